Background: an optimization exercise with open tools, aiming at small area, a short achievable clock period and few clock cycles. Do not read the settings as production practice.
RTL that was checked went through simulation tests only; none was proved equivalent to the original.
Order is by start time. A run may have started before the one above it ended, and the first run may already hold edits.
Some runs may be left out. An edit can pass the tests and still lose a function that they never use.
The RTL of run 2 was laid out without a check of its function.
Power and IR drop assume default switching activity.

$ cat flow/config.mk
export PLATFORM = sky130hd
export DESIGN_NAME = Cpu
export DESIGN_NICKNAME = Cpu
export VERILOG_FILES = /design/flow/design.v
export SDC_FILE = /design/flow/constraint.sdc
export NUM_CORES = 4
export LEC_CHECK = 0
export CAP_MARGIN = 20
export CORE_MARGIN = 2
export CORE_UTILIZATION = 30
export SETUP_SLACK_MARGIN = 0.3
export SLEW_MARGIN = 20
$ cat flow/constraint.sdc
create_clock -name core_clock -period 14.0 [get_ports {clock}]
set_input_delay 2.8000 -clock core_clock [delete_from_list [all_inputs] [get_ports {clock}]]
set_output_delay 2.8000 -clock core_clock [all_outputs]
set_load 0.01 [all_outputs]
$ cat flow/design.v
typedef enum logic[6:0] {
  OP      = 7'b0110011,
  OPIMM   = 7'b0010011,
  LOAD    = 7'b0000011,
  STORE   = 7'b0100011,
  BRANCH  = 7'b1100011,
  JAL     = 7'b1101111,
  JALR    = 7'b1100111,
  LUI     = 7'b0110111,
  AUIPC   = 7'b0010111
} opcode_t;
typedef enum logic[2:0] {
  BYTE  = 3'h0,
  HALF  = 3'h1,
  WORD  = 3'h2,
  BYTEU = 3'h4,
  HALFU = 3'h5,
  ADDRESS =  3'h6
} load_t;
typedef enum logic[1:0] {
  PCSEL_PC = 2'h0,
  PCSEL_PLUS4 = 2'h1,
  PCSEL_ALU = 2'h2
} pcsel_t;
typedef enum logic {
  IRSEL_IR = 1'b0,
  IRSEL_MEM = 1'b1
} irsel_t;
typedef enum logic[1:0] {
  REGSEL_ALU = 2'h0,
  REGSEL_MEM = 2'h1,
  REGSEL_PLUS4 = 2'h2
} regsel_t;
typedef enum logic {
  ALUSEL0_REG = 1'b0,
  ALUSEL0_PC = 1'b1
} alusel0_t;
typedef enum logic {
  ALUSEL1_REG = 1'b0,
  ALUSEL1_IR = 1'b1
} alusel1_t;
typedef enum logic {
  ADDRSEL_PC = 1'b0,
  ADDRSEL_ALU = 1'b1
} addrsel_t;
typedef struct packed {
  logic[6:0] funct7;
  logic[4:0] rs2;
  logic[4:0] rs1;
  logic[2:0] funct3;
  logic[4:0] rd;
  opcode_t  opcode;
} ir_R_t;
typedef struct packed {
  logic[11:0] imm;
  logic[4:0] rs1;
  logic[2:0] funct3;
  logic[4:0] rd;
  opcode_t  opcode;
} ir_I_t;
typedef struct packed {
  logic[6:0] imm1;
  logic[4:0] rs2;
  logic[4:0] rs1;
  logic[2:0] funct3;
  logic[4:0] imm0;
  opcode_t  opcode;
} ir_S_t;
typedef struct packed {
  logic[19:0] imm;
  logic[4:0] rd;
  opcode_t opcode;
} ir_U_t;
typedef enum logic[9:0] {
  ADD   = {3'h0, 7'h00},
  SUB   = {3'h0, 7'h20},
  XOR   = {3'h4, 7'h00},
  OR    = {3'h6, 7'h00},
  AND   = {3'h7, 7'h00},
  SLL   = {3'h1, 7'h00},
  SRL   = {3'h5, 7'h00},
  SRA   = {3'h5, 7'h20},
  SLT   = {3'h2, 7'h00},
  SLTU  = {3'h3, 7'h00}
} operation_t;
typedef enum logic {
  RS1 = 1'b0,
  RSD = 1'b1
} rs1sel_t;
typedef enum logic {
  TMPSEL_BYTE = 1'b0,
  TMPSEL_HALF = 1'b1
} tmpsel_t;
typedef enum logic[1:0] {
  DATAOUTSEL_TMP = 2'h0,
  DATAOUTSEL_REG = 2'h1
} dataoutsel_t;
typedef enum logic[2:0] {
  BEQ = 3'h0,
  BNE = 3'h1,
  BLT = 3'h4,
  BGE = 3'h5,
  BLTU = 3'h6,
  BGEU = 3'h7
} branch_t;
typedef enum logic[1:0] {
  FETCH = 2'h0,  
  PART1 = 2'h1,  
  PART2 = 2'h2,  
  HALT  = 2'h3   
} state_t;
`default_nettype none
module Cpu(
  input  logic        clock,
  input  logic        resetn,
  input  logic [31:0] rdata,
  output logic [31:0] wdata,
  output logic        read, write,
  output logic [31:0] address,
  output logic        halted
);
  logic s_f, s_e, s_m, s_r, s_w, s_h;
  logic [31:0] addr_q;    
  logic [31:0] pc;        
  logic [31:0] ir;
  logic [31:0] wd_q;      
  logic [4:0]  ld_rd;     
  logic        ld_byte, ld_word, ld_uns;
  logic        st_half;
  logic [31:1][31:0] rf;
  logic [6:0] opc;
  logic [2:0] f3;
  logic [6:0] f7;
  assign opc = ir[6:0];
  assign f3  = ir[14:12];
  assign f7  = ir[31:25];
  logic is_lui, is_auipc, is_jal, is_jalr, is_br, is_ld, is_st, is_opi, is_op;
  assign is_lui   = opc == 7'b0110111;
  assign is_auipc = opc == 7'b0010111;
  assign is_jal   = opc == 7'b1101111;
  assign is_jalr  = opc == 7'b1100111 && f3 == 3'd0;
  assign is_br    = opc == 7'b1100011 && f3[2:1] != 2'b01;
  assign is_ld    = opc == 7'b0000011 && (f3 == 3'd0 || f3 == 3'd1 || f3 == 3'd2 ||
                                          f3 == 3'd4 || f3 == 3'd5);
  assign is_st    = opc == 7'b0100011 && (f3 == 3'd0 || f3 == 3'd1 || f3 == 3'd2);
  assign is_opi   = opc == 7'b0010011 &&
                    (f3 == 3'd1 ? f7 == 7'h00 :
                     f3 == 3'd5 ? (f7 == 7'h00 || f7 == 7'h20) : 1'b1);
  assign is_op    = opc == 7'b0110011 &&
                    (f7 == 7'h00 || (f7 == 7'h20 && (f3 == 3'd0 || f3 == 3'd5)));
  logic legal;
  assign legal = is_lui | is_auipc | is_jal | is_jalr | is_br | is_ld | is_st |
                 is_opi | is_op;
  logic [31:0] rs1v, rs2v;
  always_comb begin
    rs1v = '0;
    rs2v = '0;
    for (int k = 1; k < 32; k++) begin
      rs1v = rs1v | ({32{ir[19:15] == 5'(k)}} & rf[k]);
      rs2v = rs2v | ({32{ir[24:20] == 5'(k)}} & rf[k]);
    end
  end
  logic        use_rs2;    
  logic        st_fmt;     
  logic [31:0] opb;
  assign use_rs2 = ir[5] & ~ir[2] & (ir[4] | ir[6]);
  assign st_fmt  = ~ir[6] & ir[5] & ~ir[4];
  assign opb = use_rs2 ? rs2v
                       : {{20{ir[31]}}, ir[31:25], st_fmt ? ir[11:7] : ir[24:20]};
  logic do_sub;
  assign do_sub = (ir[6:4] == 3'b110 & ~ir[2]) |
                  (ir[4] & f3[2:1] == 2'b01) |
                  (ir[4] & ir[5] & f3 == 3'd0 & ir[30]);
  logic [32:0] sum;
  assign sum = {1'b0, rs1v} + {1'b0, opb ^ {32{do_sub}}} + {32'd0, do_sub};
  logic eq, lt, ltu;
  assign eq  = rs1v == rs2v;
  assign lt  = (rs1v[31] ^ opb[31]) ? rs1v[31] : sum[31];
  assign ltu = ~sum[32];
  logic        sh_left;
  logic [31:0] sh_in, sh_rev, sh_out, sh_res;
  logic [32:0] sh_ext;
  assign sh_left = ~f3[2];
  always_comb
    for (int k = 0; k < 32; k++) sh_rev[k] = rs1v[31 - k];
  assign sh_in  = sh_left ? sh_rev : rs1v;
  assign sh_ext = $signed({ir[30] & rs1v[31] & ~sh_left, sh_in}) >>> opb[4:0];
  assign sh_out = sh_ext[31:0];
  always_comb
    for (int k = 0; k < 32; k++) sh_res[k] = sh_left ? sh_out[31 - k] : sh_out[k];
  logic [31:0] alu_res;
  always_comb
    case (f3)
      3'd0:    alu_res = sum[31:0];
      3'd1:    alu_res = sh_res;
      3'd2:    alu_res = {31'd0, lt};
      3'd3:    alu_res = {31'd0, ltu};
      3'd4:    alu_res = rs1v ^ opb;
      3'd5:    alu_res = sh_res;
      3'd6:    alu_res = rs1v | opb;
      default: alu_res = rs1v & opb;
    endcase
  logic cond;
  assign cond = (f3[2] ? (f3[1] ? ltu : lt) : eq) ^ f3[0];
  logic [31:0] tgt_imm, tgt_base, tgt;
  always_comb begin
    if (s_m | s_w)
      tgt_imm = 32'd4;
    else if (ir[2] & ir[4])    
      tgt_imm = {ir[31:12], 12'd0};
    else if (ir[3])            
      tgt_imm = {{12{ir[31]}}, ir[19:12], ir[20], ir[30:21], 1'b0};
    else                       
      tgt_imm = {{20{ir[31]}}, ir[7], ir[30:25], ir[11:8], 1'b0};
  end
  assign tgt_base = (is_lui & ~(s_m | s_w)) ? 32'd0 : pc;
  assign tgt = tgt_base + tgt_imm;
  logic [31:0] inc;
  assign inc = addr_q + 32'd4;
  logic taken_pc;    
  logic taken_alu;   
  logic mem_op;      
  logic is_sw;
  assign taken_pc  = is_jal | (is_br & cond);
  assign taken_alu = is_jalr;
  assign mem_op    = is_ld | is_st;
  assign is_sw     = is_st & f3[1];
  logic [31:0] res_e;
  always_comb begin
    if (ir[2] & ir[4])                      
      res_e = tgt;
    else if (ir[2])                         
      res_e = addr_q;
    else
      res_e = alu_res;
  end
  logic [31:0] ld_ext;
  logic        ld_sign;
  assign ld_sign = ~ld_uns & (ld_byte ? rdata[7] : rdata[15]);
  assign ld_ext = {ld_word ? rdata[31:16] : {16{ld_sign}},
                   ld_byte ? {8{ld_sign}} : rdata[15:8],
                   rdata[7:0]};
  logic        rf_we;
  logic [4:0]  rf_wa;
  logic [31:0] rf_wd;
  assign rf_we = s_m | (s_e & (is_op | is_opi | is_lui | is_auipc | is_jal | is_jalr));
  assign rf_wa = s_m ? ld_rd : ir[11:7];
  assign rf_wd = s_m ? ld_ext : res_e;
  always_ff @(posedge clock)
    for (int k = 1; k < 32; k++)
      if (rf_we && rf_wa == 5'(k)) rf[k] <= rf_wd;
  always_ff @(posedge clock, negedge resetn) begin
    if (~resetn) begin
      {s_f, s_e, s_m, s_r, s_w, s_h} <= 6'b100000;
      addr_q <= 32'd0;
    end else begin
      {s_f, s_e, s_m, s_r, s_w, s_h} <= 6'b000000;
      if (s_f) begin
        s_e    <= 1'b1;
        addr_q <= inc;
      end
      if (s_e) begin
        if (~legal)
          s_h <= 1'b1;
        else if (taken_pc) begin
          s_f    <= 1'b1;
          addr_q <= tgt;
        end else if (taken_alu) begin
          s_f    <= 1'b1;
          addr_q <= {sum[31:1], 1'b0};
        end else if (mem_op) begin
          s_m    <= is_ld;
          s_w    <= is_sw;
          s_r    <= is_st & ~f3[1];
          addr_q <= sum[31:0];
        end else begin
          s_e    <= 1'b1;
          addr_q <= inc;
        end
      end
      if (s_m | s_w) begin
        s_e    <= 1'b1;
        addr_q <= tgt;
      end
      if (s_r) s_w <= 1'b1;
      if (s_h) s_h <= 1'b1;
    end
  end
  always_ff @(posedge clock) begin
    if (s_f | s_e) begin
      ir <= rdata;
      pc <= addr_q;
    end
    if (s_e) begin
      ld_rd   <= ir[11:7];
      ld_byte <= f3[1:0] == 2'd0;
      ld_word <= f3[1];
      ld_uns  <= f3[2];
      st_half <= f3[0];
    end
    if (s_r)
      wd_q <= {rdata[31:16], st_half ? wd_q[15:8] : rdata[15:8], wd_q[7:0]};
    else
      wd_q <= rs2v;
  end
  assign address = addr_q;
  assign read    = ~s_w;
  assign write   = s_w;
  assign wdata   = wd_q;
  assign halted  = s_h;
endmodule
$ cat flow/run.sh
#!/bin/bash
# synth_recipe.tcl (not shown) runs the flow's synth.tcl, then flattens the netlist and writes it again
# the make line also repeats each setting of config.mk as NAME=value (left out here)
make -C /OpenROAD-flow-scripts/flow DESIGN_CONFIG=/design/flow/config.mk WORK_HOME=/design/flow/orfs CLKGATE_MAP_FILE= SYNTH_SCRIPT=/design/flow/synth_recipe.tcl finish
==> impl_metrics.toml, run 1 <==
[clocking]
insertion_delay_ns = 0.84
cts_hold_buffers = 0
cts_sinks = 1135
cts.repair.resized = 0
post_cts_buffers = 0
cts_buffers = 111
clk_pin_slew_ns = 0.07
cts_tree = "yes"
clk_path_buf_depth = 3
cts_max_level = 3
cts_root_buffer = "clkbuf_16"

[route]
ant_nets = 0
wl_um = 335000
drt-initial-drc-count = 13700
via_per_inst = 7.07
drc = 0
routedWlPerCell_um = 41.8
vias = 56600
drt_first_pass_iters = 13

[yosys]
async_flop_share_pct = 3.35
yosysMostFrequentCell = "edfxtp_1"
synth_area_leaders = "edfxtp_1 54%, a22oi_1 6.4%, and3_1 5.3%"
muxShareOfSynthArea_pct = 3.10
synth_largest_area_cell = "edfxtp_1"
synthSimpleGateAreaFrac_pct = 15.1
synth-seq-cells = 1135
postSynthCellCount = 5197
synth_area_per_cell_um2 = 11.6
syn_area_um2 = 60400
yosys.area_share.adder_pct = 2.67
seq_area_frac_synth_pct = 55.8
synth_nets = 5359
synthFlopType = "edfxtp_1"
synth_cell_types = 99
synth_xor_area_share_pct = 2.55
synth-edff-count = 1081
synth_compound_area_share_pct = 17.1
synth_top_area_share_pct = 53.7
synth_top_family_by_area = "compound AO/OA/AOI/OAI gates"
synth.top_cells.by_count = "1,081 x edfxtp_1, 515 x a22oi_1, 514 x and3_1, 281 x clkbuf_1, 275 x nand2_1"
synth_warnings = 1

[global_routing]
antenna_found_initial = 30
grt_use_total_pct = 31.3
grt_pass1_vias = 51200
grt_pass1_wl_um = 443000
grt_max_degree = 65
grt_overflow_total = 0

[floorplan]
die_w_um = 453
start_util_pct = 30.2
core_area_um2 = 200000
rows = 164
pin_count = 101
die_h_um = 453
die_area_um2 = 205000

[min_path]
hold_depth = 2
hp-class = "register to register"
min_to = "addr_q[0]"
min-delay-start = "pc[0]"

[sta]
setup_viol = 0
hold_viol_final = 0
final.setup.tns_ns = 0
setup_slack_ns = 4.31
slew_viol_final = 0
tightest_slew_ns = 1.23
rsz0062_at_grt = "false"
slew_headroom_pct = 18.2
post-route-min-period_ns = 9.69
finalCritPeriodShare_pct = 69.2
fmax_mhz = 103
fin_skew_ns = 0.125

[worst_setup_path]
r2r_end = "addr_q[28]"
crit_type = "register to register"
r2r_start = "ir[23]"
critPathCaptureType = "register"
r2r_slack_ns = 4.31
worstPathArrival_ns = 10.30
reg2reg_depth = 27
critPathLaunchType = "register"
critPathMaxFanout = 37
cp_data_required_time_ns = 14.61

[placement]
place.gp.congestion = 0.990
place.detailed.hpwl_um = 200000
io_buffer_count = 100
dp.cells = 7761
post-place-ws_ns = 4.92

[run]
cap_violations = 0

[status]
status = "finished clean"

[finish]
fin_cells = 8013
layout.nets = 5381
drive_above_1_share_pct = 12.3
seq_area_um2 = 33700
fillerInstances = 19600
multi_input_area_um2 = 25400
area_growth_pct = 14.8
[through the flow]
step           cell area [um2]  utilization, %  hold WS (ns)
6_report                 69400            34.7         0.571
3_5_place_dp             65600            32.8         0.557
4_1_cts                  69300            34.6         0.570
3_3_place_gp             65600            32.8         0.543
5_1_grt                  69300            34.6         0.605
2_1_floorplan            60400               -         0.424
[how the worst max path moves through the flow]
stage                       to  startpoint  cells past startpoint  slack, ns
finish              addr_q[28]      ir[23]                     27       4.31
CTS                 addr_q[17]      ir[24]                     27       4.80
global placement    addr_q[17]      ir[24]                     27       4.99
global route        addr_q[17]      ir[23]                     27       4.14
detailed placement  addr_q[28]      ir[24]                     27       4.92
floorplan              rf[123]      ir[22]                     25       6.78
[critical path, stage by stage (launching register included)]
cell	delay, ns
edfxtp_1	0.32
buf_4	0.46
nand2b_1	0.55
nor2_2	0.78
buf_4	0.58
a22oi_1	0.13
nand3_1	0.11
or4_1	0.29
o21a_1	0.53
inv_2	0.51
xnor2_1	0.36
inv_1	0.09
fa_1	0.44
nor2b_1	0.16
o31a_1	0.22
o211ai_1	0.37
a311oi_1	0.54
o21ai_0	0.18
a31oi_1	0.29
o31a_1	0.19
nor3_1	0.06
nand3_1	0.14
a31oi_1	0.18
o31ai_4	0.27
buf_4	0.30
a21o_1	0.75
inv_2	0.27
o22a_1	0.28
[placed cells by master (no fill, tap or decap), types with 112 or more instances in the layout]
master	n
o21ai_0	128
ha_1	126
nor2_1	161
and3_1	513
a22oi_1	515
buf_4	224
a21oi_1	208
nand2_1	274
edfxtp_1	1081
clkbuf_16	112
a2111oi_0	138
nand3_1	195
nand4_1	120
[state kept, by name (all words and copies together), names as in the netlist, 5 cells and up]
register	count
ir	32
ld_rd	5
rf	992
pc	32
addr_q	32
wd_q	32
[cell type report]
type,instances,share of cell area [%]
well taps,2656,4.79
clock inverters,71,1.11
repair buffers,325,3.90
inverters,111,0.600
diodes,46,0.166
multi-input cells,3535,36.6
clock buffers,134,4.19
flip-flops and latches,1135,48.6
[logic make-up after synthesis]
family | count (synthesis)
xor+xnor | 176
flops | 1135
buf+inv | 527
fa+ha+maj | 128
simple gates | 1670
mux | 144
compound gates | 1417
[per-layer routing]
metal,GRT usage [%],vias to the layer above,share of wire (%)
li1,-,20800,-
met1,37.9,27400,34
met2,43.2,6461,39
met3,14.6,1952,17
met4,22.3,22,9.3
met5,0.956,-,0.12
Testbench counts, summed over its fixed seeds: cycles 77,732.
Power of run 1 is not shown: the default activity estimate is doubtful for this run.
==> run 2, diff against run 1 <==
--- a/flow/design.v
+++ b/flow/design.v
@@ -129,4 +129,5 @@
   logic        st_half;
   logic [31:1][31:0] rf;
+  logic [31:1] rs1_oh, rs2_oh;    
   logic [6:0] opc;
   logic [2:0] f3;
@@ -157,6 +158,6 @@
     rs2v = '0;
     for (int k = 1; k < 32; k++) begin
-      rs1v = rs1v | ({32{ir[19:15] == 5'(k)}} & rf[k]);
-      rs2v = rs2v | ({32{ir[24:20] == 5'(k)}} & rf[k]);
+      rs1v = rs1v | ({32{rs1_oh[k]}} & rf[k]);
+      rs2v = rs2v | ({32{rs2_oh[k]}} & rf[k]);
     end
   end
@@ -291,4 +292,8 @@
       ir <= rdata;
       pc <= addr_q;
+      for (int k = 1; k < 32; k++) begin
+        rs1_oh[k] <= rdata[19:15] == 5'(k);
+        rs2_oh[k] <= rdata[24:20] == 5'(k);
+      end
     end
     if (s_e) begin
==> flow/flow/run.sh (new file) <==
#!/bin/bash
set -uo pipefail
MARGIN=${MARGIN:-9}
bash standard.sh SETUP_SLACK_MARGIN=$MARGIN finish > flow_make.log 2>&1
==> flow/standard.sh (new file) <==
#!/bin/bash
# synth_recipe.tcl (not shown) runs the flow's synth.tcl, then flattens the netlist and writes it again
# the make line also repeats each setting of config.mk as NAME=value (left out here)
make -C /OpenROAD-flow-scripts/flow DESIGN_CONFIG=/design/flow/config.mk WORK_HOME=/design/flow/orfs CLKGATE_MAP_FILE= SYNTH_SCRIPT=/design/flow/synth_recipe.tcl "${@:-finish}"
--- a/flow/config.mk
+++ b/flow/config.mk
@@ -8,5 +8,4 @@
 export CAP_MARGIN = 20
 export CORE_MARGIN = 2
-export CORE_UTILIZATION = 30
-export SETUP_SLACK_MARGIN = 0.3
+export CORE_UTILIZATION = 50
 export SLEW_MARGIN = 20
removed: flow/run.sh
==> impl_metrics.toml, run 2 <==
[finish]
post-route-util_pct = 62.8
top_register = "rf"
largest_reg_flops = 992
area_growth_pct = 24.3
drive_above_1_share_pct = 21.7
design_area_um2 = 74300
mostFrequentLayoutCell = "edfxtp_1"
mostFrequentLayoutCells = "1,143 x edfxtp_1, 784 x a22oi_1, 298 x buf_4, 259 x nand2_1, 196 x a21oi_1"
layout.nets = 5404

[placement]
place.gp.congestion = 1.03
placedInstanceArea_um2 = 63500
io_buffer_count = 100
place.detailed.hpwl_um = 176000

[min_path]
hp-class = "register to register"
min-delay-start = "s_h"

[yosys]
synthFlopType = "edfxtp_1"
synth_nets = 5053
synth.top_cells.by_count = "1,143 x edfxtp_1, 801 x a22oi_1, 284 x clkbuf_1, 282 x nand2_1, 240 x nor2_1"
synth_area_leaders = "edfxtp_1 57%, a22oi_1 10%, ha_1 2.6%"
synth_area_per_cell_um2 = 12.2
syn_area_um2 = 59800
synth-edff-count = 1143
synth_warnings = 1
async_flop_share_pct = 3.17
seq_area_frac_synth_pct = 59.5
yosysMostFrequentCell = "edfxtp_1"
synth_cell_types = 92
synth-seq-cells = 1197
synth_top_area_share_pct = 57.4
postSynthCellCount = 4891
synth_largest_area_cell = "edfxtp_1"

[global_routing]
grt_pass1_vias = 50500
grt_use_total_pct = 51.3
grt_overflow_total = 0
antenna_found_initial = 16
grt_max_degree = 71
grt_pass1_wl_um = 425000

[floorplan]
pin_count = 101
die_h_um = 350
start_util_pct = 50.5
die_w_um = 350
rows = 126
die_area_um2 = 122000
core_area_um2 = 118000

[sta]
fin_skew_ns = 0.0700
tightest_slew_ns = 1.19
slew_viol_final = 0
fmax_mhz = 178
finalCritPeriodShare_pct = 40.2
post-route-min-period_ns = 5.63
setup_viol = 0
slew_headroom_pct = 20.7
hold_viol_final = 0
final.setup.tns_ns = 0
rsz0062_at_grt = "true"

[clocking]
clk_pin_slew_ns = 0.06
insertion_delay_ns = 0.80
cts_hold_buffers = 0
clk_path_buf_depth = 3
cts_sinks = 1197
cts_root_buffer = "clkbuf_16"
cts_tree = "yes"
cts_max_level = 3
cts_buffers = 121

[route]
drt-initial-drc-count = 14200
drc = 0
drt_first_pass_iters = 17
via_per_inst = 8.08
wl_um = 329000
routedWlPerCell_um = 47.2
ant_nets = 0
vias = 56400

[worst_setup_path]
critPathLaunchType = "register"
critPathMaxFanout = 17
critPathCaptureType = "register"
cp_common_cell = "buf_4"
worstPathArrival_ns = 6.22
crit_path_cell_trace = "buf_6 -> buf_8 -> a222oi_1 -> nand3_1 -> or4_1 -> buf_4 -> ha_1 -> a21o_1 -> o21bai_1 -> a21oi_2 -> o31ai_4 -> buf_4 -> nand2_1 -> a211oi_2 -> nor2_2 -> a311oi_2 -> buf_4 -> o21a_4 -> o31ai_4 -> buf_6 -> buf_4 -> buf_6 -> o31ai_1 -> a22oi_1"
slowest_delay_ns = 0.55
crit_type = "register to register"
r2r_start = "rs1_oh[20]"
critical-path-slowest-cell = "or4_1"
startpoint = "rs1_oh[20]"
cp_data_required_time_ns = 14.59

[run]
cap_violations = 0

[status]
status = "finished clean"
run 2: cell types whose count changed after synthesis, moves of 24 or more:
cell	before	now
and3_1	514	24
a22oi_1	515	801
a2111oi_0	138	2
edfxtp_1	1081	1143
a222oi_1	19	67
buf_2	82	40
a22o_1	35	69
o21ai_0	134	102
nand4_1	120	148
nand3_1	195	168
mux4_2	31	7
run 2: logic make-up (layout without fill, tap and decap cells):
group / Yosys count / after routing / share of synthesized area [%]
compound gates: 1671 / 1680 / 20.5
flops: 1197 / 1197 / 59.5
simple gates: 1116 / 1116 / 9.29
buf+inv: 479 / 930 / 3.14
xor+xnor: 176 / 176 / 2.58
fa+ha+maj: 128 / 128 / 2.70
mux: 124 / 124 / 2.31
other cells: 0 / 26 / 0
run 2: metal layers:
layer | vias to the layer above | global-route usage [%] | wire [um]
met3 | 2234 | 26.4 | 60100
met1 | 26900 | 59.2 | 102000
met5 | - | 3.22 | 915
li1 | 20600 | - | -
met4 | 22 | 41.2 | 38100
met2 | 6694 | 70.7 | 128000
run 2: what timing repair did:
action	4_1_cts	5_1_grt
endpoints found under the setup margin	1026	1044
hold endpoints to repair	0	0
pin swaps	102	124
gates resized for setup	374	323
setup buffers	127	116
cloned	24	30
run 2: path summary, 6_finish.rpt:
| check | end | cells past startpoint | slack, ns |
|---|---|---|---|
| min in group asynchronous | addr_q[14] | 1 | 2.22 |
| worst max-delay path | addr_q[12] | 24 | 8.37 |
| worst min-delay path | s_h | 1 | 0.48 |
| max in group asynchronous | addr_q[16] | 1 | 11.16 |
| worst max register to register | addr_q[12] | 24 | 8.37 |
| worst min register to register | s_h | 1 | 0.48 |
run 2: through the flow:
stage               std cells  setup WS, ns  hold WS [ns]
floorplan                4891          9.00         0.490
global placement         6420          6.78         0.444
detailed placement       6422          6.80         0.457
CTS                      6805          8.53         0.473
global route             6957          8.29         0.499
finish                   6977          8.37         0.475
run 2: cell type report:
| type | count | area, um2 |
|---|---|---|
| Tap cell | 1600 | 2000 |
| Fill cell | 9055 | 44100 |
| Timing Repair Buffer | 594 | 6800 |
| Clock inverter | 87 | 927 |
| Clock buffer | 145 | 3130 |
| Sequential cell | 1197 | 35600 |
| Inverter | 104 | 397 |
| Multi-Input combinational cell | 3224 | 25400 |
| Antenna cell | 26 | 65.1 |
run 2: critical path: cells and delay by family, from the launching register on:
kind | cells | cell delay [ns]
AO/OA/AOI/OAI | 11 | 2.31
buffers and inverters | 8 | 1.52
AND/OR/NAND/NOR | 4 | 0.82
flip-flops | 1 | 0.38
adder cells (fa/ha/maj) | 1 | 0.40
Power of run 2 is not shown: the default activity estimate is doubtful for this run.
==> run 3, diff against run 2 <==
--- a/flow/design.v
+++ b/flow/design.v
@@ -130,4 +130,8 @@
   logic [31:1][31:0] rf;
   logic [31:1] rs1_oh, rs2_oh;    
+  logic        fwd1, fwd2;        
+  logic [31:0] wb_q;
+  logic [4:0]  wb_rd;
+  logic        wb_en;
   logic [6:0] opc;
   logic [2:0] f3;
@@ -155,6 +159,6 @@
   logic [31:0] rs1v, rs2v;
   always_comb begin
-    rs1v = '0;
-    rs2v = '0;
+    rs1v = {32{fwd1}} & wb_q;
+    rs2v = {32{fwd2}} & wb_q;
     for (int k = 1; k < 32; k++) begin
       rs1v = rs1v | ({32{rs1_oh[k]}} & rf[k]);
@@ -170,6 +174,5 @@
                        : {{20{ir[31]}}, ir[31:25], st_fmt ? ir[11:7] : ir[24:20]};
   logic do_sub;
-  assign do_sub = (ir[6:4] == 3'b110 & ~ir[2]) |
-                  (ir[4] & f3[2:1] == 2'b01) |
+  assign do_sub = (ir[4] & f3[2:1] == 2'b01) |
                   (ir[4] & ir[5] & f3 == 3'd0 & ir[30]);
   logic [32:0] sum;
@@ -202,6 +205,8 @@
       default: alu_res = rs1v & opb;
     endcase
-  logic cond;
-  assign cond = (f3[2] ? (f3[1] ? ltu : lt) : eq) ^ f3[0];
+  logic bltu, blt, cond;
+  assign bltu = rs1v < rs2v;
+  assign blt  = (rs1v[31] ^ rs2v[31]) ? rs1v[31] : bltu;
+  assign cond = (f3[2] ? (f3[1] ? bltu : blt) : eq) ^ f3[0];
   logic [31:0] tgt_imm, tgt_base, tgt;
   always_comb begin
@@ -219,10 +224,6 @@
   logic [31:0] inc;
   assign inc = addr_q + 32'd4;
-  logic taken_pc;    
-  logic taken_alu;   
   logic mem_op;      
   logic is_sw;
-  assign taken_pc  = is_jal | (is_br & cond);
-  assign taken_alu = is_jalr;
   assign mem_op    = is_ld | is_st;
   assign is_sw     = is_st & f3[1];
@@ -242,13 +243,33 @@
                    ld_byte ? {8{ld_sign}} : rdata[15:8],
                    rdata[7:0]};
-  logic        rf_we;
-  logic [4:0]  rf_wa;
-  logic [31:0] rf_wd;
-  assign rf_we = s_m | (s_e & (is_op | is_opi | is_lui | is_auipc | is_jal | is_jalr));
-  assign rf_wa = s_m ? ld_rd : ir[11:7];
-  assign rf_wd = s_m ? ld_ext : res_e;
-  always_ff @(posedge clock)
+  logic writes_e;    
+  assign writes_e = is_op | is_opi | is_lui | is_auipc | is_jal | is_jalr;
+  always_ff @(posedge clock) begin
+    wb_en <= s_m | (s_e & writes_e);
+    wb_rd <= s_m ? ld_rd : ir[11:7];
+    wb_q  <= s_m ? ld_ext : res_e;
     for (int k = 1; k < 32; k++)
-      if (rf_we && rf_wa == 5'(k)) rf[k] <= rf_wd;
+      if (wb_en && wb_rd == 5'(k)) rf[k] <= wb_q;
+  end
+  logic fwd_src;
+  assign fwd_src = s_e & (writes_e | is_ld) & (ir[11:7] != 5'd0);
+  logic        br_taken;    
+  logic        use_sum;     
+  logic        use_tgt;     
+  logic [31:0] addr_pre, addr_d;
+  assign br_taken = s_e & is_br & cond;
+  assign use_sum  = s_e & (mem_op | is_jalr);
+  assign use_tgt  = (s_e & is_jal) | s_m | s_w;
+  always_comb begin
+    if (use_tgt)
+      addr_pre = tgt;
+    else if (s_r)
+      addr_pre = addr_q;
+    else
+      addr_pre = inc;
+    if (use_sum)
+      addr_pre = {sum[31:1], sum[0] & ~is_jalr};
+    addr_d = br_taken ? tgt : addr_pre;
+  end
   always_ff @(posedge clock, negedge resetn) begin
     if (~resetn) begin
@@ -256,34 +277,12 @@
       addr_q <= 32'd0;
     end else begin
-      {s_f, s_e, s_m, s_r, s_w, s_h} <= 6'b000000;
-      if (s_f) begin
-        s_e    <= 1'b1;
-        addr_q <= inc;
-      end
-      if (s_e) begin
-        if (~legal)
-          s_h <= 1'b1;
-        else if (taken_pc) begin
-          s_f    <= 1'b1;
-          addr_q <= tgt;
-        end else if (taken_alu) begin
-          s_f    <= 1'b1;
-          addr_q <= {sum[31:1], 1'b0};
-        end else if (mem_op) begin
-          s_m    <= is_ld;
-          s_w    <= is_sw;
-          s_r    <= is_st & ~f3[1];
-          addr_q <= sum[31:0];
-        end else begin
-          s_e    <= 1'b1;
-          addr_q <= inc;
-        end
-      end
-      if (s_m | s_w) begin
-        s_e    <= 1'b1;
-        addr_q <= tgt;
-      end
-      if (s_r) s_w <= 1'b1;
-      if (s_h) s_h <= 1'b1;
+      addr_q <= addr_d;
+      s_f <= (s_e & legal & (is_jal | is_jalr)) | br_taken;
+      s_e <= s_f | s_m | s_w |
+             (s_e & legal & ~(is_jal | is_jalr | mem_op) & ~br_taken);
+      s_m <= s_e & is_ld;
+      s_r <= s_e & is_st & ~f3[1];
+      s_w <= s_r | (s_e & is_sw);
+      s_h <= s_h | (s_e & ~legal);
     end
   end
@@ -292,7 +291,9 @@
       ir <= rdata;
       pc <= addr_q;
+      fwd1 <= fwd_src & (rdata[19:15] == ir[11:7]);
+      fwd2 <= fwd_src & (rdata[24:20] == ir[11:7]);
       for (int k = 1; k < 32; k++) begin
-        rs1_oh[k] <= rdata[19:15] == 5'(k);
-        rs2_oh[k] <= rdata[24:20] == 5'(k);
+        rs1_oh[k] <= rdata[19:15] == 5'(k) && !(fwd_src && rdata[19:15] == ir[11:7]);
+        rs2_oh[k] <= rdata[24:20] == 5'(k) && !(fwd_src && rdata[24:20] == ir[11:7]);
       end
     end
==> flow/flow/run.sh (replaced) <==
#!/bin/bash
set -uo pipefail
MARGIN=${MARGIN:-9.5}
bash standard.sh SETUP_SLACK_MARGIN=$MARGIN finish > flow_make.log 2>&1
==> impl_metrics.toml, run 3 <==
[finish]
drive_above_1_share_pct = 24.5
largest_reg_flops = 992
top_register = "rf"
area_growth_pct = 24.3
fin_cells = 7175
layout.nets = 5609
mostFrequentLayoutCells = "1,145 x edfxtp_1, 886 x a22oi_1, 339 x buf_4, 221 x nand4_1, 214 x nor2_1"
mostFrequentLayoutCell = "edfxtp_1"

[worst_setup_path]
worstPathArrival_ns = 6.14
cp_data_required_time_ns = 14.62
r2r_start = "rs1_oh[3]"
critPathLaunchType = "register"
r2r_slack_ns = 8.48
crit_type = "register to register"
critPathCaptureType = "register"
r2r_end = "wb_q[13]"
reg2reg_depth = 18
critPathMaxFanout = 32

[yosys]
postSynthCellCount = 4973
synth_cell_types = 98
synth.top_cells.by_count = "1,145 x edfxtp_1, 922 x a22oi_1, 277 x nor2_1, 221 x nand4_1, 217 x a21oi_1"
synth_warnings = 1
synth-seq-cells = 1237
synth_top_area_share_pct = 55.8
async_flop_share_pct = 3.07
synth_nets = 5167
synth-edff-count = 1145
synth_largest_area_cell = "edfxtp_1"
seq_area_frac_synth_pct = 59.1
synth_area_leaders = "edfxtp_1 56%, a22oi_1 11%, ha_1 3.2%"
synth_area_per_cell_um2 = 12.4
yosysMostFrequentCell = "edfxtp_1"
syn_area_um2 = 61700
synthFlopType = "edfxtp_1"

[clocking]
clk_path_buf_depth = 3
insertion_delay_ns = 0.86
cts_max_level = 4
cts_buffers = 132
cts_tree = "yes"
cts_sinks = 1237
cts_root_buffer = "clkbuf_16"
clk_pin_slew_ns = 0.07

[route]
routedWlPerCell_um = 48.3
drt-initial-drc-count = 16000
via_per_inst = 8.22
drt_first_pass_iters = 15
drc = 0
wl_um = 347000
vias = 59000
ant_nets = 0

[sta]
hold_viol_final = 0
post-route-min-period_ns = 5.52
final.setup.tns_ns = 0
slew_viol_final = 0
rsz0062_at_grt = "true"
timing.hold.ws_ns = 0.482
setup_viol = 0
tightest_slew_ns = 1.19
fin_skew_ns = 0.0610
slew_headroom_pct = 19.6
fmax_mhz = 181
finalCritPeriodShare_pct = 39.4

[global_routing]
grt_pass1_wl_um = 457000
grt_use_total_pct = 53.5
antenna_found_initial = 25
grt_max_degree = 66
grt_pass1_vias = 54100
grt_overflow_total = 0

[floorplan]
die_h_um = 355
start_util_pct = 50.5
pin_count = 101
rows = 128
core_area_um2 = 122000
die_area_um2 = 126000
die_w_um = 355

[run]
cap_violations = 0

[min_path]
min_to = "wb_rd[3]"
hp-class = "register to register"
hold_depth = 1
min-delay-start = "ld_rd[3]"

[placement]
place.gp.congestion = 1.08
io_buffer_count = 100
dp.cells = 6557
place.detailed.hpwl_um = 187000

[status]
status = "finished clean"
-- run 3: repair_timing --
item | 4_1_cts | 5_1_grt
pin swaps | 165 | 107
hold buffers | 0 | 0
gates cloned | 32 | 3
setup buffers | 252 | 60
gates resized for setup | 798 | 171
setup endpoints to repair | 150 | 97
-- run 3: critical path: stages (launching register included) --
cell	delay, ns
edfxtp_1	0.40
buf_6	0.34
a22oi_1	0.31
nand4_1	0.19
nor4_2	0.47
buf_4	0.27
inv_1	0.27
ha_1	0.49
nand4_1	0.18
nor2_2	0.17
nand3_2	0.14
a21oi_4	0.30
buf_6	0.15
nor2_4	0.04
o21ai_2	0.17
buf_6	0.14
xor2_4	0.20
a21oi_2	0.08
o211ai_1	0.90
-- run 3: logic make-up (layout without fill, tap and decap cells) --
group,Yosys count,count (layout),synth area share [%]
compound gates,1761,1761,20.6
xor+xnor,118,118,1.68
fa+ha+maj,160,160,3.27
buf+inv,474,1022,3.26
flops,1237,1237,59.1
mux,146,146,3.11
other cells,0,27,0
simple gates,1077,1079,9.07
-- run 3: worst max path at each step --
stage,from,to,slack [ns],depth (start not counted)
6_report,rs1_oh[3],wb_q[13],8.48,18
5_1_grt,rs2_oh[5],wb_q[0],8.63,20
4_1_cts,rs2_oh[23],wb_q[0],8.98,22
3_5_place_dp,rs1_oh[7],addr_q[11],7.07,17
3_3_place_gp,rs1_oh[7],addr_q[20],6.36,17
2_1_floorplan,ir[4],wb_q[0],9.42,24
-- run 3: final cells by class --
type	count	area, um2
Antenna cell	27	67.6
Timing Repair Buffer	644	7020
Timing Repair inverter	3	26.3
Multi-Input combinational cell	3264	26000
Tap cell	1625	2030
Fill cell	9413	45400
Clock buffer	171	3630
Inverter	133	584
Clock inverter	71	806
Sequential cell	1237	36500
-- run 3: through the flow --
step | utilization, % | instance area, um2 | setup slack [ns]
after floorplan | - | 61700 | 9.42
after global routing | 62.8 | 76600 | 8.63
after detailed placement | 53.3 | 65000 | 7.07
final | 62.8 | 76700 | 8.48
after CTS | 61.6 | 75200 | 8.98
after global placement | 53.2 | 65000 | 6.36
-- run 3: layer usage --
metal / vias to the layer above / global-route usage (%) / part of all wire, %
met5: - / 2.49 / 0.15
met4: 30 / 47.3 / 12
li1: 21100 / - / -
met3: 2621 / 30.2 / 18
met1: 28000 / 59.2 / 30
met2: 7270 / 72.9 / 40
Testbench counts for the RTL of run 3, summed over its fixed seeds: cycles 77,732.
Power of run 3 is not shown: the default activity estimate is doubtful for this run.
==> run 4, diff against run 3 <==
--- a/flow/design.v
+++ b/flow/design.v
@@ -129,9 +129,13 @@
   logic        st_half;
   logic [31:1][31:0] rf;
-  logic [31:1] rs1_oh, rs2_oh;    
-  logic        fwd1, fwd2;        
-  logic [31:0] wb_q;
+  logic [31:0] op1_q, op2_q;      
+  logic        fwd1_q, fwd2_q;    
+  logic        fwx1_q, fwx2_q;    
+  logic [31:0] res2_q;
+  logic [31:0] wb_q;              
   logic [4:0]  wb_rd;
   logic        wb_en;
+  logic        d_use_rs2, d_sub;    
+  logic [4:0]  imm_lo;              
   logic [6:0] opc;
   logic [2:0] f3;
@@ -157,23 +161,20 @@
   assign legal = is_lui | is_auipc | is_jal | is_jalr | is_br | is_ld | is_st |
                  is_opi | is_op;
-  logic [31:0] rs1v, rs2v;
+  logic [31:0] rd1, rd2;
   always_comb begin
-    rs1v = {32{fwd1}} & wb_q;
-    rs2v = {32{fwd2}} & wb_q;
+    rd1 = '0;
+    rd2 = '0;
     for (int k = 1; k < 32; k++) begin
-      rs1v = rs1v | ({32{rs1_oh[k]}} & rf[k]);
-      rs2v = rs2v | ({32{rs2_oh[k]}} & rf[k]);
+      rd1 = rd1 | ({32{rdata[19:15] == 5'(k)}} & rf[k]);
+      rd2 = rd2 | ({32{rdata[24:20] == 5'(k)}} & rf[k]);
     end
   end
-  logic        use_rs2;    
-  logic        st_fmt;     
+  logic [31:0] rs1v, rs2v;
+  assign rs1v = fwd1_q ? wb_q : fwx1_q ? res2_q : op1_q;
+  assign rs2v = fwd2_q ? wb_q : fwx2_q ? res2_q : op2_q;
   logic [31:0] opb;
-  assign use_rs2 = ir[5] & ~ir[2] & (ir[4] | ir[6]);
-  assign st_fmt  = ~ir[6] & ir[5] & ~ir[4];
-  assign opb = use_rs2 ? rs2v
-                       : {{20{ir[31]}}, ir[31:25], st_fmt ? ir[11:7] : ir[24:20]};
+  assign opb = d_use_rs2 ? rs2v : {{20{ir[31]}}, ir[31:25], imm_lo};
   logic do_sub;
-  assign do_sub = (ir[4] & f3[2:1] == 2'b01) |
-                  (ir[4] & ir[5] & f3 == 3'd0 & ir[30]);
+  assign do_sub = d_sub;
   logic [32:0] sum;
   assign sum = {1'b0, rs1v} + {1'b0, opb ^ {32{do_sub}}} + {32'd0, do_sub};
@@ -243,15 +244,46 @@
                    ld_byte ? {8{ld_sign}} : rdata[15:8],
                    rdata[7:0]};
-  logic writes_e;    
-  assign writes_e = is_op | is_opi | is_lui | is_auipc | is_jal | is_jalr;
+  logic        rf_we;
+  logic [4:0]  rf_wa;
+  logic [31:0] rf_wd;
+  assign rf_we = s_m | (s_e & (is_op | is_opi | is_lui | is_auipc | is_jal | is_jalr));
+  assign rf_wa = s_m ? ld_rd : ir[11:7];
+  assign rf_wd = s_m ? ld_ext : res_e;
+  always_ff @(posedge clock, negedge resetn)
+    if (~resetn)
+      wb_en <= 1'b0;
+    else
+      wb_en <= rf_we & (rf_wa != 5'd0);
   always_ff @(posedge clock) begin
-    wb_en <= s_m | (s_e & writes_e);
-    wb_rd <= s_m ? ld_rd : ir[11:7];
-    wb_q  <= s_m ? ld_ext : res_e;
+    wb_q  <= rf_wd;
+    wb_rd <= rf_wa;
     for (int k = 1; k < 32; k++)
       if (wb_en && wb_rd == 5'(k)) rf[k] <= wb_q;
   end
-  logic fwd_src;
-  assign fwd_src = s_e & (writes_e | is_ld) & (ir[11:7] != 5'd0);
+  logic fwd_e1, fwd_e2, fwd_m1, fwd_m2;
+  assign fwd_e1 = s_e & rf_we & (ir[11:7] != 5'd0) & (rdata[19:15] == ir[11:7]);
+  assign fwd_e2 = s_e & rf_we & (ir[11:7] != 5'd0) & (rdata[24:20] == ir[11:7]);
+  assign fwd_m1 = (ld_rd != 5'd0) & (ir[19:15] == ld_rd);
+  assign fwd_m2 = (ld_rd != 5'd0) & (ir[24:20] == ld_rd);
+  always_ff @(posedge clock) begin
+    if (s_f | s_e) begin
+      op1_q <= rd1;
+      op2_q <= rd2;
+      d_use_rs2 <= rdata[5] & ~rdata[2] & (rdata[4] | rdata[6]);
+      imm_lo    <= (~rdata[6] & rdata[5] & ~rdata[4]) ? rdata[11:7] : rdata[24:20];
+      res2_q    <= wb_q;
+      fwx1_q    <= wb_en & (rdata[19:15] == wb_rd);
+      fwx2_q    <= wb_en & (rdata[24:20] == wb_rd);
+      d_sub     <= (rdata[4] & rdata[14:13] == 2'b01) |
+                   (rdata[4] & rdata[5] & rdata[14:12] == 3'd0 & rdata[30]);
+    end
+    if (s_f | s_e) begin
+      fwd1_q <= fwd_e1;
+      fwd2_q <= fwd_e2;
+    end else if (s_m) begin
+      fwd1_q <= fwd_m1;
+      fwd2_q <= fwd_m2;
+    end
+  end
   logic        br_taken;    
   logic        use_sum;     
@@ -291,10 +323,4 @@
       ir <= rdata;
       pc <= addr_q;
-      fwd1 <= fwd_src & (rdata[19:15] == ir[11:7]);
-      fwd2 <= fwd_src & (rdata[24:20] == ir[11:7]);
-      for (int k = 1; k < 32; k++) begin
-        rs1_oh[k] <= rdata[19:15] == 5'(k) && !(fwd_src && rdata[19:15] == ir[11:7]);
-        rs2_oh[k] <= rdata[24:20] == 5'(k) && !(fwd_src && rdata[24:20] == ir[11:7]);
-      end
     end
     if (s_e) begin
==> impl_metrics.toml, run 4 <==
[sta]
final.setup.tns_ns = 0
setup_slack_ns = 9.37
post-route-min-period_ns = 4.63
slew_viol_final = 0
tightest_slew_ns = 1.29
fin_skew_ns = 0.0472
slew_headroom_pct = 13.1
fmax_mhz = 216
hold_viol_final = 0
finalCritPeriodShare_pct = 33.1
rsz0062_at_grt = "true"
setup_viol = 0

[worst_setup_path]
critPathMaxFanout = 11
r2r_slack_ns = 9.42
r2r_start = "fwx2_q"
reg2reg_depth = 17
r2r_end = "wb_q[0]"
critPathCaptureType = "register"
cp_data_required_time_ns = 14.69
worstPathArrival_ns = 5.33
critPathLaunchType = "primary input"
crit_type = "primary input to register"
startpoint = "rdata[7]"

[finish]
layout.nets = 5584
drive_above_1_share_pct = 19.1
mostFrequentLayoutCell = "edfxtp_1"
area_growth_pct = 19.1
top_register = "rf"
fillerInstances = 10200
mostFrequentLayoutCells = "1,188 x edfxtp_1, 591 x a22oi_1, 265 x nand2_1, 226 x buf_4, 206 x nor2_1"
largest_reg_flops = 992

[min_path]
hp-class = "register to register"
min_to = "pc[30]"
hold_depth = 1
min-delay-start = "addr_q[30]"

[clocking]
clk_pin_slew_ns = 0.06
clk_path_buf_depth = 3
cts_sinks = 1280
cts_tree = "yes"
insertion_delay_ns = 0.81
cts_buffers = 138
cts_max_level = 4
cts_root_buffer = "clkbuf_16"

[floorplan]
die_area_um2 = 131000
pin_count = 101
die_w_um = 361
start_util_pct = 50.2
core_area_um2 = 127000
rows = 131
die_h_um = 361

[route]
drt_first_pass_iters = 17
routedWlPerCell_um = 46.4
ant_nets = 0
vias = 57100
wl_um = 334000
via_per_inst = 7.95
drt-initial-drc-count = 13100
drc = 0

[yosys]
synth-edff-count = 1188
synth_cell_types = 88
synth.top_cells.by_count = "1,188 x edfxtp_1, 593 x a22oi_1, 307 x nor2_1, 299 x clkbuf_1, 275 x nand2_1"
synth_largest_area_cell = "edfxtp_1"
syn_area_um2 = 63800
postSynthCellCount = 5172
synth_area_per_cell_um2 = 12.3
async_flop_share_pct = 3.05
synthFlopType = "edfxtp_1"
synth_area_leaders = "edfxtp_1 56%, a22oi_1 7.0%, ha_1 3.1%"
synth_nets = 5366
yosysMostFrequentCell = "edfxtp_1"
synth_top_area_share_pct = 55.9
seq_area_frac_synth_pct = 59.1
synth_warnings = 1
synth-seq-cells = 1280

[power]
vdd_drop_max_mv = 0.143
power_per_cell_area_nw_per_um2 = 106
p_leak_nw = 26.0

[global_routing]
grt_use_total_pct = 49.6
grt_pass1_wl_um = 443000
grt_max_degree = 69
grt_overflow_total = 0
antenna_found_initial = 24
grt_pass1_vias = 52800

[status]
status = "finished clean"

[run]
cap_violations = 0

[placement]
io_buffer_count = 100
place.gp.congestion = 1.05
place.detailed.hpwl_um = 185000
post-place-ws_ns = 7.59
run 4: cells by family after synthesis:
family,Yosys count,share of synthesized area (%)
adder cells (fa/ha/maj),160,3.16
AO/OA/AOI/OAI,1720,19.7
buffers and inverters,471,2.93
XOR/XNOR,142,1.95
AND/OR/NAND/NOR,1202,9.16
multiplexers,197,3.99
flip-flops,1280,59.1
run 4: final cells by class:
class / instances / area (um2) / share of cell area, %
repair inverters: 1 / 8.76 / 0.0115
well taps: 1662 / 2080 / 2.74
clock buffers: 184 / 3720 / 4.89
repair buffers: 439 / 4590 / 6.04
inverters: 108 / 440 / 0.579
multi-input cells: 3422 / 26700 / 35.1
clock inverters: 68 / 708 / 0.932
diodes: 21 / 52.6 / 0.0691
flip-flops and latches: 1280 / 37800 / 49.7
run 4: repair_timing:
action                                  4_1_cts  5_1_grt
setup buffers                               109       27
cloned                                       13        5
endpoints found under the setup margin      176      117
hold buffers                                  0        0
gates resized for setup                     451      161
pin swaps                                    46       47
run 4: worst max-delay path by stage:
stage                endpoint  slack [ns]
floorplan           op2_q[13]        9.46
global placement     wb_q[30]        7.24
detailed placement   op2_q[5]        7.59
CTS                   wb_q[0]        9.44
global route          wb_q[0]        9.37
finish               wb_q[16]        9.37
run 4: power breakdown:
part	switching (W)	total (W)	internal [W]
Clock	0.00165	0.00366	0.00201
Sequential	0	0.00413	0.00413
Combinational	0.000183	0.000273	0.0000898
run 4: per-layer routing:
layer | up-vias | part of all wire [%] | global-route usage (%)
met5 | - | 0.089 | 1.07
met4 | 16 | 11 | 39.7
met3 | 1954 | 15 | 19.1
met2 | 6068 | 42 | 72.3
met1 | 27700 | 32 | 58.6
li1 | 21400 | - | -
run 4: stage by stage:
stage	hold slack, ns	power [W]	cells	area (um2)	util [%]
CTS	0.531	0.00801	7130	74900	58.9
global route	0.562	0.00817	7166	76000	59.7
floorplan	0.421	0.00433	5172	64800	-
finish	0.533	0.00806	7185	76000	59.8
detailed placement	0.548	0.00443	6756	67700	53.3
global placement	0.546	0.00443	6755	67700	53.2
run 4: worst max-delay path, cell delays in order:
cell and delay, ns:
dlygate4sd2_1 0.69, nand2_1 0.20, a211o_2 0.49, nand2_2 0.35, a21o_1 0.14, o221ai_1 0.28
a31oi_2 0.36
Testbench counts for the RTL of run 4, summed over its fixed seeds: cycles 77,732.
==> run 5, diff against run 4 <==
--- a/flow/design.v
+++ b/flow/design.v
@@ -130,6 +130,7 @@
   logic [31:1][31:0] rf;
   logic [31:0] op1_q, op2_q;      
-  logic        fwd1_q, fwd2_q;    
-  logic        fwx1_q, fwx2_q;    
+  logic        s1_wb, s1_r2, s1_op;           
+  logic        s2_wb, s2_r2, s2_op;           
+  logic        b_wb, b_r2, b_op, b_imm;       
   logic [31:0] res2_q;
   logic [31:0] wb_q;              
@@ -171,8 +172,9 @@
   end
   logic [31:0] rs1v, rs2v;
-  assign rs1v = fwd1_q ? wb_q : fwx1_q ? res2_q : op1_q;
-  assign rs2v = fwd2_q ? wb_q : fwx2_q ? res2_q : op2_q;
+  assign rs1v = ({32{s1_wb}} & wb_q) | ({32{s1_r2}} & res2_q) | ({32{s1_op}} & op1_q);
+  assign rs2v = ({32{s2_wb}} & wb_q) | ({32{s2_r2}} & res2_q) | ({32{s2_op}} & op2_q);
   logic [31:0] opb;
-  assign opb = d_use_rs2 ? rs2v : {{20{ir[31]}}, ir[31:25], imm_lo};
+  assign opb = ({32{b_wb}} & wb_q) | ({32{b_r2}} & res2_q) | ({32{b_op}} & op2_q) |
+               ({32{b_imm}} & {{20{ir[31]}}, ir[31:25], imm_lo});
   logic do_sub;
   assign do_sub = d_sub;
@@ -261,5 +263,8 @@
       if (wb_en && wb_rd == 5'(k)) rf[k] <= wb_q;
   end
-  logic fwd_e1, fwd_e2, fwd_m1, fwd_m2;
+  logic fwd_e1, fwd_e2, fwd_m1, fwd_m2, fwx1, fwx2, use_rs2_d;
+  assign fwx1 = wb_en & (rdata[19:15] == wb_rd);
+  assign fwx2 = wb_en & (rdata[24:20] == wb_rd);
+  assign use_rs2_d = rdata[5] & ~rdata[2] & (rdata[4] | rdata[6]);
   assign fwd_e1 = s_e & rf_we & (ir[11:7] != 5'd0) & (rdata[19:15] == ir[11:7]);
   assign fwd_e2 = s_e & rf_we & (ir[11:7] != 5'd0) & (rdata[24:20] == ir[11:7]);
@@ -270,18 +275,25 @@
       op1_q <= rd1;
       op2_q <= rd2;
-      d_use_rs2 <= rdata[5] & ~rdata[2] & (rdata[4] | rdata[6]);
+      d_use_rs2 <= use_rs2_d;
       imm_lo    <= (~rdata[6] & rdata[5] & ~rdata[4]) ? rdata[11:7] : rdata[24:20];
       res2_q    <= wb_q;
-      fwx1_q    <= wb_en & (rdata[19:15] == wb_rd);
-      fwx2_q    <= wb_en & (rdata[24:20] == wb_rd);
       d_sub     <= (rdata[4] & rdata[14:13] == 2'b01) |
                    (rdata[4] & rdata[5] & rdata[14:12] == 3'd0 & rdata[30]);
     end
     if (s_f | s_e) begin
-      fwd1_q <= fwd_e1;
-      fwd2_q <= fwd_e2;
+      s1_wb <= fwd_e1;
+      s1_r2 <= ~fwd_e1 & fwx1;
+      s1_op <= ~fwd_e1 & ~fwx1;
+      s2_wb <= fwd_e2;
+      s2_r2 <= ~fwd_e2 & fwx2;
+      s2_op <= ~fwd_e2 & ~fwx2;
+      b_wb  <= use_rs2_d & fwd_e2;
+      b_r2  <= use_rs2_d & ~fwd_e2 & fwx2;
+      b_op  <= use_rs2_d & ~fwd_e2 & ~fwx2;
+      b_imm <= ~use_rs2_d;
     end else if (s_m) begin
-      fwd1_q <= fwd_m1;
-      fwd2_q <= fwd_m2;
+      if (fwd_m1) {s1_wb, s1_r2, s1_op} <= 3'b100;
+      if (fwd_m2) {s2_wb, s2_r2, s2_op} <= 3'b100;
+      if (fwd_m2) {b_wb, b_r2, b_op} <= {d_use_rs2, 2'b00};
     end
   end
==> impl_metrics.toml, run 5 <==
[clocking]
cts_root_buffer = "clkbuf_16"
cts_tree = "yes"
cts_buffers = 136
clk_path_buf_depth = 3
insertion_delay_ns = 0.83
cts_sinks = 1286
clk_pin_slew_ns = 0.06
cts_max_level = 4

[sta]
fin_skew_ns = 0.0459
finalCritPeriodShare_pct = 33.3
fmax_mhz = 214
setup_viol = 0
slew_headroom_pct = 16.6
post-route-min-period_ns = 4.67
hold_viol_final = 0
final.setup.tns_ns = 0
rsz0062_at_grt = "true"
slew_viol_final = 0
tightest_slew_ns = 1.25

[worst_setup_path]
r2r_start = "s1_wb"
critPathMaxFanout = 8
startpoint = "s1_wb"
crit_type = "register to register"
critPathLaunchType = "register"
cp_data_required_time_ns = 14.71
worstPathArrival_ns = 5.37
crit_path_cell_trace = "buf_12 -> buf_4 -> a222oi_1 -> buf_4 -> inv_1 -> ha_1 -> a2111oi_0 -> o21a_1 -> a221o_1 -> nand3_1 -> a221oi_4 -> nand3_2 -> buf_8 -> nor2_4 -> buf_8 -> nand2_1 -> o31ai_1"
critical-path-slowest-cell = "a222oi_1"
critPathCaptureType = "register"
slowest_delay_ns = 0.52

[power]
finalPower_w = 0.00823
vdd_drop_max_mv = 0.124
p_leak_nw = 26.0
power_per_cell_area_nw_per_um2 = 108

[floorplan]
die_h_um = 360
rows = 130
start_util_pct = 50.5
core_area_um2 = 126000
pin_count = 101
die_w_um = 360
die_area_um2 = 130000

[placement]
dp.cells = 6662
io_buffer_count = 100
placedInstanceArea_um2 = 67600
place.gp.congestion = 1.02
place.detailed.hpwl_um = 184000

[global_routing]
grt_use_total_pct = 50.6
grt_max_degree = 62
grt_pass1_wl_um = 448000
antenna_found_initial = 21
grt_overflow_total = 0
grt_pass1_vias = 53000

[yosys]
synth_largest_area_cell = "edfxtp_1"
postSynthCellCount = 5046
synth-edff-count = 1194
synth_area_leaders = "edfxtp_1 57%, a22oi_1 7.6%, ha_1 3.1%"
synth_nets = 5240
synth_area_per_cell_um2 = 12.6
synth-seq-cells = 1286
syn_area_um2 = 63400
synthFlopType = "edfxtp_1"
async_flop_share_pct = 3.03
synth_cell_types = 96
yosysMostFrequentCell = "edfxtp_1"
synth_warnings = 1
synth.top_cells.by_count = "1,194 x edfxtp_1, 645 x a22oi_1, 311 x clkbuf_1, 253 x nor2_1, 231 x nand3_1"
synth_top_area_share_pct = 56.5
seq_area_frac_synth_pct = 59.7

[finish]
largest_reg_flops = 992
mostFrequentLayoutCells = "1,194 x edfxtp_1, 641 x a22oi_1, 261 x buf_4, 209 x nand3_1, 207 x nand2_1"
design_area_um2 = 75900
fillerInstances = 9935
fin_cells = 7105
area_growth_pct = 19.6
mostFrequentLayoutCell = "edfxtp_1"
post-route-util_pct = 60.3
top_register = "rf"
layout.nets = 5510
drive_above_1_share_pct = 17.9

[route]
ant_nets = 0
routedWlPerCell_um = 47.6
drc = 0
via_per_inst = 8.19
wl_um = 338000
vias = 58200
drt_first_pass_iters = 13
drt-initial-drc-count = 13800

[min_path]
hp-class = "register to register"
min-delay-start = "s_h"

[status]
status = "finished clean"

[run]
cap_violations = 0
-- run 5: cell count changes in the layout (fill, tap and decap cells not counted), sizes merged, moves of 19 or more --
cell	previous run	this run
xor2	50	69
nor3	56	33
a21oi	231	184
a22oi	593	645
nand3	196	231
mux2i	111	92
buf	330	366
a222oi	66	131
o21ai	178	136
nand2	275	227
xnor2	92	65
nor2	307	255
-- run 5: path summary, 6_finish.rpt --
check | slack [ns] | endpoint | depth (start not counted)
max in group asynchronous | 11.50 | addr_q[31] | 1
max | 9.33 | addr_q[28] | 17
max reg2reg | 9.33 | addr_q[28] | 17
min | 0.49 | s_h | 1
min in group asynchronous | 2.02 | addr_q[6] | 1
min reg2reg | 0.49 | s_h | 1
-- run 5: critical path: cells and delay by family (launching register included) --
kind / cells / cell delay [ns]
simple gates: 4 / 0.68
buf+inv: 6 / 1.25
compound gates: 6 / 1.79
fa+ha+maj: 1 / 0.37
flops: 1 / 0.44
-- run 5: kinds of logic (layout without fill, tap and decap cells) --
kind of cell / Yosys count / count (layout) / synth area share, %
and+or+nand+nor: 1088 / 1089 / 8.49
other: 0 / 27 / 0
muxes: 156 / 156 / 3.07
buffers and inverters: 468 / 849 / 2.84
AOI/OAI and AO/OA: 1754 / 1754 / 20.8
adders and majority gates: 160 / 160 / 3.18
DFF: 1286 / 1286 / 59.7
xor gates and xnor gates: 134 / 134 / 1.85
-- run 5: layer usage --
| layer | up-vias | track usage (%) | wire, um | part of all wire (%) |
|---|---|---|---|---|
| li1 | 21400 | - | - | - |
| met1 | 28000 | 59.9 | 108000 | 32 |
| met2 | 6815 | 71.5 | 138000 | 41 |
| met3 | 2028 | 22.3 | 56000 | 17 |
| met4 | 16 | 40.0 | 36100 | 11 |
| met5 | - | 1.63 | 312 | 0.092 |
-- run 5: metrics by stage --
| stage | setup slack [ns] | hold slack, ns |
|---|---|---|
| 2_1_floorplan | 9.48 | 0.424 |
| 3_3_place_gp | 7.91 | 0.471 |
| 3_5_place_dp | 7.82 | 0.476 |
| 4_1_cts | 9.37 | 0.484 |
| 5_1_grt | 9.40 | 0.502 |
| 6_report | 9.33 | 0.491 |
-- run 5: power by group --
group          internal (W)  switching (W)  total (W)
Clock               0.00213        0.00167    0.00380
Sequential          0.00414              0    0.00414
Combinational     0.0000946       0.000188   0.000282
Total               0.00637        0.00185    0.00823
-- run 5: repair_timing --
action	CTS	global route
pin swaps	48	45
resized for setup	349	142
hold buffers	0	0
endpoints found under the setup margin	177	100
cloned	20	5
buffers inserted	107	34
-- run 5: area by class of cell --
class                           instances  area [um2]  area share, %
Clock buffer                          172        3680           4.86
Tap cell                             1650        2060           2.72
Sequential cell                      1286       37900           50.0
Antenna cell                           27        67.6         0.0891
Multi-Input combinational cell       3293       25500           33.6
Inverter                              115         488          0.643
Clock inverter                         78         946           1.25
Timing Repair Buffer                  484        5150           6.79
Testbench counts for the RTL of run 5, summed over its fixed seeds: cycles 77,732.
==> run 6, diff against run 5 <==
--- a/flow/config.mk
+++ b/flow/config.mk
@@ -9,3 +9,5 @@
 export CORE_MARGIN = 2
 export CORE_UTILIZATION = 50
+export CTS_CLUSTER_DIAMETER = 60
+export CTS_CLUSTER_SIZE = 28
 export SLEW_MARGIN = 20
==> impl_metrics.toml, run 6 <==
[route]
routedWlPerCell_um = 47.6
drc = 0
ant_nets = 0
via_per_inst = 8.13
vias = 57400
drt_first_pass_iters = 14
drt-initial-drc-count = 13700
wl_um = 336000

[clocking]
cts_sinks = 1286
clk_pin_slew_ns = 0.08
cts_tree = "yes"
cts_root_buffer = "clkbuf_16"
cts_hold_buffers = 0
insertion_delay_ns = 0.80
clk_path_buf_depth = 3
cts_buffers = 103
cts_max_level = 3

[global_routing]
grt_max_degree = 62
grt_overflow_total = 0
grt_pass1_vias = 52600
grt_pass1_wl_um = 445000
antenna_found_initial = 18
grt_use_total_pct = 50.2

[power]
p_comb_share_pct = 3.6
clock_power_share_pct = 43.6
vdd_drop_max_mv = 0.141
internal_power_w = 0.00588
switching_power_w = 0.00196
power_per_cell_area_nw_per_um2 = 104
swShare_pct = 25.0
pwr-share-seq_pct = 52.8
p_leak_nw = 25.8

[worst_setup_path]
cp_data_required_time_ns = 14.66
slowest_delay_ns = 0.53
critPathCaptureType = "register"
critical-path-slowest-cell = "a222oi_1"
critPathMaxFanout = 8
crit_path_cell_trace = "buf_12 -> a222oi_1 -> buf_4 -> inv_1 -> ha_2 -> o211ai_1 -> o211ai_1 -> a41oi_2 -> buf_4 -> a211oi_4 -> nand3_2 -> a21oi_4 -> a221oi_1 -> a211o_1 -> a31oi_1"
crit_type = "register to register"
worstPathArrival_ns = 5.33
critPathLaunchType = "register"

[floorplan]
rows = 130
die_h_um = 360
die_w_um = 360
pin_count = 101
start_util_pct = 50.5
core_area_um2 = 126000
die_area_um2 = 130000

[yosys]
synth_area_per_cell_um2 = 12.6
synth_warnings = 1
synth_area_leaders = "edfxtp_1 57%, a22oi_1 7.6%, ha_1 3.1%"
synth_nets = 5240
synth-seq-cells = 1286
synthFlopType = "edfxtp_1"
synth_top_area_share_pct = 56.5
synth.top_cells.by_count = "1,194 x edfxtp_1, 645 x a22oi_1, 311 x clkbuf_1, 253 x nor2_1, 231 x nand3_1"
synth_largest_area_cell = "edfxtp_1"
syn_area_um2 = 63400
async_flop_share_pct = 3.03
yosysMostFrequentCell = "edfxtp_1"
synth-edff-count = 1194
seq_area_frac_synth_pct = 59.7
postSynthCellCount = 5046
synth_cell_types = 96

[finish]
multi_input_area_um2 = 25600
fillerInstances = 9928
largest_reg_flops = 992
area_growth_pct = 19.0
drive_above_1_share_pct = 18.3
mostFrequentLayoutCell = "edfxtp_1"
fin_cells = 7063
layout.nets = 5490
top_register = "rf"
mostFrequentLayoutCells = "1,194 x edfxtp_1, 643 x a22oi_1, 272 x buf_4, 210 x nand3_1, 205 x nand2_1"
seq_area_um2 = 37900

[sta]
post-route-min-period_ns = 4.66
fin_skew_ns = 0.0924
final.setup.tns_ns = 0
timing.hold.ws_ns = 0.506
slew_headroom_pct = 15.0
setup_viol = 0
slew_viol_final = 0
tightest_slew_ns = 1.26
rsz0062_at_grt = "true"
fmax_mhz = 214
finalCritPeriodShare_pct = 33.3
hold_viol_final = 0

[run]
cap_violations = 0

[min_path]
hp-class = "register to register"

[placement]
place.gp.congestion = 1.02
io_buffer_count = 100
dp.cells = 6662
place.detailed.hpwl_um = 184000

[status]
status = "finished clean"
## run 6: cell count changes in the layout (fill, tap and decap cells not counted), moves of 14 or more
cell | previous run | this run
clkbuf_16 | 145 | 110
dlygate4sd2_1 | 56 | 41
clkinv_8 | 5 | 23
clkbuf_1 | 27 | 2
clkinv_2 | 19 | 5
clkinv_1 | 23 | 0
## run 6: area by class of cell
class | count | area share (%)
timing repair buffer | 497 | 7.06
tap | 1650 | 2.73
clock inverter | 89 | 1.89
antenna | 26 | 0.0862
clock buffer | 107 | 3.49
multi-input combinational | 3293 | 33.9
inverter | 115 | 0.635
sequential | 1286 | 50.2
## run 6: through the flow
step           worst slack (ns)  area (um2)  utilization [%]  total power [W]
6_report                   9.34       75500             60.1          0.00784
5_1_grt                    9.38       75500             60.0          0.00797
4_1_cts                    9.37       74300             59.1          0.00779
3_5_place_dp               7.82       67600             53.8          0.00445
3_3_place_gp               7.91       67600             53.7          0.00445
2_1_floorplan              9.48       63800                -          0.00434
## run 6: layer usage
metal / track usage (%) / vias to the layer above / routed length (um)
met3: 22.3 / 1977 / 54900
met2: 70.7 / 6338 / 137000
met5: 3.33 / - / 642
met4: 40.0 / 18 / 35700
met1: 59.0 / 27800 / 107000
li1: - / 21300 / -
## run 6: cells by family (layout without fill, tap and decap cells)
group	after synthesis	in the layout	share of synthesized area (%)
adders and majority gates	160	160	3.18
buffers and inverters	468	808	2.84
AOI/OAI and AO/OA	1754	1754	20.8
other	0	26	0
xor gates and xnor gates	134	134	1.85
muxes	156	156	3.07
and+or+nand+nor	1088	1089	8.49
DFF	1286	1286	59.7
## run 6: timing repair
item,4_1_cts,5_1_grt
endpoints found under the setup margin,166,111
gates resized for setup,330,156
pin swaps,44,64
setup buffers,109,45
cloned,19,6
## run 6: path summary, 6_finish.rpt
kind,startpoint,to,slack (ns),depth (start not counted)
setup / recovery,s1_wb,wb_q[22],9.34,15
hold / removal,s_h,s_h,0.51,1
setup reg to reg,s1_wb,wb_q[22],9.34,15
hold reg to reg,s_h,s_h,0.51,1
max in group asynchronous,resetn,addr_q[3],11.48,1
min in group asynchronous,resetn,addr_q[28],2.03,1
## run 6: power by group through the flow
stage | combinational (W) | clock [W] | sequential, W
after floorplan | 0.000115 | 0 | 0.00423
after global placement | 0.000221 | 0 | 0.00423
after detailed placement | 0.000223 | 0 | 0.00423
after CTS | 0.000253 | 0.00340 | 0.00414
after global routing | 0.000282 | 0.00354 | 0.00414
final | 0.000286 | 0.00342 | 0.00414
## run 6: critical path: cells and delay by family, from the launching register on
| family | cells | cell delay (ns) |
|---|---|---|
| compound gates | 9 | 2.69 |
| fa+ha+maj | 1 | 0.43 |
| flops | 1 | 0.45 |
| buf+inv | 4 | 0.77 |
| simple gates | 1 | 0.19 |
==> run 7, diff against run 6 <==
--- a/flow/design.v
+++ b/flow/design.v
@@ -133,4 +133,5 @@
   logic        s2_wb, s2_r2, s2_op;           
   logic        b_wb, b_r2, b_op, b_imm;       
+  logic        r_add, r_sh, r_slt, r_sltu, r_xor, r_or, r_and, r_tgt, r_link;
   logic [31:0] res2_q;
   logic [31:0] wb_q;              
@@ -196,16 +197,4 @@
   always_comb
     for (int k = 0; k < 32; k++) sh_res[k] = sh_left ? sh_out[31 - k] : sh_out[k];
-  logic [31:0] alu_res;
-  always_comb
-    case (f3)
-      3'd0:    alu_res = sum[31:0];
-      3'd1:    alu_res = sh_res;
-      3'd2:    alu_res = {31'd0, lt};
-      3'd3:    alu_res = {31'd0, ltu};
-      3'd4:    alu_res = rs1v ^ opb;
-      3'd5:    alu_res = sh_res;
-      3'd6:    alu_res = rs1v | opb;
-      default: alu_res = rs1v & opb;
-    endcase
   logic bltu, blt, cond;
   assign bltu = rs1v < rs2v;
@@ -232,12 +221,13 @@
   assign is_sw     = is_st & f3[1];
   logic [31:0] res_e;
-  always_comb begin
-    if (ir[2] & ir[4])                      
-      res_e = tgt;
-    else if (ir[2])                         
-      res_e = addr_q;
-    else
-      res_e = alu_res;
-  end
+  assign res_e = ({32{r_add}}  & sum[31:0]) |
+                 ({32{r_sh}}   & sh_res) |
+                 ({32{r_slt}}  & {31'd0, lt}) |
+                 ({32{r_sltu}} & {31'd0, ltu}) |
+                 ({32{r_xor}}  & (rs1v ^ opb)) |
+                 ({32{r_or}}   & (rs1v | opb)) |
+                 ({32{r_and}}  & (rs1v & opb)) |
+                 ({32{r_tgt}}  & tgt) |             
+                 ({32{r_link}} & addr_q);           
   logic [31:0] ld_ext;
   logic        ld_sign;
@@ -276,4 +266,13 @@
       op2_q <= rd2;
       d_use_rs2 <= use_rs2_d;
+      r_add  <= rdata[4] & ~rdata[2] & rdata[14:12] == 3'd0;
+      r_sh   <= rdata[4] & ~rdata[2] & rdata[13:12] == 2'd1;
+      r_slt  <= rdata[4] & ~rdata[2] & rdata[14:12] == 3'd2;
+      r_sltu <= rdata[4] & ~rdata[2] & rdata[14:12] == 3'd3;
+      r_xor  <= rdata[4] & ~rdata[2] & rdata[14:12] == 3'd4;
+      r_or   <= rdata[4] & ~rdata[2] & rdata[14:12] == 3'd6;
+      r_and  <= rdata[4] & ~rdata[2] & rdata[14:12] == 3'd7;
+      r_tgt  <= rdata[4] & rdata[2];
+      r_link <= ~rdata[4] & rdata[2];
       imm_lo    <= (~rdata[6] & rdata[5] & ~rdata[4]) ? rdata[11:7] : rdata[24:20];
       res2_q    <= wb_q;
--- a/flow/config.mk
+++ b/flow/config.mk
@@ -9,5 +9,3 @@
 export CORE_MARGIN = 2
 export CORE_UTILIZATION = 50
-export CTS_CLUSTER_DIAMETER = 60
-export CTS_CLUSTER_SIZE = 28
 export SLEW_MARGIN = 20
==> impl_metrics.toml, run 7 <==
[min_path]
hold_depth = 2
min_to = "b_wb"
hp-class = "register to register"
min-delay-start = "d_use_rs2"

[clocking]
insertion_delay_ns = 0.81
cts_tree = "yes"
cts_max_level = 4
clk_pin_slew_ns = 0.06
cts_buffers = 137
cts_sinks = 1295
cts_hold_buffers = 0
cts_root_buffer = "clkbuf_16"
clk_path_buf_depth = 3

[finish]
top_register = "rf"
fin_cells = 6998
mostFrequentLayoutCell = "edfxtp_1"
area_growth_pct = 17.5
layout.nets = 5418
post-route-util_pct = 59.1
drive_above_1_share_pct = 15.0
largest_reg_flops = 992
mostFrequentLayoutCells = "1,203 x edfxtp_1, 626 x a22oi_1, 268 x nand2_1, 224 x nand3_1, 206 x buf_4"

[yosys]
async_flop_share_pct = 3.01
synth.top_cells.by_count = "1,203 x edfxtp_1, 627 x a22oi_1, 300 x clkbuf_1, 279 x nand2_1, 262 x nor2_1"
synth_area_per_cell_um2 = 12.6
syn_area_um2 = 63100
synth-seq-cells = 1295
postSynthCellCount = 5016
synth_warnings = 1
synth_area_leaders = "edfxtp_1 57%, a22oi_1 7.5%, ha_1 3.1%"
synth-edff-count = 1203
synthFlopType = "edfxtp_1"
synth_nets = 5210
synth_top_area_share_pct = 57.2
synth_largest_area_cell = "edfxtp_1"
synth_cell_types = 84
yosysMostFrequentCell = "edfxtp_1"
seq_area_frac_synth_pct = 60.5

[worst_setup_path]
critPathCaptureType = "register"
r2r_start = "ir[0]"
crit_type = "primary input to register"
critPathMaxFanout = 9
worstPathArrival_ns = 5.20
critPathLaunchType = "primary input"
cp_data_required_time_ns = 14.59
r2r_slack_ns = 9.47
r2r_end = "wb_q[21]"
reg2reg_depth = 17

[placement]
place.detailed.hpwl_um = 177000
io_buffer_count = 100
dp.cells = 6639
place.gp.congestion = 1.06

[global_routing]
grt_overflow_total = 0
grt_max_degree = 122
grt_pass1_vias = 51800
grt_use_total_pct = 48.5
antenna_found_initial = 31
grt_pass1_wl_um = 431000

[sta]
slew_headroom_pct = 17.5
fin_skew_ns = 0.0260
final.setup.tns_ns = 0
finalCritPeriodShare_pct = 32.9
hold_viol_final = 0
rsz0062_at_grt = "true"
timing.hold.ws_ns = 0.523
tightest_slew_ns = 1.23
slew_viol_final = 0
fmax_mhz = 217
setup_viol = 0
post-route-min-period_ns = 4.61

[route]
drt-initial-drc-count = 14400
wl_um = 324000
via_per_inst = 8.06
vias = 56400
drc = 0
routedWlPerCell_um = 46.3
drt_first_pass_iters = 14
ant_nets = 0

[floorplan]
core_area_um2 = 125000
start_util_pct = 50.3
pin_count = 101
rows = 130
die_h_um = 359
die_area_um2 = 129000
die_w_um = 359

[power]
swShare_pct = 22.1
vdd_drop_max_mv = 0.103
clock_power_share_pct = 46.0
p_leak_nw = 24.9
internal_power_w = 0.00645
power_per_cell_area_nw_per_um2 = 112
p_comb_share_pct = 3.5
switching_power_w = 0.00183
pwr-share-seq_pct = 50.4
finalPower_w = 0.00828

[run]
cap_violations = 0

[status]
status = "finished clean"
-- run 7: how the worst max path moves through the flow --
stage | from | end | slack, ns | cells after the start
4_1_cts | s2_wb | addr_q[13] | 9.38 | 13
6_report | rdata[7] | wb_q[21] | 9.39 | 6
3_3_place_gp | rdata[23] | op2_q[2] | 7.82 | 9
3_5_place_dp | rdata[23] | op2_q[31] | 7.79 | 9
5_1_grt | ir[0] | wb_q[21] | 9.36 | 17
2_1_floorplan | rdata[16] | op1_q[15] | 9.47 | 9
-- run 7: repair_timing --
action                                  in CTS  in global routing
gates cloned                                13                  1
pin swaps                                   25                 19
endpoints found under the setup margin     173                100
resized for setup                          291                 75
buffers inserted                            66                 16
-- run 7: cells by family (layout without fill, tap and decap cells) --
logic type	after synthesis	count (layout)	synth area share, %
xor gates and xnor gates	143	143	1.98
other	0	16	0
muxes	119	119	2.38
DFF	1295	1295	60.5
and+or+nand+nor	1150	1151	8.84
adders and majority gates	160	160	3.20
buffers and inverters	460	775	2.78
AOI/OAI and AO/OA	1689	1689	20.4
-- run 7: worst max-delay path, stage by stage --
cell and delay (ns):
clkdlybuf4s50_1 0.61, a21oi_1 0.34, o31ai_4 0.15, buf_4 0.26, a21oi_1 0.79, a21oi_1 0.25
-- run 7: area by class of cell --
class	count	area, um2
fillers	10000	51300
clock inverters	78	960
repair buffers	409	4200
diodes	16	40.0
flip-flops and latches	1295	38200
inverters	119	459
clock buffers	169	3630
well taps	1650	2060
multi-input cells	3262	24600
-- run 7: stage by stage --
| step | worst slack, ns | instance area (um2) |
|---|---|---|
| after global routing | 9.36 | 74100 |
| after global placement | 7.82 | 67300 |
| after CTS | 9.38 | 73600 |
| after detailed placement | 7.79 | 67300 |
| final | 9.39 | 74100 |
| after floorplan | 9.47 | 63600 |
-- run 7: routing by layer --
metal | share of wire, % | wire length [um] | GRT usage (%)
met5 | 0.065 | 211 | 0.592
met3 | 16 | 52800 | 20.9
met1 | 32 | 104000 | 56.9
met4 | 11 | 36100 | 40.6
met2 | 40 | 131000 | 68.7
-- run 7: power groups by stage --
stage | clock network [W] | registers (W) | logic (W)
floorplan | 0 | 0.00426 | 0.000134
global placement | 0 | 0.00426 | 0.000242
detailed placement | 0 | 0.00426 | 0.000244
CTS | 0.00379 | 0.00418 | 0.000266
global route | 0.00395 | 0.00417 | 0.000289
finish | 0.00381 | 0.00418 | 0.000291
Testbench counts for the RTL of run 7, summed over its fixed seeds: cycles 77,732.

[static timing again, ports no longer ideal]
In the flow no input, the clock included, has a driving cell. The finished layouts below were timed again as built, in two steps.
Step 1, drivers: a clkbuf_16 drives clock and a buf_2 each remaining input, both assumed.
Step 2, shift: input delay + t, output delay - t, t = (earliest + latest rising clock arrival at the registers) / 2. This alone moves slack from input paths to output paths.
Slacks: ideal / step 1 / step 2; pairs: ideal / step 1.
| run | t, ns | setup slack, ns | worst setup path at the end | slew at the worst register clock pin (ns) | worst data-port slew with drivers (ns) |
|---|---|---|---|---|---|
| run 1 | 0.863 | 4.311 / 4.311 / 4.311 | register to register | 0.07 / 0.07 | 0.09 |
| run 2 | 0.837 | 8.373 / 8.373 / 8.028 | input to register | 0.07 / 0.07 | 0.06 |
| run 3 | 0.905 | 8.479 / 8.479 / 8.393 | input to register | 0.07 / 0.07 | 0.04 |
| run 4 | 0.867 | 9.366 / 9.418 / 8.556 | input to register | 0.07 / 0.07 | 0.04 |
| run 5 | 0.883 | 9.334 / 9.334 / 8.630 | input to register | 0.07 / 0.07 | 0.04 |
| run 6 | 0.839 | 9.335 / 9.335 / 8.609 | input to register | 0.11 / 0.11 | 0.05 |
| run 7 | 0.881 | 9.390 / 9.433 / 8.563 | input to register | 0.07 / 0.07 | 0.05 |
After both steps setup and hold are still met in every run listed. For run 7, which loses most, drivers alone change the setup slack by +0.043 ns; drivers and shift together by -0.827 ns.
